Background: an optimization exercise with open tools, aiming at a short achievable clock period and few clock cycles. Do not read the settings as production practice.
Where RTL was checked, it was by simulation tests only, not by an equivalence proof against the original.
Order is by start time. A run may have started before the one above it ended, and the first run may already hold edits.
Some runs may be left out. An edit can pass the tests and still lose a function that they never use.
The RTL of runs 2 to 4 was laid out without a check of its function.

### flow/config.mk
export PLATFORM = sky130hd
export DESIGN_NAME = mips
export DESIGN_NICKNAME = mips
export VERILOG_FILES = /design/flow/design.v
export SDC_FILE = /design/flow/constraint.sdc
export NUM_CORES = 4
export LEC_CHECK = 0
export CAP_MARGIN = 20
export CORE_MARGIN = 2
export CORE_UTILIZATION = 40
export PLACE_DENSITY = 0.6
export SLEW_MARGIN = 20
### flow/constraint.sdc
create_clock -name core_clock -period 12.0 [get_ports {clk}]
set_input_delay 2.4000 -clock core_clock [delete_from_list [all_inputs] [get_ports {clk}]]
set_output_delay 2.4000 -clock core_clock [all_outputs]
set_load 0.01 [all_outputs]
### flow/design.v
module alu(a, b, aluop, c, compare);
   input  signed [31:0] a, b;
   input  signed [4:0]  aluop;
   output signed [31:0] c;
   output               compare;
   reg signed [31:0]    c;
   integer              i;
   always @( a or b or aluop ) begin
      case ( aluop )
        5'b00000:  c = b;                         
        5'b00010:  c = a + b;                     
        5'b00001: c = a + b;                     
        5'b00100:  c = a - b;                     
        5'b00011: c = a - b;                     
        5'b00101:  c = a & b;                     
        5'b00110:   c = a | b;                     
        5'b01000:  c = a ^ b;                     
        5'b00111:  c = ~(a | b);                  
        5'b10001:  c = (b << a[4:0]);             
        5'b10010:  c = (b >> a[4:0]);             
        5'b01001:  c = (a < b) ? 32'd1 : 32'd0;   
        5'b01010: c = ({1'b0, a} < {1'b0, b}) ? 32'd1 : 32'd0;  
        5'b01011:  c = (a == b) ? 32'd1 : 32'd0;  
        5'b01100:  c = (a != b) ? 32'd1 : 32'd0;  
        5'b01101:  c = (a >  0) ? 32'd1 : 32'd0;  
        5'b01110:  c = (a >= 0) ? 32'd1 : 32'd0;  
        5'b01111:  c = (a <  0) ? 32'd1 : 32'd0;  
        5'b10000:  c = (a <= 0) ? 32'd1 : 32'd0;  
        5'b10011:  c = b >>> a[4:0];              
        default:   c = 32'd0;                       
      endcase
   end  
   assign compare = c[0];
endmodule
module regfile( clk, rst, ra, rb, rw, busa, busb, busw, regwr);
   input         clk;
   input         rst;
   input [4:0]   ra, rb, rw;
   input [31:0]  busw;
   output [31:0] busa, busb;
   input         regwr;
   reg [31:0]    rf[31:0];
   integer       i;
   always @(posedge clk) begin
      if (rst) begin
         for (i=0; i<32; i=i+1)
           rf[i] = 0;
      end else if (regwr) begin
         if (rw!=0)
           rf[rw] <= busw;
      end
   end  
   assign busa = (ra == 0) ? 32'd0 : rf[ra];
   assign busb = (rb == 0) ? 32'd0 : rf[rb];
endmodule
module mips( clk, rst, imem_addr, imem_dout, dmem_addr, dmem_din, dmem_be, dmem_wren, dmem_dout );
   input   clk;
   input   rst;
   output [31:0] imem_addr;
   input [31:0]  imem_dout;
   output [31:0] dmem_addr;
   output [31:0] dmem_din;
   output [3:0]  dmem_be;
   output        dmem_wren;
   input [31:0]  dmem_dout;
   wire [5:0]    opcode;
   wire [5:0]    func;
   wire [4:0]    rs;
   wire [4:0]    rt;
   wire [4:0]    rd;
   wire [15:0]   imm16;
   wire [25:0]   imm26;
   reg [31:0]    imm32;
   wire [4:0]    rw;
   wire [31:0]   busw;
   wire [31:0]   busa, busb;
   reg           regwr;
   wire [31:0]   alu_b;
   reg [4:0]     aluctr;
   wire [31:0]   aluout;
   wire          compare;
   regfile U_RF (
                 .clk(clk), .rst(rst), .rw(rw), .ra(rs), .rb(rt),
                 .busa(busa), .busb(busb), .busw(busw), .regwr(regwr)
                 );
   alu U_ALU (
              .a(busa), .b(alu_b), .c(aluout), .aluop(aluctr), .compare(compare)
              );
   reg [31:0]    pc;
   reg           regdst;
   reg [1:0]     extop;
   reg           alusrc;
   reg           memwr;
   reg           memtoreg;
   assign opcode = imem_dout[31:26];
   assign func = imem_dout[5:0];
   assign rs = imem_dout[25:21];
   assign rt = imem_dout[20:16];
   assign rd = imem_dout[15:11];
   assign imm16 = imem_dout[15:0];
   assign imm26 = imem_dout[25:0];
   assign dmem_addr = aluout;
   assign dmem_din = busb;
   assign imem_addr = pc;
   assign dmem_wren = memwr;
   assign dmem_be = 4'b1111;
   always @(posedge clk) begin
      if (rst)
        pc<=32'b0;
      else begin
         pc<=pc+4;
         if ((opcode==6'b000100)&&(compare==1'b1))
           pc<=pc+4+(imm32 << 2);
         if (opcode==6'b000010)
           pc<={pc[31:28],imm26,2'b00};
      end
   end  
   always @(*) begin
      imm32 <= {{16{imm16[15]}}, imm16};
      if (opcode==6'b001101)
        imm32 <= {{16{1'b0}}, imm16};
   end
   assign alu_b = alusrc ? imm32:busb;
   assign rw = regdst ? rd: rt;
   assign busw = memtoreg ? dmem_dout:aluout;
   always @(*) begin
      {regwr, regdst, extop, alusrc, aluctr, memwr, memtoreg}={1'b0, 1'b0, 2'b01, 1'b0, 5'b00001, 1'b0, 1'b0};
      case(opcode)
        6'b000000: begin
           case (func)
             6'b100001: {regwr, regdst, extop, alusrc, aluctr, memwr, memtoreg}={1'b1, 1'b1, 2'b01, 1'b0, 5'b00001, 1'b0, 1'b0};
             6'b100011: {regwr, regdst, extop, alusrc, aluctr, memwr, memtoreg}={1'b1, 1'b1, 2'b01, 1'b0, 5'b00011, 1'b0, 1'b0};
           endcase
        end
        6'b001101: {regwr, regdst, extop, alusrc, aluctr, memwr, memtoreg}={1'b1, 1'b0, 2'b01, 1'b1, 5'b00110, 1'b0, 1'b0};
        6'b100011:  {regwr, regdst, extop, alusrc, aluctr, memwr, memtoreg}={1'b1, 1'b0, 2'b01, 1'b1, 5'b00010, 1'b0, 1'b1};
        6'b101011:  {regwr, regdst, extop, alusrc, aluctr, memwr, memtoreg}={1'b0, 1'b0, 2'b01, 1'b1, 5'b00010, 1'b1, 1'b0};
        6'b000100: {regwr, regdst, extop, alusrc, aluctr, memwr, memtoreg}={1'b0, 1'b0, 2'b01, 1'b0, 5'b01011, 1'b0, 1'b0};
        6'b000010:   {regwr, regdst, extop, alusrc, aluctr, memwr, memtoreg}={1'b0, 1'b0, 2'b01, 1'b0, 5'b00001, 1'b0, 1'b0};
      endcase
   end  
endmodule
### flow/run.sh
#!/bin/bash
# synth_recipe.tcl (not shown) runs the flow's synth.tcl, then flattens the netlist and writes it again
# the make line also repeats each setting of config.mk as NAME=value (left out here)
make -C /OpenROAD-flow-scripts/flow DESIGN_CONFIG=/design/flow/config.mk WORK_HOME=/design/flow/orfs CLKGATE_MAP_FILE= SYNTH_SCRIPT=/design/flow/synth_recipe.tcl finish
==> out/results.ini, run 1 <==
[critical_path]
worst_r2r_endpoint = U_RF.rf[9][29]
worstPathCellList = buf_8 -> or2_2 -> buf_12 -> o221ai_1 -> o22ai_1 -> nor3_1 -> o21ai_0 -> buf_4 -> o21a_1 -> ha_1 -> nor2b_1 -> o31ai_1 -> a21o_1 -> o21ai_1 -> o2111ai_1 -> a2111oi_0 -> o21ai_0 -> a31oi_4 -> inv_1 -> clkdlybuf4s50_1
cpMostUsedCell = o21ai_0
rrSetupSlack_ps = 5540
worst_path_max_delay_cell = a2111oi_0
end_kind = output pin
path_class = primary input to output pin
worstReg2RegStart = U_RF.rf[15][1]
ff2ff_path_depth = 17
cp-start-kind = primary input
worstPathArrival_ps = 8930
cp_slowest_stage_delay_ps = 780
critPathRequiredTime_ps = 9600
cp_max_fo = 69

[global_routing]
antenna_found_initial = 10
use_met1_pct = 37.91
use_met3_pct = 5.952
grt.overflow.total = 0
grt_pass1_vias = 45640
grt_pass1_wl_um = 329400
grt_max_degree = 99
grt_use_met2_pct = 47.04
grt_most_used_layer = met2
grt_usage_pct = 28.92

[synthesis]
synth_top_flop_cell = edfxtp_1
ys_ff_latch = 1054
synth_area_per_cell_um2 = 12.46
async_flop_share_pct = 0
syn_inst = 4975
synth_seq_area_share_pct = 50.58
synth.distinct_cells = 79
syn-cell-area_um2 = 61980
synth-warning-count = 3
synth_edf_count = 1024

[floorplan]
die_y_um = 397.7
io_pins = 167
die_w_um = 397.7
die_area_um2 = 158100
start_util_pct = 40.24
fp.coreArea_um2 = 154000
rows = 144

[worst_hold_path]
worstHoldEndpoint = pc[31]
min-delay-path-class = register to register
min-delay-start = pc[31]
hold_depth = 2

[detailed_routing]
wl_per_cell_um = 32.38
drc = 0
vias = 46170
drt_first_pass_iters = 6
drt_iter0_drc = 5848
vias_per_cell = 6.466
routed_wl_um = 231200
ant_nets = 0

[sta]
setup_tns_ps = 0
finalCritPeriodShare_pct = 94.44
final-setup-viol-count = 0
hold_viol = 0
setup_ws_ps = 667.3
fin_crit_ps = 11330
maxSlewViolCount = 0
fin_skew_ps = 33.94
worstMarginPinSlew_ps = 1093
rsz0062_at_grt = no
fmax_ghz = 0.08824
relSlewSlack_pct = 25.55

[place]
dp_hpwl_um = 144600
placedCellCount = 6918
gp_congestion = 0.9227
io_buffers = 160
pre_cts_slack_ps = 656.9

[cts]
postCtsSetupRepairBufs = 0
cts.sinks = 1054
cts_tree = done
htree_levels = 3
cts_buffers = 111
root_buffer = clkbuf_16
path_clk_slew_ps = 60
ctsResizeCount = 0
clk_path_buf_depth = 3
clk-insertion-delay-late_ps = 750
cts_hold_buf = 0

[final_layout]
fillers = 13770
postLayoutCoreUtil_pct = 45.78
final_common_cell = edfxtp_1
final_cell_mix = edfxtp_1 (1024), nor2_1 (934), mux4_2 (479), mux2i_1 (204), buf_4 (183)
syn_to_final_growth_pct = 13.76
final_nets = 5196
drive_gt1_share_pct = 20.49
layoutNonFillerInstCount = 7141

[job]
maxCapViolations = 0

[outcome]
outcome = complete, no violations

## state kept, by name, indices dropped and copies added (netlist names)
name / flops
U_RF.rf: 1024
pc: 30
## cells by family (layout without fill, tap and decap cells)
group	Yosys count	after routing	share of synthesized area, %
adder cells (fa/ha/maj)	132	132	2.701
XOR/XNOR	54	54	0.7630
AO/OA/AOI/OAI	857	857	9.750
AND/OR/NAND/NOR	1488	1488	10.31
other	2	40	0.01212
multiplexers	747	747	21.82
buffers and inverters	641	725	4.065
flip-flops	1054	1054	50.58
## area by class of cell
| cell class | instances | area [um^2] | share of cell area, % |
|---|---|---|---|
| Antenna cell | 2 | 5.005 | 0.007097 |
| Clock buffer | 137 | 2897 | 4.108 |
| Clock inverter | 73 | 653.1 | 0.9262 |
| Inverter | 145 | 544.3 | 0.7718 |
| Multi-Input combinational cell | 3316 | 28850 | 40.91 |
| Sequential cell | 1054 | 31350 | 44.46 |
| Tap cell | 2044 | 2557 | 3.627 |
| Timing Repair Buffer | 370 | 3664 | 5.195 |
## worst max-delay path, delay by kind of cell
kind | cells | cell delay [ps]
compound gates | 11 | 3660
buf+inv | 5 | 1610
fa+ha+maj | 1 | 310
simple gates | 3 | 810
## worst max-delay path by stage
stage,startpoint,end,cells past startpoint
after floorplan,imem_dout[16],dmem_addr[26],19
after global placement,imem_dout[16],dmem_addr[29],19
after detailed placement,imem_dout[16],dmem_addr[29],19
after CTS,imem_dout[16],dmem_addr[29],19
after global routing,imem_dout[16],dmem_addr[29],19
final,imem_dout[17],dmem_addr[29],20
## synthesized netlist by cell type, types with 86 or more instances
library cell	n	area (um^2)
nand2_1	177	664.4
nor2_1	941	3532
mux2i_1	222	2222
ha_1	129	1614
clkbuf_1	372	1396
edfxtp_1	1024	30750
o221ai_1	86	753.2
a211oi_1	181	1359
a21oi_1	142	710.7
mux4_2	479	10790
o21ai_0	97	485.5
inv_1	142	533.0
nor3_1	107	535.5
## stage by stage
step / hold WS [ps] / area (um^2)
4_1_cts: 607.7 / 70230
6_report: 611.5 / 70520
3_5_place_dp: 591.4 / 66680
5_1_grt: 627.8 / 70510
3_3_place_gp: 577.5 / 66590
2_1_floorplan: 588.3 / 62120
## per-layer routing
layer / part of all wire, % / up-vias
li1: - / 19180
met1: 38 / 23620
met2: 47 / 2837
met3: 11 / 528
met4: 4.3 / 4
met5: 0.012 / -
Testbench counts, summed over its fixed seeds: cycles 77,331.
Power of run 1 is not shown: the default activity estimate is doubtful for this run.
==> inputs of run 2 (changes only) <==
==> flow/design.v (replaced) <==
module regfile(clk, rst, we, wa, wd, q01, q02, q03, q04, q05, q06, q07, q08, q09, q10, q11, q12, q13, q14, q15, q16, q17, q18, q19, q20, q21, q22, q23, q24, q25, q26, q27, q28, q29, q30, q31);
   input         clk;
   input         rst;
   input         we;
   input [4:0]   wa;
   input [31:0]  wd;
   output [31:0] q01;
   assign q01 = rf[1];
   output [31:0] q02;
   assign q02 = rf[2];
   output [31:0] q03;
   assign q03 = rf[3];
   output [31:0] q04;
   assign q04 = rf[4];
   output [31:0] q05;
   assign q05 = rf[5];
   output [31:0] q06;
   assign q06 = rf[6];
   output [31:0] q07;
   assign q07 = rf[7];
   output [31:0] q08;
   assign q08 = rf[8];
   output [31:0] q09;
   assign q09 = rf[9];
   output [31:0] q10;
   assign q10 = rf[10];
   output [31:0] q11;
   assign q11 = rf[11];
   output [31:0] q12;
   assign q12 = rf[12];
   output [31:0] q13;
   assign q13 = rf[13];
   output [31:0] q14;
   assign q14 = rf[14];
   output [31:0] q15;
   assign q15 = rf[15];
   output [31:0] q16;
   assign q16 = rf[16];
   output [31:0] q17;
   assign q17 = rf[17];
   output [31:0] q18;
   assign q18 = rf[18];
   output [31:0] q19;
   assign q19 = rf[19];
   output [31:0] q20;
   assign q20 = rf[20];
   output [31:0] q21;
   assign q21 = rf[21];
   output [31:0] q22;
   assign q22 = rf[22];
   output [31:0] q23;
   assign q23 = rf[23];
   output [31:0] q24;
   assign q24 = rf[24];
   output [31:0] q25;
   assign q25 = rf[25];
   output [31:0] q26;
   assign q26 = rf[26];
   output [31:0] q27;
   assign q27 = rf[27];
   output [31:0] q28;
   assign q28 = rf[28];
   output [31:0] q29;
   assign q29 = rf[29];
   output [31:0] q30;
   assign q30 = rf[30];
   output [31:0] q31;
   assign q31 = rf[31];
   reg [31:0]    rf [1:31];
   integer       i;
   always @(posedge clk) begin
      if (rst) begin
         for (i = 1; i < 32; i = i + 1)
           rf[i] <= 32'd0;
      end else if (we && wa != 5'd0)
        rf[wa] <= wd;
   end
endmodule
module mips( clk, rst, imem_addr, imem_dout, dmem_addr, dmem_din, dmem_be, dmem_wren, dmem_dout );
   input         clk;
   input         rst;
   output [31:0] imem_addr;
   input [31:0]  imem_dout;
   output [31:0] dmem_addr;
   output [31:0] dmem_din;
   output [3:0]  dmem_be;
   output        dmem_wren;
   input [31:0]  dmem_dout;
   localparam RSPLIT = 2;             
   localparam NC     = 1 << RSPLIT;   
   wire [31:0]   rf_rd [0:31];
   wire          wb_en;
   wire [4:0]    wb_rd;
   wire [31:0]   wb_val;
   assign rf_rd[0] = 32'd0;
   regfile U_RF (.clk(clk), .rst(rst), .we(wb_en), .wa(wb_rd), .wd(wb_val),
                 .q01(rf_rd[1]),  .q02(rf_rd[2]),  .q03(rf_rd[3]),  .q04(rf_rd[4]),
                 .q05(rf_rd[5]),  .q06(rf_rd[6]),  .q07(rf_rd[7]),  .q08(rf_rd[8]),
                 .q09(rf_rd[9]),  .q10(rf_rd[10]), .q11(rf_rd[11]), .q12(rf_rd[12]),
                 .q13(rf_rd[13]), .q14(rf_rd[14]), .q15(rf_rd[15]), .q16(rf_rd[16]),
                 .q17(rf_rd[17]), .q18(rf_rd[18]), .q19(rf_rd[19]), .q20(rf_rd[20]),
                 .q21(rf_rd[21]), .q22(rf_rd[22]), .q23(rf_rd[23]), .q24(rf_rd[24]),
                 .q25(rf_rd[25]), .q26(rf_rd[26]), .q27(rf_rd[27]), .q28(rf_rd[28]),
                 .q29(rf_rd[29]), .q30(rf_rd[30]), .q31(rf_rd[31]));
   reg [31:0]    pc;
   wire [31:0]   ir = imem_dout;
   wire [5:0]    op = ir[31:26];
   wire [5:0]    fn = ir[5:0];
   wire [4:0]    rs = ir[25:21];
   wire [4:0]    rt = ir[20:16];
   wire [4:0]    rd = ir[15:11];
   wire          d_rtype = (op == 6'b000000);
   wire          d_addu  = d_rtype && (fn == 6'b100001);
   wire          d_subu  = d_rtype && (fn == 6'b100011);
   wire          d_ori   = (op == 6'b001101);
   wire          d_lw    = (op == 6'b100011);
   wire          d_sw    = (op == 6'b101011);
   wire          d_beq   = (op == 6'b000100);
   wire          d_j     = (op == 6'b000010);
   wire [4:0]    d_dst   = d_rtype ? rd : rt;
   wire          d_wr    = (d_addu | d_subu | d_ori | d_lw) && (d_dst != 5'd0);
   wire          d_use_rs = d_rtype | d_ori | d_lw | d_sw | d_beq;
   wire          d_use_rt = d_rtype | d_beq;    
   reg           e_wr, e_load, e_store, e_beq, e_sub, e_ori, e_imm;
   reg [4:0]     e_rd, e_rs, e_rt;
   reg [15:0]    e_imm16;
   reg [31:0]    e_pc4;
   reg [31:0]    e_ca [0:NC-1];
   reg [31:0]    e_cb [0:NC-1];
   reg           m_wr, m_load;
   reg [4:0]     m_rd;
   reg [31:0]    m_res;
   reg [31:0]    dm_addr, dm_din;
   reg           dm_wren;
   reg           w_wr;
   reg [4:0]     w_rd;
   reg [31:0]    w_val;
   wire          stall = e_load && e_wr &&
                 ((d_use_rs && rs == e_rd) || (d_use_rt && rt == e_rd));
   wire          fa_m = m_wr && (m_rd == e_rs);
   wire          fa_w = w_wr && (w_rd == e_rs);
   wire          fb_m = m_wr && (m_rd == e_rt);
   wire          fb_w = w_wr && (w_rd == e_rt);
   wire [31:0]   a_rf = e_ca[e_rs[RSPLIT-1:0]];
   wire [31:0]   b_rf = e_cb[e_rt[RSPLIT-1:0]];
   wire [31:0]   a = fa_m ? m_res : fa_w ? w_val : a_rf;
   wire [31:0]   b = fb_m ? m_res : fb_w ? w_val : b_rf;
   wire [31:0]   imm32 = {{16{e_imm16[15] & ~e_ori}}, e_imm16};
   wire [31:0]   bop = e_imm ? imm32 : b;
   wire [31:0]   sum = a + (e_sub ? ~bop : bop) + {31'd0, e_sub};
   wire [31:0]   res = e_ori ? (a | imm32) : sum;
   wire          taken = e_beq && (a == b);
   wire [31:0]   target = e_pc4 + {imm32[29:0], 2'b00};
   always @(posedge clk) begin
      if (rst)
        pc <= 32'd0;
      else if (taken)
        pc <= target;
      else if (stall)
        pc <= pc;
      else if (d_j)
        pc <= {pc[31:28], ir[25:0], 2'b00};
      else
        pc <= pc + 32'd4;
   end
   integer k;
   always @(posedge clk) begin
      if (rst || taken || stall) begin
         e_wr <= 1'b0; e_load <= 1'b0; e_store <= 1'b0; e_beq <= 1'b0;
      end else begin
         e_wr <= d_wr; e_load <= d_lw; e_store <= d_sw; e_beq <= d_beq;
      end
      e_sub <= d_subu;
      e_ori <= d_ori;
      e_imm <= d_ori | d_lw | d_sw;
      e_rd <= d_dst;
      e_rs <= rs;
      e_rt <= rt;
      e_imm16 <= ir[15:0];
      e_pc4 <= pc + 32'd4;
      for (k = 0; k < NC; k = k + 1) begin
         e_ca[k] <= rf_rd[{rs[4:RSPLIT], k[RSPLIT-1:0]}];
         e_cb[k] <= rf_rd[{rt[4:RSPLIT], k[RSPLIT-1:0]}];
      end
   end
   always @(posedge clk) begin
      if (rst) begin
         m_wr <= 1'b0; m_load <= 1'b0; dm_wren <= 1'b0;
      end else begin
         m_wr <= e_wr; m_load <= e_load; dm_wren <= e_store;
      end
      m_rd <= e_rd;
      m_res <= res;
      dm_addr <= sum;
      dm_din <= (m_load && fb_m) ? dmem_dout : b;
   end
   assign wb_en  = m_wr;
   assign wb_rd  = m_rd;
   assign wb_val = m_load ? dmem_dout : m_res;
   always @(posedge clk) begin
      if (rst)
        w_wr <= 1'b0;
      else
        w_wr <= m_wr;
      w_rd <= m_rd;
      w_val <= wb_val;
   end
   assign imem_addr = pc;
   assign dmem_addr = dm_addr;
   assign dmem_din  = dm_din;
   assign dmem_wren = dm_wren;
   assign dmem_be   = 4'b1111;
endmodule
==> run 2 against run 1 <==
  * Core utilization grew 0.079 points
  * Critical path depth shrank 2
  * Flip-flop and latch count grew 438
  * Clock skew grew 6.5 ps
  * Count of clock-buffer cells in the layout grew 97
  * Global-route usage grew 3.4 points
  * Area after synthesis grew 14%
  * Worst setup slack gained 4800 ps
  * Via count grew 27%
  * Routed wire length grew 29%
  * Critical path type is now register to register
  * Critical endpoint is now m_res[28]
  * Highest routed layer unchanged
==> out/results.ini, run 2 <==
[place]
io_buffers = 162
gp_congestion = 1.008
dp_hpwl_um = 185000

[synthesis]
syn-cell-area_um2 = 70830
synth-warning-count = 6
synth_top_flop_cell = edfxtp_1
synth_commonest_cells = nor2_1 (1510), edfxtp_1 (992), dfxtp_1 (500)
synth_top_cell_area_share_pct = 42.05
synth_top_cell_by_area = edfxtp_1
ys_ff_latch = 1492
synth_edf_count = 992
synth_seq_area_share_pct = 56.18
synth_area_per_cell_um2 = 10.74
synth_area_leaders = edfxtp_1 (42%), dfxtp_1 (14%), nor2_1 (8.0%)
syn_inst = 6594
yosysMostFrequentCell = nor2_1
async_flop_share_pct = 0
synth.distinct_cells = 89

[global_routing]
grt_usage_pct = 32.32
grt_max_degree = 104
grt_pass1_wl_um = 417100
grt.overflow.total = 0
grt_pass1_vias = 54960
antenna_found_initial = 22

[detailed_routing]
drc = 0
drt_first_pass_iters = 8
ant_nets = 0
wl_per_cell_um = 33.02
vias_per_cell = 6.461
routed_wl_um = 298600
vias = 58420
drt_iter0_drc = 10150

[sta]
relSlewSlack_pct = 11.41
final-setup-viol-count = 0
maxSlewViolCount = 0
worstMarginPinSlew_ps = 1326
hold_viol = 0
rsz0062_at_grt = no
fmax_ghz = 0.1532
fin_crit_ps = 6527
finalCritPeriodShare_pct = 54.39
fin_skew_ps = 40.49
setup_tns_ps = 0

[final_layout]
largest_reg_flops = 992
final_nets = 6689
top_regs = U_RF.rf x992, e_ca x128, e_cb x128
final_common_cell = nor2_1
drive_gt1_share_pct = 13.06
final_cell_mix = nor2_1 (1494), edfxtp_1 (992), dfxtp_1 (494), a21oi_1 (351), nand2_1 (289)
syn_to_final_growth_pct = 14.01
regMostFlops = U_RF.rf

[cts]
cts_tree = done
cts_hold_buf = 0
cts_buffers = 162
ctsResizeCount = 0
clk_path_buf_depth = 3
cts.sinks = 1492
path_clk_slew_ps = 60
root_buffer = clkbuf_16
htree_levels = 4
postCtsSetupRepairBufs = 0
clk-insertion-delay-late_ps = 830

[floorplan]
fp.coreArea_um2 = 176100
die_area_um2 = 180500
die_y_um = 424.8
die_w_um = 424.8
io_pins = 167
start_util_pct = 40.22
rows = 154

[job]
maxCapViolations = 0

[critical_path]
worst_path_max_delay_cell = o41ai_1
cp_slowest_stage_delay_ps = 720
ff2ff_path_depth = 18
critPathRequiredTime_ps = 12710
end_kind = register
worstPathArrival_ps = 7240
cp-start-kind = register
path_class = register to register
cpMostUsedCell = a21oi_1
worstPathCellList = buf_4 -> xnor2_1 -> nand4_2 -> nor2_4 -> mux2i_1 -> a21oi_1 -> ha_1 -> a21o_1 -> a21oi_1 -> o21bai_1 -> a311oi_1 -> a2111oi_0 -> buf_4 -> o41ai_1 -> o211ai_1 -> a21oi_1 -> xnor2_1 -> mux2_2
cp_max_fo = 26

[outcome]
outcome = complete, no violations

[worst_hold_path]
min-delay-path-class = register to register
hold_depth = 0

run 2: changes by cell type after synthesis, sizes merged, moves of 152 or more:
cell	previous run	this run
dfxtp	30	500
o21ai	100	299
a21oi	142	352
mux4	479	133
a22oi	6	158
nor2	945	1513
run 2: area by class of cell:
type	instances	area (um^2)
fill	16100	95360
multi-input combinational	4421	28970
timing repair buffer	370	3301
antenna	10	25.02
tap	2340	2928
sequential	1492	39810
inverter	110	417.9
clock inverter	66	670.6
clock buffer	234	4639
run 2: layer usage:
| layer | GRT usage (%) | vias to the layer above | wire, um |
|---|---|---|---|
| met3 | 10.59 | 1008 | 44220 |
| met1 | 42.17 | 28620 | 109700 |
| met5 | 0 | - | 128 |
| li1 | - | 23960 | - |
| met2 | 47.59 | 4813 | 126700 |
| met4 | 17.28 | 20 | 17860 |
run 2: worst paths after layout:
check	startpoint	to	slack [ps]
worst min-delay path	pc[1]	e_pc4[1]	380
worst max register to register	e_rs[0]	m_res[28]	5470
worst min register to register	pc[1]	e_pc4[1]	380
worst max-delay path	e_rs[0]	m_res[28]	5470
run 2: cells by family after synthesis:
| kind of cell | Yosys count | share of synthesized area [%] |
|---|---|---|
| XOR/XNOR | 165 | 2.093 |
| buffers and inverters | 684 | 3.863 |
| adder cells (fa/ha/maj) | 66 | 1.187 |
| multiplexers | 549 | 10.35 |
| flip-flops | 1492 | 56.18 |
| AND/OR/NAND/NOR | 2171 | 12.66 |
| other | 1 | 0.005294 |
| AO/OA/AOI/OAI | 1466 | 13.65 |
run 2: per-stage QoR:
step / area [um^2] / hold WS [ps] / setup slack, ps / utilization, % / std cells
finish: 80760 / 381.7 / 5473 / 45.85 / 9043
global route: 80730 / 401.7 / 4829 / 45.84 / 9034
CTS: 80670 / 385.8 / 5491 / 45.81 / 9031
detailed placement: 75360 / 378.0 / 5537 / 42.79 / 8731
global placement: 75360 / 366.4 / 5532 / 42.79 / 8731
floorplan: 70850 / 325.8 / 7109 / - / 6597
run 2: critical path: cells and delay by family, from the launching register on:
family	cells	cell delay, ps
DFF	1	560
buffers and inverters	2	720
and+or+nand+nor	2	1200
muxes	2	700
xor gates and xnor gates	2	350
adders and majority gates	1	440
AOI/OAI and AO/OA	9	2410
Power of run 2 is not shown: the default activity estimate is doubtful for this run.
==> inputs of run 3 (changes only) <==
==> flow/flow/run.sh (new file) <==
#!/bin/bash
set -uo pipefail
bash standard.sh SETUP_SLACK_MARGIN=8.6 finish > flow_standard.log 2>&1
st=$?
tail -5 flow_standard.log
exit $st
==> flow/standard.sh (new file) <==
#!/bin/bash
# synth_recipe.tcl (not shown) runs the flow's synth.tcl, then flattens the netlist and writes it again
# the make line also repeats each setting of config.mk as NAME=value (left out here)
make -C /OpenROAD-flow-scripts/flow DESIGN_CONFIG=/design/flow/config.mk WORK_HOME=/design/flow/orfs CLKGATE_MAP_FILE= SYNTH_SCRIPT=/design/flow/synth_recipe.tcl "${@:-finish}"
removed: flow/run.sh
==> run 3 against run 2 <==
  * Worst setup slack gained 1900 ps
  * Routed wire length grew 25%
  * Clock skew shrank 10 ps
  * Die area is the same
  * Critical path depth grew 4
  * Core utilization grew 7.3 points
  * Global-route usage grew 6.8 points
  * Area after synthesis is the same
  * Non-clock buffer count grew 485
  * Final cell count grew 6.3%
  * Worst hold slack gained 9.5 ps
==> out/results.ini, run 3 <==
[sta]
hold_ws_ps = 391.1
setup_tns_ps = 0
finalCritPeriodShare_pct = 38.86
fin_skew_ps = 30.41
maxSlewViolCount = 0
rsz0062_at_grt = yes
fin_crit_ps = 4663
final-setup-viol-count = 0
hold_viol = 0
fmax_ghz = 0.2144
relSlewSlack_pct = 16.37
worstMarginPinSlew_ps = 1254

[final_layout]
drive_gt1_share_pct = 28.38
final_nets = 7232
final_cell_mix = nor2_1 (1463), edfxtp_1 (992), dfxtp_1 (425), buf_4 (341), a21oi_1 (281)
top_regs = U_RF.rf x992, e_ca x128, e_cb x128
final_common_cell = nor2_1
regMostFlops = U_RF.rf
postLayoutCoreUtil_pct = 53.17
syn_to_final_growth_pct = 32.20
largest_reg_flops = 992

[critical_path]
worstPathCellList = xnor2_4 -> nand4_1 -> buf_6 -> nor2_4 -> buf_6 -> mux2i_4 -> a21oi_4 -> mux2i_1 -> xnor2_1 -> ha_2 -> a21o_1 -> a21oi_2 -> o21bai_2 -> a311oi_2 -> buf_4 -> a2111oi_4 -> buf_4 -> o41ai_4 -> o211ai_1 -> a31oi_1 -> xnor2_1 -> mux2_2
worstReg2RegStart = e_rt[1]
cp-start-kind = register
critPathRequiredTime_ps = 12740
cp_max_fo = 6
path_class = register to register
end_kind = register
worst_path_max_delay_cell = dfxtp_4
ff2ff_path_depth = 22
rrSetupSlack_ps = 7340
cp_slowest_stage_delay_ps = 490
worst_r2r_endpoint = m_res[30]
worstPathArrival_ps = 5400

[synthesis]
synth_xor_area_share_pct = 2.093
synth-warning-count = 6
synth_area_leaders = edfxtp_1 (42%), dfxtp_1 (14%), nor2_1 (8.0%)
synth_top_cell_by_area = edfxtp_1
synthMuxAreaShare_pct = 10.35
syn_inst = 6594
synth_top_family_by_area = compound AO/OA/AOI/OAI gates
synth-simple-area-share_pct = 12.66
synth_edf_count = 992
synth_compound_area_share_pct = 13.65
synth_commonest_cells = nor2_1 (1510), edfxtp_1 (992), dfxtp_1 (500)
yosysMostFrequentCell = nor2_1
synth_area_per_cell_um2 = 10.74
async_flop_share_pct = 0
syn-cell-area_um2 = 70830
ys_ff_latch = 1492
synth_seq_area_share_pct = 56.18
synth_top_cell_area_share_pct = 42.05
synth_fa_ha_area_share_pct = 1.187
synth.distinct_cells = 89
synth_top_flop_cell = edfxtp_1

[cts]
clk-insertion-delay-late_ps = 860
clk_path_buf_depth = 3
path_clk_slew_ps = 60
cts.sinks = 1492
root_buffer = clkbuf_16
cts_buffers = 162
cts_tree = done
htree_levels = 4
cts_hold_buf = 0

[detailed_routing]
vias = 66130
drc = 0
wl_per_cell_um = 38.85
ant_nets = 0
vias_per_cell = 6.880
drt_iter0_drc = 13360
routed_wl_um = 373400
drt_first_pass_iters = 14

[place]
gp_congestion = 0.9575
io_buffers = 162
dp_hpwl_um = 184700

[job]
maxCapViolations = 0

[floorplan]
rows = 154
die_w_um = 424.8
io_pins = 167
start_util_pct = 40.22
fp.coreArea_um2 = 176100
die_y_um = 424.8
die_area_um2 = 180500

[global_routing]
grt_use_met2_pct = 53.72
grt_most_used_layer = met2
grt.overflow.total = 0
grt_usage_pct = 39.07
antenna_found_initial = 47
use_met1_pct = 46.32
use_met3_pct = 19.00
grt_pass1_vias = 59910
grt_max_degree = 60
grt_pass1_wl_um = 489600

[outcome]
outcome = complete, no violations

[worst_hold_path]
worstHoldEndpoint = m_rd[4]
hold_depth = 0
min-delay-start = e_rd[4]
min-delay-path-class = register to register

run 3: final cells by class:
cell class | count | area, um^2
fill | 14630 | 82470
antenna | 31 | 77.57
clock inverter | 81 | 970.9
clock buffer | 224 | 4508
inverter | 110 | 509.2
multi-input combinational | 4478 | 33040
timing repair inverter | 1 | 8.758
sequential | 1492 | 39990
timing repair buffer | 855 | 11610
tap | 2340 | 2928
run 3: kinds of logic after synthesis:
kind of cell	count (synthesis)
other	1
AND/OR/NAND/NOR	2171
XOR/XNOR	165
AO/OA/AOI/OAI	1466
flip-flops	1492
adder cells (fa/ha/maj)	66
multiplexers	549
buffers and inverters	684
run 3: stage by stage:
stage / area, um^2 / instances / worst slack (ps)
after global routing: 93580 / 9586 / 7121
final: 93640 / 9612 / 7337
after global placement: 76630 / 8677 / 6049
after floorplan: 75670 / 6597 / 7631
after detailed placement: 76730 / 8681 / 6075
after CTS: 90750 / 9446 / 7530
run 3: worst max-delay path, delay by kind of cell, from the launching register on:
| family | cells | cell delay [ps] |
|---|---|---|
| simple gates | 2 | 320 |
| xor+xnor | 3 | 430 |
| compound gates | 9 | 1560 |
| mux | 3 | 720 |
| flops | 1 | 490 |
| buf+inv | 4 | 710 |
| fa+ha+maj | 1 | 320 |
run 3: how the worst max path moves through the flow:
stage                              from     endpoint  slack, ps  cells past startpoint
after CTS                       e_rt[1]    m_res[30]       7530                     19
final                           e_rt[1]    m_res[30]       7340                     22
after global placement    imem_dout[18]  e_cb[1][11]       6050                      9
after detailed placement  imem_dout[18]  e_cb[1][11]       6070                      9
after global routing            e_rt[1]    m_res[30]       7120                     22
after floorplan           imem_dout[27]       pc[23]       7630                     10
run 3: per-layer routing:
metal / share of wire [%] / routed length, um
met1: 32 / 120600
met2: 39 / 146600
met3: 18 / 66360
met4: 11 / 39490
met5: 0.12 / 438
run 3: timing repair:
action,CTS,global route
resized for setup,1114,285
endpoints found under the setup margin,2440,1220
buffers inserted,346,110
pin swaps,145,115
gates cloned,114,21
Power of run 3 is not shown: the default activity estimate is doubtful for this run.
==> inputs of run 4 (changes only) <==
--- a/flow/design.v
+++ b/flow/design.v
@@ -86,8 +86,6 @@
    output [3:0]  dmem_be;
    output        dmem_wren;
    input [31:0]  dmem_dout;
-   localparam RSPLIT = 2;             
-   localparam NC     = 1 << RSPLIT;   
    wire [31:0]   rf_rd [0:31];
    wire          wb_en;
    wire [4:0]    wb_rd;
@@ -103,6 +101,16 @@
                  .q25(rf_rd[25]), .q26(rf_rd[26]), .q27(rf_rd[27]), .q28(rf_rd[28]),
                  .q29(rf_rd[29]), .q30(rf_rd[30]), .q31(rf_rd[31]));
    reg [31:0]    pc;
+   reg           e_wr, e_load, e_store, e_beq, e_sub, e_ori, e_imm;
+   reg [4:0]     e_rd, e_rt;
+   reg [15:0]    e_imm16;
+   reg [31:0]    e_a, e_b;
+   reg [31:0]    e_target;
+   reg           m_wr, m_load;
+   reg [4:0]     m_rd;
+   reg [31:0]    m_res;
+   reg [31:0]    dm_addr, dm_din;
+   reg           dm_wren;
    wire [31:0]   ir = imem_dout;
    wire [5:0]    op = ir[31:26];
    wire [5:0]    fn = ir[5:0];
@@ -117,71 +125,57 @@
    wire          d_sw    = (op == 6'b101011);
    wire          d_beq   = (op == 6'b000100);
    wire          d_j     = (op == 6'b000010);
+   wire          d_same  = (rs == rt);           
    wire [4:0]    d_dst   = d_rtype ? rd : rt;
    wire          d_wr    = (d_addu | d_subu | d_ori | d_lw) && (d_dst != 5'd0);
    wire          d_use_rs = d_rtype | d_ori | d_lw | d_sw | d_beq;
    wire          d_use_rt = d_rtype | d_beq;    
-   reg           e_wr, e_load, e_store, e_beq, e_sub, e_ori, e_imm;
-   reg [4:0]     e_rd, e_rs, e_rt;
-   reg [15:0]    e_imm16;
-   reg [31:0]    e_pc4;
-   reg [31:0]    e_ca [0:NC-1];
-   reg [31:0]    e_cb [0:NC-1];
-   reg           m_wr, m_load;
-   reg [4:0]     m_rd;
-   reg [31:0]    m_res;
-   reg [31:0]    dm_addr, dm_din;
-   reg           dm_wren;
-   reg           w_wr;
-   reg [4:0]     w_rd;
-   reg [31:0]    w_val;
    wire          stall = e_load && e_wr &&
                  ((d_use_rs && rs == e_rd) || (d_use_rt && rt == e_rd));
-   wire          fa_m = m_wr && (m_rd == e_rs);
-   wire          fa_w = w_wr && (w_rd == e_rs);
-   wire          fb_m = m_wr && (m_rd == e_rt);
-   wire          fb_w = w_wr && (w_rd == e_rt);
-   wire [31:0]   a_rf = e_ca[e_rs[RSPLIT-1:0]];
-   wire [31:0]   b_rf = e_cb[e_rt[RSPLIT-1:0]];
-   wire [31:0]   a = fa_m ? m_res : fa_w ? w_val : a_rf;
-   wire [31:0]   b = fb_m ? m_res : fb_w ? w_val : b_rf;
-   wire [31:0]   imm32 = {{16{e_imm16[15] & ~e_ori}}, e_imm16};
-   wire [31:0]   bop = e_imm ? imm32 : b;
-   wire [31:0]   sum = a + (e_sub ? ~bop : bop) + {31'd0, e_sub};
-   wire [31:0]   res = e_ori ? (a | imm32) : sum;
-   wire          taken = e_beq && (a == b);
-   wire [31:0]   target = e_pc4 + {imm32[29:0], 2'b00};
+   wire [31:0]   e_imm32 = {{16{e_imm16[15] & ~e_ori}}, e_imm16};
+   wire [31:0]   e_bop   = e_imm ? e_imm32 : e_b;
+   wire [31:0]   e_sum   = e_a + (e_sub ? ~e_bop : e_bop) + {31'd0, e_sub};
+   wire [31:0]   e_res   = e_ori ? (e_a | e_imm32) : e_sum;
+   wire          taken   = e_beq && (e_a == e_b);
+   wire [31:0]   m_val = m_load ? dmem_dout : m_res;
+   wire          fa_e = e_wr && (rs == e_rd);
+   wire          fa_m = m_wr && (rs == m_rd);
+   wire          fb_e = e_wr && (rt == e_rd);
+   wire          fb_m = m_wr && (rt == m_rd);
+   wire [31:0]   d_a = fa_e ? e_res : fa_m ? m_val : rf_rd[rs];
+   wire [31:0]   d_b = fb_e ? e_res : fb_m ? m_val : rf_rd[rt];
+   wire [31:0]   pc4 = pc + 32'd4;
+   wire [31:0]   br_target = pc4 + {{14{ir[15]}}, ir[15:0], 2'b00};
+   wire [31:0]   j_target  = {pc[31:28], ir[25:0], 2'b00};
    always @(posedge clk) begin
       if (rst)
         pc <= 32'd0;
       else if (taken)
-        pc <= target;
+        pc <= e_target;
       else if (stall)
         pc <= pc;
       else if (d_j)
-        pc <= {pc[31:28], ir[25:0], 2'b00};
+        pc <= j_target;
+      else if (d_beq && d_same)
+        pc <= br_target;
       else
-        pc <= pc + 32'd4;
+        pc <= pc4;
    end
-   integer k;
    always @(posedge clk) begin
       if (rst || taken || stall) begin
          e_wr <= 1'b0; e_load <= 1'b0; e_store <= 1'b0; e_beq <= 1'b0;
       end else begin
-         e_wr <= d_wr; e_load <= d_lw; e_store <= d_sw; e_beq <= d_beq;
+         e_wr <= d_wr; e_load <= d_lw; e_store <= d_sw; e_beq <= d_beq && !d_same;
       end
       e_sub <= d_subu;
       e_ori <= d_ori;
       e_imm <= d_ori | d_lw | d_sw;
       e_rd <= d_dst;
-      e_rs <= rs;
       e_rt <= rt;
       e_imm16 <= ir[15:0];
-      e_pc4 <= pc + 32'd4;
-      for (k = 0; k < NC; k = k + 1) begin
-         e_ca[k] <= rf_rd[{rs[4:RSPLIT], k[RSPLIT-1:0]}];
-         e_cb[k] <= rf_rd[{rt[4:RSPLIT], k[RSPLIT-1:0]}];
-      end
+      e_a <= d_a;
+      e_b <= d_b;
+      e_target <= br_target;
    end
    always @(posedge clk) begin
       if (rst) begin
@@ -190,21 +184,13 @@
          m_wr <= e_wr; m_load <= e_load; dm_wren <= e_store;
       end
       m_rd <= e_rd;
-      m_res <= res;
-      dm_addr <= sum;
-      dm_din <= (m_load && fb_m) ? dmem_dout : b;
+      m_res <= e_res;
+      dm_addr <= e_sum;
+      dm_din <= (m_load && m_wr && m_rd == e_rt) ? dmem_dout : e_b;
    end
    assign wb_en  = m_wr;
    assign wb_rd  = m_rd;
-   assign wb_val = m_load ? dmem_dout : m_res;
-   always @(posedge clk) begin
-      if (rst)
-        w_wr <= 1'b0;
-      else
-        w_wr <= m_wr;
-      w_rd <= m_rd;
-      w_val <= wb_val;
-   end
+   assign wb_val = m_val;
    assign imem_addr = pc;
    assign dmem_addr = dm_addr;
    assign dmem_din  = dm_din;
==> run 4 against run 3 <==
  * The flow now stops in global routing (5_1_grt)
  * Area after synthesis fell by 15%
  * Synthesized cell count fell by 13%
==> out/results.ini, run 4 <==
[outcome]
outcome = did not finish
haltStage = global routing (5_1_grt)
error = [ERROR GRT-0232] Routing congestion too high. Check the congestion heatmap in the GUI.

[synthesis]
synth-warning-count = 2
syn_inst = 5731
synth-simple-area-share_pct = 14.74
syn-cell-area_um2 = 60320
synth_edf_count = 992
synth_fa_ha_area_share_pct = 1.456
synth_commonest_cells = nor2_1 (1189), edfxtp_1 (992), a22oi_1 (852)
yosysMostFrequentCell = nor2_1
synth_area_leaders = edfxtp_1 (49%), a22oi_1 (11%), dfxtp_1 (8.8%)
async_flop_share_pct = 0
synthMuxAreaShare_pct = 1.964
synth_area_per_cell_um2 = 10.53
synth_top_cell_by_area = edfxtp_1
synth.distinct_cells = 78
synth_top_cell_area_share_pct = 49.38
synth_xor_area_share_pct = 2.599
synth_seq_area_share_pct = 58.18
synth_top_family_by_area = compound AO/OA/AOI/OAI gates
synth_top_flop_cell = edfxtp_1
synth_compound_area_share_pct = 17.39
ys_ff_latch = 1257

[cts]
clk_path_buf_depth = 3
htree_levels = 4
cts.sinks = 1257
root_buffer = clkbuf_16
cts_buffers = 141

[global_routing]
grt.overflow.total = 1
grt_usage_pct = 62.33
grt_max_degree = 59

[floorplan]
rows = 142
io_pins = 167
die_w_um = 392.3
die_y_um = 392.3
start_util_pct = 40.28

[place]
dp_hpwl_um = 186600
gp_congestion = 1.004
io_buffers = 162

## run 4: cell types whose count changed after synthesis, sizes merged, moves of 147 or more
cell / before / now
a21oi: 352 / 117
a22oi: 158 / 852
dfxtp: 500 / 265
mux2i: 278 / 67
nand2: 294 / 441
nor2: 1513 / 1190
o21ai: 299 / 104
## run 4: worst min-delay path by stage
stage                        to
CTS                     m_rd[4]
detailed placement  e_target[1]
global placement    e_target[1]
floorplan           e_target[0]
## run 4: kinds of logic after synthesis
| logic type | count (synthesis) |
|---|---|
| other | 1 |
| DFF | 1257 |
| xor gates and xnor gates | 179 |
| muxes | 112 |
| AOI/OAI and AO/OA | 1419 |
| buffers and inverters | 584 |
| and+or+nand+nor | 2110 |
| adders and majority gates | 69 |
## run 4: repair_timing
action                                  4_1_cts
resized for setup                          1810
hold buffers                                  0
pin swaps                                   502
endpoints found under the setup margin     2249
cloned                                      117
setup buffers                               680
## run 4: stage by stage
| stage | setup WS (ps) | area [um^2] | instances | hold slack, ps |
|---|---|---|---|---|
| 2_1_floorplan | 7396 | 64400 | 5734 | 351.5 |
| 3_3_place_gp | 5531 | 65970 | 7548 | 358.3 |
| 3_5_place_dp | 5514 | 66070 | 7552 | 359.2 |
| 4_1_cts | 7881 | 84620 | 8603 | 398.0 |
## run 4: metal layers
layer | overflow | global-route usage [%]
met1 | 0 | 63.48
met4 | 0 | 54.70
met3 | 1 | 53.26
met5 | 0 | 44.37
met2 | 0 | 73.18
==> inputs of run 5 (changes only) <==
==> flow/design.v (replaced) <==
module alu(a, b, ci, s, co);
   parameter W = 32;
   input  [W-1:0] a, b;
   input          ci;
   output [W-1:0] s;
   output         co;
   localparam L = (W > 16) ? 5 : (W > 8) ? 4 : (W > 4) ? 3 : 2;   
   wire [W-1:0]   g0 = a & b;
   wire [W-1:0]   p0 = a ^ b;
   wire [W-1:0]   G [0:L];
   wire [W-1:0]   P [0:L];
   assign G[0] = {g0[W-1:1], g0[0] | (p0[0] & ci)};
   assign P[0] = p0;
   genvar l, i;
   generate
      for (l = 0; l < L; l = l + 1) begin : lv
         for (i = 0; i < W; i = i + 1) begin : bt
            if (i >= (1 << l)) begin : cmb
               assign G[l+1][i] = G[l][i] | (P[l][i] & G[l][i - (1 << l)]);
               assign P[l+1][i] = P[l][i] & P[l][i - (1 << l)];
            end else begin : pas
               assign G[l+1][i] = G[l][i];
               assign P[l+1][i] = P[l][i];
            end
         end
      end
   endgenerate
   assign s  = p0 ^ {G[L][W-2:0], ci};
   assign co = G[L][W-1];
endmodule
module regfile(clk, we, wa, wd, q01, q02, q03, q04, q05, q06, q07, q08, q09, q10, q11, q12, q13, q14, q15, q16, q17, q18, q19, q20, q21, q22, q23, q24, q25, q26, q27, q28, q29, q30, q31);
   input         clk;
   input         we;
   input [4:0]   wa;
   input [31:0]  wd;
   output [31:0] q01;
   assign q01 = rf[1];
   output [31:0] q02;
   assign q02 = rf[2];
   output [31:0] q03;
   assign q03 = rf[3];
   output [31:0] q04;
   assign q04 = rf[4];
   output [31:0] q05;
   assign q05 = rf[5];
   output [31:0] q06;
   assign q06 = rf[6];
   output [31:0] q07;
   assign q07 = rf[7];
   output [31:0] q08;
   assign q08 = rf[8];
   output [31:0] q09;
   assign q09 = rf[9];
   output [31:0] q10;
   assign q10 = rf[10];
   output [31:0] q11;
   assign q11 = rf[11];
   output [31:0] q12;
   assign q12 = rf[12];
   output [31:0] q13;
   assign q13 = rf[13];
   output [31:0] q14;
   assign q14 = rf[14];
   output [31:0] q15;
   assign q15 = rf[15];
   output [31:0] q16;
   assign q16 = rf[16];
   output [31:0] q17;
   assign q17 = rf[17];
   output [31:0] q18;
   assign q18 = rf[18];
   output [31:0] q19;
   assign q19 = rf[19];
   output [31:0] q20;
   assign q20 = rf[20];
   output [31:0] q21;
   assign q21 = rf[21];
   output [31:0] q22;
   assign q22 = rf[22];
   output [31:0] q23;
   assign q23 = rf[23];
   output [31:0] q24;
   assign q24 = rf[24];
   output [31:0] q25;
   assign q25 = rf[25];
   output [31:0] q26;
   assign q26 = rf[26];
   output [31:0] q27;
   assign q27 = rf[27];
   output [31:0] q28;
   assign q28 = rf[28];
   output [31:0] q29;
   assign q29 = rf[29];
   output [31:0] q30;
   assign q30 = rf[30];
   output [31:0] q31;
   assign q31 = rf[31];
   reg [31:0]    rf [1:31];
   always @(posedge clk) begin
      if (we && wa != 5'd0)
        rf[wa] <= wd;
   end
endmodule
module mips( clk, rst, imem_addr, imem_dout, dmem_addr, dmem_din, dmem_be, dmem_wren, dmem_dout );
   input         clk;
   input         rst;
   output [31:0] imem_addr;
   input [31:0]  imem_dout;
   output [31:0] dmem_addr;
   output [31:0] dmem_din;
   output [3:0]  dmem_be;
   output        dmem_wren;
   input [31:0]  dmem_dout;
   wire [31:0]   rf_rd [0:31];
   wire          wb_en;
   wire [4:0]    wb_rd;
   wire [31:0]   wb_val;
   assign rf_rd[0] = 32'd0;
   regfile U_RF (.clk(clk), .we(wb_en), .wa(wb_rd), .wd(wb_val),
                 .q01(rf_rd[1]),  .q02(rf_rd[2]),  .q03(rf_rd[3]),  .q04(rf_rd[4]),
                 .q05(rf_rd[5]),  .q06(rf_rd[6]),  .q07(rf_rd[7]),  .q08(rf_rd[8]),
                 .q09(rf_rd[9]),  .q10(rf_rd[10]), .q11(rf_rd[11]), .q12(rf_rd[12]),
                 .q13(rf_rd[13]), .q14(rf_rd[14]), .q15(rf_rd[15]), .q16(rf_rd[16]),
                 .q17(rf_rd[17]), .q18(rf_rd[18]), .q19(rf_rd[19]), .q20(rf_rd[20]),
                 .q21(rf_rd[21]), .q22(rf_rd[22]), .q23(rf_rd[23]), .q24(rf_rd[24]),
                 .q25(rf_rd[25]), .q26(rf_rd[26]), .q27(rf_rd[27]), .q28(rf_rd[28]),
                 .q29(rf_rd[29]), .q30(rf_rd[30]), .q31(rf_rd[31]));
   reg [31:0]    pc;
   reg           d_valid;
   reg [31:0]    d_ir;
   reg [31:0]    d_pc4;
   reg           d_pred;      
   reg           d_far;       
   reg [31:1]    d_rs_oh, d_rt_oh;   
   reg [31:1]    rf_valid;           
   reg           d_fa_e, d_fa_m, d_fb_e, d_fb_m;
   reg           d_stall;
   reg           e_wr, e_load, e_store, e_beq, e_cin;
   reg [4:0]     e_rd, e_rt;
   reg [31:0]    e_a, e_b, e_bop;
   reg [31:0]    e_target;
   reg           m_wr, m_load;
   reg [4:0]     m_rd;
   reg [31:0]    m_res;
   reg [31:0]    dm_din;
   reg           dm_wren;
   wire [31:0]   e_sum;
   wire          e_co;
   alu #(32) U_ADD (.a(e_a), .b(e_bop), .ci(e_cin), .s(e_sum), .co(e_co));
   wire          e_taken = e_beq && (e_a == e_b);
   wire [31:0]   m_val = m_load ? dmem_dout : m_res;
   wire [5:0]    op = d_ir[31:26];
   wire [5:0]    fn = d_ir[5:0];
   wire [4:0]    rs = d_ir[25:21];
   wire [4:0]    rt = d_ir[20:16];
   wire [4:0]    rd = d_ir[15:11];
   wire [15:0]   imm = d_ir[15:0];
   wire          d_rtype = (op == 6'b000000);
   wire          d_addu  = d_rtype && (fn == 6'b100001);
   wire          d_subu  = d_rtype && (fn == 6'b100011);
   wire          d_ori   = (op == 6'b001101);
   wire          d_lw    = (op == 6'b100011);
   wire          d_sw    = (op == 6'b101011);
   wire          d_beq   = (op == 6'b000100);
   wire          d_same  = (rs == rt);           
   wire [4:0]    d_dst   = d_rtype ? rd : rt;
   wire          d_wr    = d_valid && (d_addu | d_subu | d_ori | d_lw) && (d_dst != 5'd0);
   wire          stall = d_valid && d_stall;
   wire          d_redirect = d_valid && d_pred && d_far;
   reg [31:0]    rf_a, rf_b;
   integer       k;
   always @(*) begin
      rf_a = 32'd0;
      rf_b = 32'd0;
      for (k = 1; k < 32; k = k + 1) begin
         rf_a = rf_a | (rf_rd[k] & {32{d_rs_oh[k]}});
         rf_b = rf_b | (rf_rd[k] & {32{d_rt_oh[k]}});
      end
   end
   wire [31:0]   d_a = (e_sum & {32{d_fa_e}}) | (m_val & {32{d_fa_m}}) | rf_a;
   wire [31:0]   d_b = (e_sum & {32{d_fb_e}}) | (m_val & {32{d_fb_m}}) | rf_b;
   wire [31:0]   d_zimm = {16'd0, imm};
   wire [31:0]   d_simm = {{16{imm[15]}}, imm};
   wire [31:0]   d_bop  = ((d_b ^ {32{d_subu}}) & {32{d_rtype}}) |
                          (d_zimm & ~d_a & {32{d_ori}}) |
                          (d_simm & {32{d_lw | d_sw}});
   wire [29:0]   d_tgt;
   wire          d_tco;
   alu #(30) U_TGT (.a(d_pc4[31:2]), .b(d_simm[29:0]), .ci(1'b0), .s(d_tgt), .co(d_tco));
   wire [31:0]   d_target = {d_tgt, 2'b00};
   wire [5:0]    f_op = imem_dout[31:26];
   wire [4:0]    f_rs = imem_dout[25:21];
   wire [4:0]    f_rt = imem_dout[20:16];
   wire          f_rtype = (f_op == 6'b000000);
   wire          f_beq = (f_op == 6'b000100);
   wire          f_j = (f_op == 6'b000010);
   wire          f_b = f_beq && (f_rs == f_rt);
   wire          f_use_rs = f_rtype | (f_op == 6'b001101) | (f_op == 6'b100011) |
                            (f_op == 6'b101011) | (f_beq & ~f_b);
   wire          f_use_rt = f_rtype | (f_beq & ~f_b);    
   wire [31:0]   pc4 = pc + 32'd4;
   wire [9:0]    f_blo;
   wire          f_bco;
   alu #(10) U_BLO (.a(pc4[11:2]), .b(imem_dout[9:0]), .ci(1'b0), .s(f_blo), .co(f_bco));
   wire          f_far = f_bco ? (imem_dout[15:10] != 6'h3f) : (imem_dout[15:10] != 6'h00);
   wire          y_wr = d_wr && !stall;            
   wire          y_ld = d_valid && d_lw && !stall;
   wire          f_fa_e = y_wr && (f_rs == d_dst);
   wire          f_fb_e = y_wr && (f_rt == d_dst);
   wire          f_fa_m = e_wr && (f_rs == e_rd);
   wire          f_fb_m = e_wr && (f_rt == e_rd);
   wire          f_stall = y_ld && y_wr &&
                 ((f_use_rs && f_rs == d_dst) || (f_use_rt && f_rt == d_dst));
   wire          pc_hold = e_taken | stall | d_redirect;
   wire [31:0]   pc_early = e_taken ? e_target : stall ? pc : d_target;
   wire [31:0]   pc_f = f_j ? {pc[31:28], imem_dout[25:0], 2'b00} :
                        f_b ? {pc4[31:12], f_blo, 2'b00} : pc4;
   always @(posedge clk) begin
      if (rst)
        pc <= 32'd0;
      else
        pc <= pc_hold ? pc_early : pc_f;
   end
   wire [31:1]   rf_valid_nx;
   genvar gv;
   generate
      for (gv = 1; gv < 32; gv = gv + 1) begin : vn
         assign rf_valid_nx[gv] = rf_valid[gv] | (wb_en && wb_rd == gv);
      end
   endgenerate
   always @(posedge clk) begin
      if (rst)
        rf_valid <= 31'd0;
      else
        rf_valid <= rf_valid_nx;
   end
   integer r;
   always @(posedge clk) begin
      if (rst || e_taken || d_redirect)
        d_valid <= 1'b0;
      else if (!stall)
        d_valid <= !f_j;
      if (stall) begin
         d_fa_e <= 1'b0;
         d_fb_e <= 1'b0;
         d_fa_m <= d_fa_e;
         d_fb_m <= d_fb_e;
         d_stall <= 1'b0;
         for (r = 1; r < 32; r = r + 1) begin
            d_rs_oh[r] <= (rs == r) && !d_fa_e && rf_valid_nx[r];
            d_rt_oh[r] <= (rt == r) && !d_fb_e && rf_valid_nx[r];
         end
      end else begin
         d_ir <= imem_dout;
         d_pc4 <= pc4;
         d_pred <= f_b;
         d_far <= f_far;
         d_fa_e <= f_fa_e;
         d_fb_e <= f_fb_e;
         d_fa_m <= f_fa_m && !f_fa_e;
         d_fb_m <= f_fb_m && !f_fb_e;
         d_stall <= f_stall;
         for (r = 1; r < 32; r = r + 1) begin
            d_rs_oh[r] <= (f_rs == r) && !f_fa_e && !f_fa_m && rf_valid_nx[r];
            d_rt_oh[r] <= (f_rt == r) && !f_fb_e && !f_fb_m && rf_valid_nx[r];
         end
      end
   end
   always @(posedge clk) begin
      if (rst || e_taken || stall || !d_valid) begin
         e_wr <= 1'b0; e_load <= 1'b0; e_store <= 1'b0; e_beq <= 1'b0;
      end else begin
         e_wr <= d_wr; e_load <= d_lw; e_store <= d_sw; e_beq <= d_beq && !d_same;
      end
      e_cin <= d_subu;
      e_rd <= d_dst;
      e_rt <= rt;
      e_a <= d_a;
      e_b <= d_b;
      e_bop <= d_bop;
      e_target <= d_target;
   end
   always @(posedge clk) begin
      if (rst) begin
         m_wr <= 1'b0; m_load <= 1'b0; dm_wren <= 1'b0;
      end else begin
         m_wr <= e_wr; m_load <= e_load; dm_wren <= e_store;
      end
      m_rd <= e_rd;
      m_res <= e_sum;
      dm_din <= (m_load && m_wr && m_rd == e_rt) ? dmem_dout : e_b;
   end
   assign wb_en  = m_wr;
   assign wb_rd  = m_rd;
   assign wb_val = m_val;
   assign imem_addr = pc;
   assign dmem_addr = m_res;
   assign dmem_din  = dm_din;
   assign dmem_wren = dm_wren;
   assign dmem_be   = 4'b1111;
endmodule
==> flow/flow/run.sh (replaced) <==
#!/bin/bash
set -uo pipefail
bash standard.sh SETUP_SLACK_MARGIN=8.6 MATCH_CELL_FOOTPRINT=0 \
  "BUFFER_PORTS_ARGS=-buffer_cell sky130_fd_sc_hd__buf_6" finish > flow_standard.log 2>&1
st=$?
tail -5 flow_standard.log
exit $st
--- a/flow/config.mk
+++ b/flow/config.mk
@@ -6,6 +6,8 @@
 export NUM_CORES = 4
 export LEC_CHECK = 0
 export CAP_MARGIN = 20
+export CELL_PAD_IN_SITES_DETAIL_PLACEMENT = 1
+export CELL_PAD_IN_SITES_GLOBAL_PLACEMENT = 2
 export CORE_MARGIN = 2
 export CORE_UTILIZATION = 40
 export PLACE_DENSITY = 0.6
==> run 5 against run 4 <==
  * Now clean on timing, DRC and antenna
  * Synthesized cell count down 21%
  * Area after synthesis down 0.87%
==> out/results.ini, run 5 <==
[outcome]
outcome = complete, no violations

[place]
pre_cts_slack_ps = 7200
io_buffers = 160
dp_hpwl_um = 180500
gp_congestion = 0.8805

[global_routing]
grt_pass1_vias = 48370
antenna_found_initial = 8
grt_max_degree = 78
grt_pass1_wl_um = 417400
grt.overflow.total = 0
grt_usage_pct = 40.12

[floorplan]
fp.coreArea_um2 = 148000
die_y_um = 390.7
die_area_um2 = 152600
die_w_um = 390.7
io_pins = 167
start_util_pct = 40.40
rows = 141

[detailed_routing]
routed_wl_um = 313900
drt_first_pass_iters = 6
drt_iter0_drc = 7782
vias_per_cell = 7.237
ant_nets = 0
vias = 49430
wl_per_cell_um = 45.96
drc = 0

[critical_path]
path_class = register to output pin
critPathRequiredTime_ps = 9600
cp_max_fo = 3
cp-start-kind = register
path_buf_inv = 1
end_kind = output pin
worst_r2r_endpoint = e_bop[6]
rrSetupSlack_ps = 8560
worstReg2RegStart = d_rt_oh[23]
crit_family = flip-flops
cp_num_cells = 1
worstSetupStartpoint = m_res[2]
cp_slowest_stage_delay_ps = 420
ff2ff_path_depth = 8
worstPathCellList = buf_6
worst_path_max_delay_cell = dfxtp_4
worstPathArrival_ps = 1350

[cts]
path_clk_slew_ps = 60
clk_path_buf_depth = 3
clk-insertion-delay-late_ps = 840
cts_buffers = 160
cts.sinks = 1398
root_buffer = clkbuf_16
htree_levels = 4
cts_tree = done

[synthesis]
synth.distinct_cells = 96
synth_seq_area_share_pct = 64.48
synth_area_per_cell_um2 = 13.22
syn-cell-area_um2 = 59800
async_flop_share_pct = 0
synth-warning-count = 5
synth_top_flop_cell = edfxtp_1
ys_ff_latch = 1398
syn_inst = 4524
synth_top_cell_area_share_pct = 53.03
synth_top_cell_by_area = edfxtp_1
synth_commonest_cells = edfxtp_1 (1056), a22oi_1 (607), dfxtp_1 (342)
synth_edf_count = 1056
synth_area_leaders = edfxtp_1 (53%), dfxtp_1 (11%), a22oi_1 (7.6%)
yosysMostFrequentCell = edfxtp_1

[final_layout]
final_common_cell = edfxtp_1
largest_reg_flops = 992
final_cell_mix = edfxtp_1 (1056), a22oi_1 (607), nor2_1 (248), nand3_1 (202), dfxtp_1 (182)
syn_to_final_growth_pct = 19.47
drive_gt1_share_pct = 20.64
fillers = 14720
regMostFlops = U_RF.rf
final_nets = 4903

[sta]
maxSlewViolCount = 0
fin_crit_ps = 3746
fmax_ghz = 0.2669
fin_skew_ps = 58.69
hold_viol = 0
setup_tns_ps = 0
rsz0062_at_grt = yes
finalCritPeriodShare_pct = 31.22
final-setup-viol-count = 0
setup_ws_ps = 8254
relSlewSlack_pct = 16.68
worstMarginPinSlew_ps = 1250

[worst_hold_path]
worstHoldEndpoint = m_load
min-delay-start = e_load
min-delay-path-class = register to register
hold_depth = 1

[job]
maxCapViolations = 0

==> run 5: changes by cell type after synthesis, moves of 82 or more <==
cell      delta
nor2_1     -894
a22o_1     +127
clkbuf_1   -255
nand2_1    -323
nand3_1     +82
a221oi_1   +102
a22oi_1    -245
==> run 5: cell families after synthesis <==
family	Yosys count	synth area share (%)
AOI/OAI and AO/OA	1422	18.73
xor gates and xnor gates	165	2.417
adders and majority gates	74	1.599
buffers and inverters	351	2.364
DFF	1398	64.48
muxes	98	1.781
other	2	0.01256
and+or+nand+nor	1014	8.625
==> run 5: how the worst max path moves through the flow <==
stage | endpoint | slack [ps]
after detailed placement | e_bop[16] | 7200
final | dmem_addr[2] | 8250
after global routing | pc[10] | 8150
after CTS | dmem_addr[3] | 8270
after floorplan | pc[10] | 7650
after global placement | e_bop[16] | 6690
==> run 5: cell type report <==
class,instances,area [um^2],share of cell area [%]
Clock inverter,83,924.6,1.294
Sequential cell,1398,38870,54.41
Clock buffer,214,4496,6.293
Tap cell,1930,2415,3.380
Multi-Input combinational cell,2782,20950,29.32
Inverter,61,241.5,0.3380
Antenna cell,2,5.005,0.007005
Timing Repair Buffer,360,3537,4.951
==> run 5: metal layers <==
metal / GRT usage [%] / routed length [um] / part of all wire [%] / vias to the layer above
li1: - / - / - / 19020
met1: 52.87 / 117700 / 38 / 25580
met2: 59.77 / 134700 / 43 / 3842
met3: 10.42 / 38240 / 12 / 973
met4: 23.18 / 23170 / 7.4 / 12
met5: 0 / 68 / 0.022 / -
==> run 5: through the flow <==
stage	area [um^2]	hold slack, ps	util [%]	instances
after floorplan	60220	346.2	-	4528
final	71440	442.2	48.27	6830
after detailed placement	64380	429.2	43.50	6448
after CTS	70880	445.4	47.88	6802
after global routing	71440	462.6	48.26	6828
after global placement	64370	432.3	43.49	6448
==> run 5: what timing repair did <==
item | CTS | global route
hold buffers | 0 | 0
setup buffers | 52 | 22
endpoints found under the setup margin | 193 | 167
gates cloned | 5 | 3
hold endpoints to repair | 0 | 0
gates resized for setup | 197 | 79
pin swaps | 36 | 56
Testbench counts for the RTL of run 5, summed over its fixed seeds: cycles 80,481.
Power of run 5 is not shown: the default activity estimate is doubtful for this run.
==> inputs of run 6 (changes only) <==
--- a/flow/design.v
+++ b/flow/design.v
@@ -199,9 +199,13 @@
                             (f_op == 6'b101011) | (f_beq & ~f_b);
    wire          f_use_rt = f_rtype | (f_beq & ~f_b);    
    wire [31:0]   pc4 = pc + 32'd4;
-   wire [9:0]    f_blo;
-   wire          f_bco;
-   alu #(10) U_BLO (.a(pc4[11:2]), .b(imem_dout[9:0]), .ci(1'b0), .s(f_blo), .co(f_bco));
+   wire [4:0]    f_bl, f_bh0, f_bh1;
+   wire          f_blc, f_bhc0, f_bhc1;
+   alu #(5) U_BL  (.a(pc4[6:2]),  .b(imem_dout[4:0]), .ci(1'b0), .s(f_bl),  .co(f_blc));
+   alu #(5) U_BH0 (.a(pc4[11:7]), .b(imem_dout[9:5]), .ci(1'b0), .s(f_bh0), .co(f_bhc0));
+   alu #(5) U_BH1 (.a(pc4[11:7]), .b(imem_dout[9:5]), .ci(1'b1), .s(f_bh1), .co(f_bhc1));
+   wire [9:0]    f_blo = {f_blc ? f_bh1 : f_bh0, f_bl};
+   wire          f_bco = f_blc ? f_bhc1 : f_bhc0;
    wire          f_far = f_bco ? (imem_dout[15:10] != 6'h3f) : (imem_dout[15:10] != 6'h00);
    wire          y_wr = d_wr && !stall;            
    wire          y_ld = d_valid && d_lw && !stall;
==> run 6 against run 5 <==
  * Still clean on timing, DRC and antenna
  * Flip-flop and latch count did not move
  * Routed wire length rose by 0.93%
  * Global-route usage rose by 0.50 points
  * Clock skew fell by 23 ps
  * First-iteration DRC count rose by 10%
  * Count of clock-buffer cells in the layout rose by 5
  * Area after synthesis fell by 0.37%
  * Core utilization fell by 0.55 points
  * Final cell count fell by 0.37%
==> out/results.ini, run 6 <==
[outcome]
outcome = complete, no violations

[sta]
relSlewSlack_pct = 18.51
fin_skew_ps = 35.48
worstMarginPinSlew_ps = 1222
rsz0062_at_grt = yes
setup_tns_ps = 0
hold_viol = 0
fmax_ghz = 0.2663
fin_crit_ps = 3755
final-setup-viol-count = 0
finalCritPeriodShare_pct = 31.29
maxSlewViolCount = 0

[detailed_routing]
vias_per_cell = 7.251
routed_wl_um = 316800
ant_nets = 0
drt_first_pass_iters = 8
drc = 0
drt_iter0_drc = 8572
vias = 49340
wl_per_cell_um = 46.56

[global_routing]
antenna_found_initial = 5
use_met1_pct = 54.75
grt_pass1_vias = 48530
grt_max_degree = 72
grt.overflow.total = 0
use_met3_pct = 9.162
grt_pass1_wl_um = 421600
grt_use_met2_pct = 60.01
grt_usage_pct = 40.62
grt_most_used_layer = met2

[cts]
htree_levels = 4
root_buffer = clkbuf_16
cts_buffers = 157
clk-insertion-delay-late_ps = 800
cts_tree = done
clk_path_buf_depth = 3
cts.sinks = 1398
path_clk_slew_ps = 60

[final_layout]
drive_gt1_share_pct = 19.59
syn_to_final_growth_pct = 18.41
largest_reg_flops = 992
regMostFlops = U_RF.rf
final_common_cell = edfxtp_1
final_nets = 4893
final_cell_mix = edfxtp_1 (1056), a22oi_1 (637), nor2_1 (239), nand3_1 (194), buf_4 (183)

[job]
maxCapViolations = 0

[place]
dp_hpwl_um = 180100
io_buffers = 160
gp_congestion = 0.8809

[critical_path]
worstPathCellList = buf_8 -> or4_4 -> buf_12 -> or3b_4 -> mux2i_1 -> nor2_1 -> a211oi_1 -> o22ai_1 -> nor2b_1
cp_max_fo = 6
path_buf_inv = 2
critPathRequiredTime_ps = 12650
worstPathArrival_ps = 4400
end_kind = register
cp_slowest_stage_delay_ps = 580
worst_path_max_delay_cell = or4_4
path_class = primary input to register
cp-start-kind = primary input
crit_family = simple AND/OR/NAND/NOR gates

[floorplan]
rows = 141
io_pins = 167
die_area_um2 = 152100
die_w_um = 389.9
start_util_pct = 40.30
die_y_um = 389.9
fp.coreArea_um2 = 147800

[worst_hold_path]
min-delay-path-class = register to register

[synthesis]
synth_area_per_cell_um2 = 13.17
synth.distinct_cells = 81
synth_top_cell_area_share_pct = 53.22
synth-warning-count = 5
syn-cell-area_um2 = 59580
synth_seq_area_share_pct = 64.71
synth_top_cell_by_area = edfxtp_1
ys_ff_latch = 1398
synth_top_flop_cell = edfxtp_1
synth_area_leaders = edfxtp_1 (53%), dfxtp_1 (11%), a22oi_1 (8.0%)
synth_edf_count = 1056
synth_commonest_cells = edfxtp_1 (1056), a22oi_1 (638), dfxtp_1 (342)
yosysMostFrequentCell = edfxtp_1
syn_inst = 4523
async_flop_share_pct = 0

run 6: area by class of cell:
cell class              instances  area (um^2)
diodes                          1        2.502
clock buffers                 219         4378
multi-input cells            2776        20730
inverters                      63        242.7
repair buffers                356         3358
fillers                     14790        77290
well taps                    1930         2415
flip-flops and latches       1398        38850
clock inverters                62        575.6
run 6: path summary, 6_finish.rpt:
check / end / depth (start not counted) / start / slack (ps)
worst min-delay path: m_rd[0] / 0 / e_rd[0] / 430
worst max-delay path: pc[21] / 9 / imem_dout[30] / 8250
worst min register to register: m_rd[0] / 0 / e_rd[0] / 430
worst max register to register: pc[31] / 12 / e_b[9] / 8470
run 6: per-stage QoR:
step | setup WS [ps] | util [%] | hold WS, ps | area, um^2 | std cells
floorplan | 7637 | - | 346.2 | 60000 | 4527
global placement | 6456 | 43.39 | 423.7 | 64140 | 6439
detailed placement | 6460 | 43.41 | 426.9 | 64180 | 6441
CTS | 8256 | 47.44 | 438.0 | 70130 | 6789
global route | 8200 | 47.72 | 449.2 | 70550 | 6804
finish | 8245 | 47.72 | 431.0 | 70550 | 6805
run 6: worst register-to-register path: cells and delay by family (launching register included):
family	cells	cell delay, ps
buffers and inverters	3	830
AO/OA/AOI/OAI	1	290
AND/OR/NAND/NOR	7	1450
XOR/XNOR	1	230
flip-flops	1	610
run 6: cells by family (layout without fill, tap and decap cells):
group,Yosys count,after routing,synth area share (%)
compound gates,1431,1431,18.71
xor+xnor,146,146,2.146
fa+ha+maj,75,75,1.625
buf+inv,360,700,2.323
flops,1398,1398,64.71
mux,116,118,2.077
other cells,2,7,0.01260
simple gates,995,1000,8.396
run 6: repair_timing:
action | 4_1_cts | 5_1_grt
pin swaps | 36 | 34
gates cloned | 5 | 2
hold buffers | 0 | 0
setup endpoints to repair | 240 | 202
resized for setup | 182 | 69
hold endpoints to repair | 0 | 0
setup buffers | 62 | 13
run 6: routing by layer:
metal	vias up	part of all wire, %	wire length, um
li1	18950	-	-
met2	3861	43	135200
met3	915	12	38230
met5	-	0.029	93
met1	25610	38	120600
met4	8	7.2	22730
Testbench counts for the RTL of run 6, summed over its fixed seeds: cycles 80,481.
Power of run 6 is not shown: the default activity estimate is doubtful for this run.
==> inputs of run 7 (changes only) <==
--- a/flow/design.v
+++ b/flow/design.v
@@ -167,6 +167,7 @@
    wire          d_wr    = d_valid && (d_addu | d_subu | d_ori | d_lw) && (d_dst != 5'd0);
    wire          stall = d_valid && d_stall;
    wire          d_redirect = d_valid && d_pred && d_far;
+   wire          d_taken;     
    reg [31:0]    rf_a, rf_b;
    integer       k;
    always @(*) begin
@@ -179,6 +180,14 @@
    end
    wire [31:0]   d_a = (e_sum & {32{d_fa_e}}) | (m_val & {32{d_fa_m}}) | rf_a;
    wire [31:0]   d_b = (e_sum & {32{d_fb_e}}) | (m_val & {32{d_fb_m}}) | rf_b;
+   wire [31:0]   zt = e_a ^ e_bop;
+   wire [31:0]   zc = (e_a & e_bop) | ((e_a | e_bop) & zt);
+   wire          e_zero = (zt[0] == e_cin) && (zc[30:0] == zt[31:1]);
+   wire          m_zero = (m_res == 32'd0);
+   wire          z_e = (d_fa_e && rt == 5'd0) || (d_fb_e && rs == 5'd0);
+   wire          z_m = !m_load && ((d_fa_m && rt == 5'd0) || (d_fb_m && rs == 5'd0));
+   wire          d_res = d_valid && !stall && d_beq && !d_same && (z_e || z_m);
+   assign        d_taken = d_res && (z_e ? e_zero : m_zero);
    wire [31:0]   d_zimm = {16'd0, imm};
    wire [31:0]   d_simm = {{16{imm[15]}}, imm};
    wire [31:0]   d_bop  = ((d_b ^ {32{d_subu}}) & {32{d_rtype}}) |
@@ -215,7 +224,7 @@
    wire          f_fb_m = e_wr && (f_rt == e_rd);
    wire          f_stall = y_ld && y_wr &&
                  ((f_use_rs && f_rs == d_dst) || (f_use_rt && f_rt == d_dst));
-   wire          pc_hold = e_taken | stall | d_redirect;
+   wire          pc_hold = e_taken | stall | d_redirect | d_taken;
    wire [31:0]   pc_early = e_taken ? e_target : stall ? pc : d_target;
    wire [31:0]   pc_f = f_j ? {pc[31:28], imem_dout[25:0], 2'b00} :
                         f_b ? {pc4[31:12], f_blo, 2'b00} : pc4;
@@ -240,7 +249,7 @@
    end
    integer r;
    always @(posedge clk) begin
-      if (rst || e_taken || d_redirect)
+      if (rst || e_taken || d_redirect || d_taken)
         d_valid <= 1'b0;
       else if (!stall)
         d_valid <= !f_j;
@@ -274,7 +283,7 @@
       if (rst || e_taken || stall || !d_valid) begin
          e_wr <= 1'b0; e_load <= 1'b0; e_store <= 1'b0; e_beq <= 1'b0;
       end else begin
-         e_wr <= d_wr; e_load <= d_lw; e_store <= d_sw; e_beq <= d_beq && !d_same;
+         e_wr <= d_wr; e_load <= d_lw; e_store <= d_sw; e_beq <= d_beq && !d_same && !d_res;
       end
       e_cin <= d_subu;
       e_rd <= d_dst;
==> run 7 against run 6 <==
  * Still clean on timing, DRC and antenna
  * Synthesized cell count rose by 5.1%
  * Maximum frequency is 2.6% lower
  * Count of clock-buffer cells in the layout down 23
==> out/results.ini, run 7 <==
[worst_hold_path]
worstHoldEndpoint = m_rd[0]
min-delay-path-class = register to register
min-delay-start = e_rd[0]
hold_depth = 0

[synthesis]
synth_area_per_cell_um2 = 12.86
synth_commonest_cells = edfxtp_1 (1056), a22oi_1 (667), dfxtp_1 (342)
synth_top_flop_cell = edfxtp_1
synth_top_cell_area_share_pct = 51.86
synth.distinct_cells = 98
async_flop_share_pct = 0
syn_inst = 4754
synth_seq_area_share_pct = 63.06
syn-cell-area_um2 = 61150
ys_ff_latch = 1398
synth-warning-count = 5
yosysMostFrequentCell = edfxtp_1
synth_area_leaders = edfxtp_1 (52%), dfxtp_1 (11%), a22oi_1 (8.2%)
synth_top_cell_by_area = edfxtp_1
synth_edf_count = 1056

[critical_path]
cp-start-kind = primary input
worstReg2RegStart = e_a[26]
worst_r2r_endpoint = pc[23]
worstPathCellList = buf_16 -> xor2_4 -> nor4_4 -> and3_4 -> nor4b_4 -> buf_4 -> mux2i_1 -> a211o_1 -> a311o_1 -> a21oi_2
rrSetupSlack_ps = 8490
ff2ff_path_depth = 10
worstPathArrival_ps = 4560
cp_max_fo = 3
critPathRequiredTime_ps = 12710
worst_path_max_delay_cell = a311o_1
path_class = primary input to register
cp_slowest_stage_delay_ps = 350
end_kind = register

[detailed_routing]
wl_per_cell_um = 45.45
drt_iter0_drc = 8358
routed_wl_um = 328900
vias_per_cell = 7.103
drc = 0
vias = 51410
ant_nets = 0
drt_first_pass_iters = 10

[sta]
fin_skew_ps = 38.08
rsz0062_at_grt = yes
hold_viol = 0
fmax_ghz = 0.2594
worstMarginPinSlew_ps = 1212
fin_crit_ps = 3855
relSlewSlack_pct = 19.22
finalCritPeriodShare_pct = 32.12
final-setup-viol-count = 0
maxSlewViolCount = 0
setup_tns_ps = 0

[global_routing]
grt_pass1_vias = 50390
grt_max_degree = 61
antenna_found_initial = 12
grt_usage_pct = 40.79
grt.overflow.total = 0
grt_pass1_wl_um = 437700

[place]
dp_hpwl_um = 191300
placed_area_um2 = 66060
gp_congestion = 0.8845
io_buffers = 160

[cts]
cts.sinks = 1398
clk-insertion-delay-late_ps = 810
path_clk_slew_ps = 60
root_buffer = clkbuf_16
cts_tree = done
cts_hold_buf = 0
cts_buffers = 156
clk_path_buf_depth = 3
htree_levels = 4

[final_layout]
final_nets = 5246
syn_to_final_growth_pct = 21.15
final_cell_mix = edfxtp_1 (1056), a22oi_1 (651), buf_4 (264), nor2_1 (215), nand3_1 (204)
fin_area_um2 = 74080
fillers = 15090
largest_reg_flops = 992
final_common_cell = edfxtp_1
drive_gt1_share_pct = 23.34
regMostFlops = U_RF.rf

[floorplan]
rows = 143
io_pins = 167
die_w_um = 395.0
start_util_pct = 40.25
fp.coreArea_um2 = 151900
die_y_um = 395.0
die_area_um2 = 156000

[outcome]
outcome = complete, no violations

[job]
maxCapViolations = 0

[run 7: metal layers]
layer  routed length, um  up-vias  track usage [%]
li1                    -    19840                -
met1              124600    26570            53.96
met2              142400     3989            61.62
met3               38740      999            9.923
met4               22970       14            22.02
met5                 230        -           0.7389
[run 7: what timing repair did]
action                                  CTS  global route
pin swaps                                66            73
resized for setup                       269           125
setup buffers                           124            41
cloned                                    6             5
endpoints found under the setup margin  216           210
[run 7: area by class of cell]
cell class	count	area, um^2	share of cell area [%]
repair buffers	458	4359	5.884
clock buffers	196	4243	5.727
multi-input cells	2921	22650	30.57
diodes	5	12.51	0.01689
inverters	139	530.5	0.7161
flip-flops and latches	1398	38870	52.46
clock inverters	90	880.8	1.189
well taps	2030	2540	3.429
[run 7: worst max-delay path by stage]
stage / startpoint / to / depth (start not counted)
floorplan: imem_dout[20] / pc[3] / 9
global placement: imem_dout[20] / pc[3] / 9
detailed placement: imem_dout[20] / pc[3] / 9
CTS: imem_dout[21] / pc[3] / 9
global route: imem_dout[20] / pc[3] / 10
finish: imem_dout[20] / pc[3] / 10
[run 7: per-stage QoR]
step | util, % | hold WS [ps] | setup WS (ps) | std cells
6_report | 48.77 | 427.0 | 8145 | 7237
2_1_floorplan | - | 346.2 | 7678 | 4758
3_5_place_dp | 43.49 | 416.6 | 6570 | 6769
4_1_cts | 48.12 | 425.3 | 8209 | 7185
5_1_grt | 48.76 | 436.0 | 8104 | 7232
3_3_place_gp | 43.49 | 421.9 | 6587 | 6769
[run 7: logic make-up (layout without fill, tap and decap cells)]
| family | count (synthesis) | count (layout) | synth area share [%] |
|---|---|---|---|
| AO/OA/AOI/OAI | 1462 | 1462 | 18.53 |
| flip-flops | 1398 | 1398 | 63.06 |
| AND/OR/NAND/NOR | 1055 | 1056 | 8.913 |
| buffers and inverters | 446 | 883 | 2.809 |
| XOR/XNOR | 172 | 172 | 2.476 |
| multiplexers | 113 | 119 | 1.985 |
| adder cells (fa/ha/maj) | 106 | 106 | 2.218 |
| other | 2 | 11 | 0.01228 |
[run 7: worst max-delay path: cells and delay by family]
family                    cells  cell delay [ps]
and+or+nand+nor               3              820
AOI/OAI and AO/OA             3              790
buffers and inverters         2              290
xor gates and xnor gates      1              180
muxes                         1               80
Testbench counts for the RTL of run 7, summed over its fixed seeds: cycles 79,317.
Power of run 7 is not shown: the default activity estimate is doubtful for this run.

-- static timing again, ports no longer ideal --
The flow's constraints put no driver on any port. The routed layouts listed below were extracted and timed again, unchanged, in two steps.
Step 1, drivers: a clkbuf_16 drives clk and a buf_2 each remaining input, both assumed.
Step 2 also shifts input and output timing later by t, the mid clock arrival at the registers, as if the neighbouring blocks saw the same clock.
Slacks: ideal / step 1 / step 2; pairs: ideal / step 1.
run | t (ns) | setup WS [ns] | hold WS [ns] | pins driven straight from the clock port
run 1 | 0.818 | 0.667 / 0.590 / 0.590 | 0.612 / 0.612 / 0.612 | 1
run 2 | 0.891 | 5.473 / 5.473 / 5.473 | 0.382 / 0.382 / 0.382 | 1
run 3 | 0.936 | 7.337 / 7.337 / 6.989 | 0.391 / 0.391 / 0.391 | 1
run 5 | 0.900 | 8.254 / 8.163 / 7.415 | 0.442 / 0.442 / 0.442 | 1
run 6 | 0.864 | 8.245 / 8.200 / 7.422 | 0.431 / 0.431 / 0.431 | 1
run 7 | 0.872 | 8.145 / 8.168 / 7.296 | 0.427 / 0.427 / 0.427 | 1
After both steps setup and hold are still met in every run listed. The setup slack of run 7, which loses most, moves by +0.023 ns with the drivers and by -0.849 ns with both steps.
